What follows belongs to an exercise in optimizing a design on an open flow for a short achievable clock period and few clock cycles; a production flow would make more cautious choices. In this exercise RTL edits were held to simulation tests only and were not proved equivalent to the original. The runs stand in the order in which they began. Some may have run side by side, so a run need not build on the results above it, and the first need not be the original design. The series may have gaps, and a smaller design here may also do less where the tests do not look. Power and IR drop assume default switching activity.

==> flow/design.v <==
module alu(
    input [5:0] op,        
    input [31:0] rv1,      
    input [31:0] rv2,      
    output reg [31:0] rvout,   
    input [31:0] drdata,   
    output reg [31:0] dwdata,  
    output reg [3:0] dwe,      
    input [31:0] daddr,     
    input [31:0] iaddr,
    input [31:0] instr
);
    always @* begin
	case(op)
        0  : begin rvout = rv1 + rv2;                   dwe=0;dwdata = 0;end					     
        1  : begin rvout = $signed(rv1) < $signed(rv2); dwe=0;dwdata = 0; end	     
        2  : begin rvout = rv1 < rv2;                   dwe=0;dwdata = 0;end				             
		3  : begin rvout = rv1 ^ rv2;                   dwe=0;dwdata = 0;end					         
		4  : begin rvout = rv1 | rv2;                   dwe=0;dwdata = 0;end					         
		5  : begin rvout = rv1 & rv2;                   dwe=0;dwdata = 0;end					         
        6  : begin rvout = rv1 << rv2[4:0];             dwe=0;dwdata = 0;end				     
        7  : begin rvout = $signed(rv1) >>> rv2[4:0];   dwe=0;dwdata = 0;end			 
        8  : begin rvout = rv1 >> rv2[4:0];             dwe=0;dwdata = 0;end				     
		9  : begin rvout = rv1 - rv2;                   dwe=0;dwdata = 0;end					         
		10 : begin rvout = rv1 + rv2;                   dwe=0;dwdata = 0;end					         
        11 : begin rvout = rv1 << rv2[4:0];             dwe=0;dwdata = 0;end				     
        12 : begin rvout = $signed(rv1) < $signed(rv2); dwe=0;dwdata = 0;end	     
		13 : begin rvout = rv1 < rv2;                   dwe=0;dwdata = 0;end				             
		14 : begin rvout = rv1 ^ rv2;                   dwe=0;dwdata = 0;end					         
        15 : begin rvout = $signed(rv1) >>> rv2[4:0];   dwe=0;dwdata = 0;end			 
        16 : begin rvout = rv1 >> rv2[4:0];             dwe=0;dwdata = 0;end				     
		17 : begin rvout = rv1 | rv2;                   dwe=0;dwdata = 0;end					         
        18 : begin rvout = rv1 & rv2;                   dwe=0;dwdata = 0;end					         
        19 : begin dwe = 0;dwdata = 0;                                              
            case (daddr[1:0])
                2'b00: rvout = {{24{drdata[7]}}, drdata[7:0]};
                2'b01: rvout = {{24{drdata[15]}}, drdata[15:8]};
                2'b10: rvout = {{24{drdata[23]}}, drdata[23:16]};
                2'b11: rvout = {{24{drdata[31]}}, drdata[31:24]};
                default: rvout = {{24{drdata[7]}}, drdata[7:0]};
            endcase
                end                                                    
        20 : begin  dwe = 0;dwdata = 0;                                               
            case (daddr[1:0])
                2'b00: rvout = {{16{drdata[15]}}, drdata[15:0]};
                2'b10: rvout = {{16{drdata[31]}}, drdata[31:16]};
                default:rvout = {{16{drdata[15]}}, drdata[15:0]};
            endcase
                end                                                     
        21 : begin rvout = drdata; dwe = 0;dwdata = 0; end                            
        22 : begin dwe = 0;dwdata = 0;                                                
            case (daddr[1:0])
                2'b00: rvout = {{24{1'b0}}, drdata[7:0]};
                2'b01: rvout = {{24{1'b0}}, drdata[15:8]};
                2'b10: rvout = {{24{1'b0}}, drdata[23:16]};
                2'b11: rvout = {{24{1'b0}}, drdata[31:24]};
                default: rvout = {{24{1'b0}}, drdata[7:0]};
            endcase
                end                                                     
        23 : begin dwe = 0;dwdata = 0;                                                 
            case (daddr[1:0])
                2'b00: rvout = {{16{1'b0}}, drdata[15:0]};
                2'b10: rvout = {{16{1'b0}}, drdata[31:16]};
                default:rvout = {{16{1'b0}}, drdata[15:0]};
            endcase
                end                                                   
        24 : begin dwdata = {4{rv2[7:0]}};rvout=0;                                            
            case(daddr[1:0])
                2'b00: dwe = 4'b0001;
                2'b01: dwe = 4'b0010;
                2'b10: dwe = 4'b0100;
                2'b11: dwe = 4'b1000;
                default:dwe = 4'b0001;
            endcase 
        end                                                            
        25 : begin dwdata = {2{rv2[15:0]}};rvout=0;                                             
            case(daddr[1:0])
                2'b00: dwe = 4'b0011;
                2'b10: dwe = 4'b1100;
                default:dwe = 4'b0011;
            endcase
        end                                                            
        26 : begin dwdata = rv2; dwe = 4'b1111;rvout=0; end                          
        27 : begin dwe = 0;dwdata = 0;rvout=0; end                                              
        28 : begin dwe = 0;dwdata = 0;rvout=0; end                                              
        29 : begin dwe = 0;dwdata = 0;rvout=0; end                                              
        30 : begin dwe = 0;dwdata = 0;rvout=0; end                                              
        31 : begin dwe = 0;dwdata = 0;rvout=0; end                                              
        32 : begin dwe = 0;dwdata = 0;rvout=0; end                                              
        33 : begin rvout = iaddr + 4; dwe = 0;dwdata = 0;end                            
        34 : begin rvout = iaddr + 4; dwe = 0;dwdata = 0;end                            
        35 : begin rvout = {instr[31:12],{12{1'b0}}}; dwe = 0;dwdata = 0;end            
        36 : begin rvout = iaddr + {instr[31:12],{12{1'b0}}}; dwe = 0;dwdata = 0;end    
        default : begin rvout = 0;dwdata=0;dwe=0;end
	endcase
    end
endmodule
module regfile(
    input [4:0] rs1,       
    input [4:0] rs2,       
    input [4:0] rd,        
    input we,              
    input [31:0] wdata,    
    output reg [31:0] rv1,     
    output reg [31:0] rv2,     
    input clk,             
    input [5:0] op,        
    input [31:0] instr,    
    output reg [31:0] daddr 
);
        integer i;
    reg [31:0] Reg [0:31];
    always @* begin
		rv1 = (rs1 == 0) ? 32'd0 : Reg[rs1];   
		rv2 = (rs2 == 0) ? 32'd0 : Reg[rs2]; 
        case (op)
            19,20,21,22,
            23: daddr = rv1 + {{20{instr[31]}},instr[31:20]};  
            24,25,
            26: daddr = rv1 + {{20{instr[31]}},instr[31:25], instr[11:7]};  
            default: daddr =0;
        endcase 
        end
    always @(posedge clk)begin
		if (we == 1)begin
            if (rd != 0)begin             
                Reg[rd] <= wdata;
            end
		end
    end   
endmodule
module dummydecoder(
    input [31:0] instr,       
    output reg [5:0] op,      
    output reg [4:0] rs1,     
    output reg [4:0] rs2,     
    output reg [4:0] rd,      
    input  [31:0] r_rv2,      
    output reg [31:0] rv2,    
    output reg we             
);
    always @* begin
        case({instr[14:12], instr[6:0]})
            10'b0000010011 : begin op = 0; rv2 = {{20{instr[31]}},instr[31:20]}; we = 1;end			 
            10'b0100010011 : begin op = 1; rv2 = {{20{instr[31]}},instr[31:20]}; we = 1;end			 
            10'b0110010011 : begin op = 2; rv2 = {{20{instr[31]}},instr[31:20]}; we = 1;end			 
            10'b1000010011 : begin op = 3; rv2 = {{20{instr[31]}},instr[31:20]}; we = 1;end			 
            10'b1100010011 : begin op = 4; rv2 = {{20{instr[31]}},instr[31:20]}; we = 1;end			 
            10'b1110010011 : begin op = 5; rv2 = {{20{instr[31]}},instr[31:20]}; we = 1;end			 
            10'b0010010011 : begin op = 6; rv2 = {{20{instr[31]}},instr[31:20]}; we = 1;end			 
            10'b1010010011 : begin op = instr[30] ? 7 : 8;  rv2 = instr[24:20]; we = 1;end	 
            10'b0000110011 : begin op = instr[30] ? 9 : 10; rv2 = r_rv2; we = 1;end	 
		    10'b0010110011 : begin op = 11; rv2 = r_rv2; we = 1;end			    
		    10'b0100110011 : begin op = 12; rv2 = r_rv2; we = 1;end			    
		    10'b0110110011 : begin op = 13; rv2 = r_rv2; we = 1;end			    
		    10'b1000110011 : begin op = 14; rv2 = r_rv2; we = 1;end			    
            10'b1010110011 : begin op = instr[30] ? 15 : 16; rv2 = r_rv2; we = 1;end	 
		    10'b1100110011 : begin op = 17; rv2 = r_rv2; we = 1;end			    
		    10'b1110110011 : begin op = 18; rv2 = r_rv2; we = 1;end			    
            10'b0000000011 : begin op = 19; rv2 = r_rv2; we = 1;end             
            10'b0010000011 : begin op = 20; rv2 = r_rv2; we = 1;end             
            10'b0100000011 : begin op = 21; rv2 = r_rv2; we = 1;end             
            10'b1000000011 : begin op = 22; rv2 = r_rv2; we = 1;end             
            10'b1010000011 : begin op = 23; rv2 = r_rv2; we = 1;end             
            10'b0000100011 : begin op = 24; rv2 = r_rv2; we = 0;end             
            10'b0010100011 : begin op = 25; rv2 = r_rv2; we = 0;end             
            10'b0100100011 : begin op = 26; rv2 = r_rv2; we = 0;end             
            10'b0001100011 : begin op = 27; rv2 = r_rv2; we = 0;end             
            10'b0011100011 : begin op = 28; rv2 = r_rv2; we = 0;end             
            10'b1001100011 : begin op = 29; rv2 = r_rv2; we = 0;end             
            10'b1011100011 : begin op = 30; rv2 = r_rv2; we = 0;end             
            10'b1101100011 : begin op = 31; rv2 = r_rv2; we = 0;end             
            10'b1111100011 : begin op = 32; rv2 = r_rv2; we = 0;end             
            10'b0001100111 : begin op = 34; rv2 = r_rv2; we = 1;end             
            default:begin
                 case (instr[6:0])
            7'b1101111 : begin op = 33; rv2 = r_rv2; we = 1;end             
            7'b0110111 : begin op = 35; rv2 = r_rv2; we = 1;end             
            7'b0010111 : begin op = 36; rv2 = r_rv2; we = 1;end             
                     default:begin op = 0; we = 0;rv2=r_rv2; end
        endcase
            end
	endcase
     rs1 = instr [19:15];
     rs2 = instr [24:20];
     rd  = instr [11:7];
    end
endmodule
module cpu (
    input clk, 
    input reset,
    output reg [31:0] iaddr,
    input [31:0] idata,
    output reg [31:0] daddr,
    input [31:0] drdata,
    output reg [31:0] dwdata,
    output reg [3:0] dwe
);
    wire [31:0] daddr1, dwdata1, rv1, rv2, rvout, r_rv2, wdata;
    wire [3:0] dwe1;
    wire [5:0] op;
    wire [4:0] rs1, rs2, rd;
    wire we;
    alu u1(
        .op(op),              
        .rv1(rv1),            
        .rv2(rv2),
        .rvout(rvout),        
        .drdata(drdata),      
        .dwdata(dwdata1),     
        .dwe(dwe1),
        .daddr(daddr1),
        .iaddr(iaddr),        
        .instr(idata)         
    );
    regfile u2(
        .rs1(rs1),            
        .rs2(rs2),
        .rd(rd),
        .we(we),              
        .wdata(rvout),
        .rv1(rv1),
        .rv2(r_rv2),
        .clk(clk),
        .op(op),              
        .instr(idata),
        .daddr(daddr1)        
    );
    dummydecoder u3(
        .instr(idata),
        .op(op),
        .rs1(rs1),
        .rs2(rs2),
        .rd(rd),
        .r_rv2(r_rv2),
        .rv2(rv2),
        .we(we)
    );
    always @* begin
        if (reset) begin
            daddr = 0;
            dwdata = 0;
            dwe = 0;
        end
            else begin
        daddr = daddr1;
        dwdata = dwdata1;
        dwe = dwe1;
            end
    end
    always @(posedge clk) begin
        if (reset) begin
            iaddr <= 0;
        end else begin 
            case (op)
                27 : begin if (rv1 == rv2) iaddr <= iaddr + {{20{idata[31]}},idata[7],idata[30:25],idata[11:8],1'b0};
                else iaddr <= iaddr + 4;end                                                                  
                28 : begin if (rv1 != rv2) iaddr <= iaddr + {{20{idata[31]}},idata[7],idata[30:25],idata[11:8],1'b0};
                else iaddr <= iaddr + 4;end                                                                  
                29 : begin if ($signed(rv1) < $signed(rv2)) iaddr <= iaddr + {{20{idata[31]}},idata[7],idata[30:25],idata[11:8],1'b0};
                else iaddr <= iaddr + 4;end                                                                  
                30 : begin if ($signed(rv1) >= $signed(rv2)) iaddr <= iaddr + {{20{idata[31]}},idata[7],idata[30:25],idata[11:8],1'b0};
                else iaddr <= iaddr + 4;end                                                                  
                31 : begin if (rv1 < rv2) iaddr <= iaddr + {{20{idata[31]}},idata[7],idata[30:25],idata[11:8],1'b0};
                else iaddr <= iaddr + 4;end                                                                  
                32 : begin if (rv1 >= rv2) iaddr <= iaddr + {{20{idata[31]}},idata[7],idata[30:25],idata[11:8],1'b0};
                else iaddr <= iaddr + 4;end                                                                  
                33 : begin iaddr <= iaddr + {{12{idata[31]}},idata[19:12],idata[20],idata[30:21],1'b0}; end   
                34 : begin iaddr <= (rv1 + {{20{idata[31]}},idata[31:20]}) & 32'hFFFFFFFE; end                    
           default: iaddr <= iaddr + 4; 
            endcase
        end
    end
endmodule
==> flow/run.sh <==
#!/bin/bash
# synth_recipe.tcl (not shown) runs the flow's synth.tcl, then flattens the netlist and writes it again
# the make line also repeats each setting of config.mk as NAME=value (left out here)
make -C /OpenROAD-flow-scripts/flow DESIGN_CONFIG=/design/flow/config.mk WORK_HOME=/design/flow/orfs CLKGATE_MAP_FILE= SYNTH_SCRIPT=/design/flow/synth_recipe.tcl finish
==> flow/config.mk <==
export PLATFORM = sky130hd
export DESIGN_NAME = cpu
export DESIGN_NICKNAME = cpu
export VERILOG_FILES = /design/flow/design.v
export SDC_FILE = /design/flow/constraint.sdc
export NUM_CORES = 4
export LEC_CHECK = 0
export CAP_MARGIN = 20
export CORE_MARGIN = 2
export CORE_UTILIZATION = 40
export SLEW_MARGIN = 20
==> flow/constraint.sdc <==
create_clock -name core_clock -period 10.0 [get_ports {clk}]
set_input_delay 2.0000 -clock core_clock [delete_from_list [all_inputs] [get_ports {clk}]]
set_output_delay 2.0000 -clock core_clock [all_outputs]
set_load 0.01 [all_outputs]
==> results.cfg, run 1 <==
[outcome]
status = complete, no violations

[worst_setup_path]
reg2reg_slack_ns = 3.26
critPathMaxFanout = 14
r2r_end = u2.Reg[29][25]
cp-start-kind = input port
crit_path_end_kind = primary output
cp.required_ns = 8.00
crit_type = in2out
r2r_cells = 21
r2r_start = u2.Reg[31][5]
cp.arrival_ns = 7.75

[yosys]
synth_common_cells = 1024 x edfxtp_1, 473 x mux4_2, 421 x nand2_1
ys_warn_count = 4
netlist_area_sq_mm = 0.06795
syn_inst = 5468
synth.avg_cell_area_sq_um = 12.43
synthFlopType = edfxtp_1
ys_seq_elements = 1055
yosys-top-cells-area = edfxtp_1 45%, mux4_2 16%, mux2i_1 3.7%
yosysSeqAreaShare_pct = 46.16
synthArstFlopShare_pct = 0
yosysMostFrequentCell = edfxtp_1
synth_edf_count = 1024
synth_top_area_share_pct = 45.25
ys_types = 134
yosysTopAreaCell = edfxtp_1

[grt]
grt_usage_pct = 36.53
grt_overflow = 0
grt_pass1_wl_um = 441100
grt_pass1_vias = 53940
grt_max_degree = 65
antenna_found_initial = 13

[place]
gp_congestion = 1.047
dp_hpwl_um = 237200
port_buffers = 164

[min_path]
holdPathEnd = iaddr[1]
hold_depth = 2
hp-class = reg2reg
min_from = iaddr[1]

[timing]
rsz0062_at_grt = false
slew_violations = 0
finalHoldViolations = 0
fin_crit_ns = 9.749
fmax_ghz = 0.1026
final-setup-viol-count = 0
slew_headroom_pct = 10.16
tightest_slew_ns = 1.335
fin_crit_sh_pct = 97.49
skew_ns = 0.05574

[floorplan]
dieArea_sq_mm = 0.1732
rows = 151
die_w_um = 416.2
fp.dieH_um = 416.2
core_sq_mm = 0.1691
ios = 166
start_util_pct = 40.19

[power]
p_sw_share_pct = 36.06
finalPower_w = 0.01519
seqPwrFrac_pct = 37.2
leakagePower_nw = 27.60
peakVddDrop_mv = 0.1787
p_int_w = 0.009712
power_switching_w = 0.005477
p_per_area_mw_per_mm2 = 193.1
comb_power_share_pct = 34.6
p_clk_share_pct = 28.2

[clocking]
h-tree-depth = 3
cts_tree = yes
ctsHoldBuffers = 0
clockBufferDepth = 3
path_clk_slew_ns = 0.05
postCtsSetupBuffers = 0
clock-root-buffer = clkbuf_16
clock_sinks = 1055
cts_buffers = 112
clkLatencyLatePin_ns = 0.80

[finish]
area_growth_syn_to_layout_pct = 15.79
nNetsFinal = 6131
utilization_pct = 46.53
nFillCells = 15090
final_layout_size_suffix_gt1_share_pct = 22.84

[detailed_routing]
via_per_inst = 6.864
drtIter0Drc = 8129
vias = 56150
wire_per_inst_um = 39.45
first_pass_iters = 9
wirelength_um = 322700
remaining_drc_errors = 0
drtAntennaViolNets = 0

[job]
drv_cap = 0
==> how the worst max path moves through the flow <==
stage          startpoint       endpoint  cells past startpoint
4_1_cts         idata[17]      daddr[28]                     20
2_1_floorplan   idata[20]  u2.Reg[0][30]                     23
5_1_grt         idata[17]      daddr[28]                     20
6_report        idata[17]      daddr[28]                     20
3_5_place_dp    idata[17]      daddr[28]                     20
3_3_place_gp    idata[17]      daddr[28]                     20
==> layout by cell type (no fill, tap or decap), types with 34 or more instances in the layout <==
| cell | n |
|---|---|
| a31oi_1 | 51 |
| xnor2_1 | 89 |
| nor2_1 | 309 |
| nor2_4 | 34 |
| nor4_1 | 37 |
| buf_4 | 447 |
| o21bai_1 | 39 |
| a221oi_1 | 57 |
| buf_12 | 39 |
| mux2_2 | 59 |
| ha_1 | 188 |
| xor2_1 | 43 |
| inv_1 | 132 |
| nand3_1 | 122 |
| o21ai_0 | 242 |
| nor3_1 | 104 |
| clkdlybuf4s50_1 | 153 |
| mux4_2 | 473 |
| o22ai_1 | 79 |
| clkbuf_16 | 112 |
| nand4_1 | 45 |
| a211oi_1 | 41 |
| o211ai_1 | 44 |
| a21oi_1 | 346 |
| a21o_1 | 68 |
| nand2b_1 | 42 |
| nand2_1 | 421 |
| edfxtp_1 | 1024 |
| a22oi_1 | 51 |
| mux2i_1 | 250 |
==> registers in the layout, indices dropped and copies added (netlist names) <==
register  flops
iaddr        31
u2.Reg     1024
==> area by class of cell <==
type | instances | area [sq um] | area share (%)
Sequential cell | 1055 | 31370 | 39.87
Inverter | 146 | 553.0 | 0.7029
Clock inverter | 72 | 857.1 | 1.089
Clock buffer | 130 | 2870 | 3.648
Antenna cell | 5 | 12.51 | 0.01590
Tap cell | 2218 | 2775 | 3.527
Timing Repair Buffer | 649 | 5764 | 7.326
Multi-Input combinational cell | 3906 | 34480 | 43.82
==> critical path, cell delays in order <==
cell and delay [ns]:
buf_4 0.24, buf_4 0.33, or3b_1 0.60, buf_4 0.27, o22ai_1 0.21, nor4_1 0.11
nor4_4 0.63, buf_4 0.23, nand2_1 0.17, inv_1 0.27, ha_1 0.26, buf_4 0.19
nand4_1 0.20, or3_1 0.48, nor4_1 0.36, buf_4 0.21, a21oi_1 0.08, o21bai_1 0.15
a2bb2oi_1 0.17, clkdlybuf4s50_1 0.55
==> logic make-up after synthesis <==
group                      after synthesis  synth area share [%]
muxes                                  800                 20.97
other                                    1              0.005519
AOI/OAI and AO/OA                     1410                 14.14
adders and majority gates              195                 3.668
and+or+nand+nor                       1336                 9.446
DFF                                   1055                 46.16
xor gates and xnor gates               132                 1.701
buffers and inverters                  539                 3.900
==> per-layer routing <==
metal	track usage [%]	wire, um	vias up
li1	-	-	22770
met1	47.25	122600	28880
met2	56.79	145800	3716
met3	7.578	31630	782
met4	21.68	22620	8
met5	0	53	-
==> stage by stage <==
| step | std cells | worst slack [ns] | hold slack [ns] | cell area, sq um | TNS [ns] |
|---|---|---|---|---|---|
| 6_report | 8181 | 0.2512 | 0.7321 | 78680 | 0 |
| 5_1_grt | 8176 | 0.09617 | 0.7921 | 78670 | 0 |
| 4_1_cts | 8175 | 0.1542 | 0.7453 | 78650 | 0 |
| 3_5_place_dp | 7973 | 0.1682 | 0.7315 | 74920 | 0 |
| 3_3_place_gp | 7973 | -0.2433 | 0.6958 | 74890 | -0.5242 |
| 2_1_floorplan | 5500 | 1.731 | 0.6156 | 68070 | 0 |
==> power by group through the flow <==
stage	clock, W	combinational (W)	sequential, W
after global placement	0	0.00509	0.00573
after CTS	0.00432	0.00512	0.00564
after floorplan	0	0.00285	0.00571
final	0.00428	0.00526	0.00565
after global routing	0.00448	0.00552	0.00566
after detailed placement	0	0.00509	0.00573
==> timing repair <==
action	CTS	global route
gates resized for setup	0	1
endpoints found under the hold margin	0	0
endpoints found under the setup margin	0	3
Testbench counts, summed over its fixed seeds: cycles 94,604.
==> run 2, diff against run 1 <==
==> flow/design.v (replaced) <==
module alu (
    input      [3:0]  op,
    input      [31:0] a,
    input      [31:0] b,
    output reg [31:0] y,
    output     [31:0] sum,       
    input      [2:0]  f3,        
    output reg        cond
);
    assign sum = a + b;
    wire lt  = $signed(a) < $signed(b);
    wire ltu = a < b;
    wire eq  = a == b;
    always @* begin
        case (op)
            4'd0: y = sum;
            4'd1: y = a - b;
            4'd2: y = {31'd0, lt};
            4'd3: y = {31'd0, ltu};
            4'd4: y = a ^ b;
            4'd5: y = a | b;
            4'd6: y = a & b;
            4'd7: y = a << b[4:0];
            4'd8: y = a >> b[4:0];
            default: y = $signed(a) >>> b[4:0];
        endcase
        case (f3)
            3'b000: cond = eq;
            3'b001: cond = !eq;
            3'b100: cond = lt;
            3'b101: cond = !lt;
            3'b110: cond = ltu;
            default: cond = !ltu;
        endcase
    end
endmodule
module regfile (
    input             clk,
    input      [4:0]  rs1,
    input      [4:0]  rs2,
    output     [31:0] rv1,
    output     [31:0] rv2,
    input             we,
    input      [4:0]  rd,
    input      [31:0] wdata
);
    reg [31:0] r [1:31];
    assign rv1 = (rs1 == 5'd0) ? 32'd0 : r[rs1];
    assign rv2 = (rs2 == 5'd0) ? 32'd0 : r[rs2];
    always @(posedge clk)
        if (we && rd != 5'd0)
            r[rd] <= wdata;
endmodule
module dummydecoder (
    input  [31:0] instr,
    output        is_lui,
    output        is_auipc,
    output        is_jal,
    output        is_jalr,
    output        is_branch,
    output        is_load,
    output        is_store,
    output        is_opimm,
    output        is_op,
    output        wen,         
    output        use_rs1,
    output        use_rs2,
    output        use_imm,     
    output [3:0]  aluop,       
    output [31:0] imm_i,
    output [31:0] imm_s,
    output [31:0] imm_b,
    output [31:0] imm_u,
    output [31:0] imm_j
);
    wire [6:0] opc = instr[6:0];
    wire [2:0] f3  = instr[14:12];
    wire [4:0] rd  = instr[11:7];
    assign is_lui    = opc == 7'b0110111;
    assign is_auipc  = opc == 7'b0010111;
    assign is_jal    = opc == 7'b1101111;
    assign is_jalr   = opc == 7'b1100111 && f3 == 3'b000;
    assign is_branch = opc == 7'b1100011 && f3[2:1] != 2'b01;
    assign is_load   = opc == 7'b0000011 && f3 != 3'b011 && f3 != 3'b110 && f3 != 3'b111;
    assign is_store  = opc == 7'b0100011 && f3[2] == 1'b0 && f3 != 3'b011;
    assign is_opimm  = opc == 7'b0010011;
    assign is_op     = opc == 7'b0110011;
    assign wen = (rd != 5'd0) && (is_lui | is_auipc | is_jal | is_jalr | is_load | is_opimm | is_op);
    assign use_rs1 = is_jalr | is_branch | is_load | is_store | is_opimm | is_op;
    assign use_rs2 = is_branch | is_store | is_op;
    assign use_imm = is_opimm | is_load | is_store | is_jalr;
    reg [3:0] op;
    always @* begin
        if (is_opimm | is_op) begin
            case (f3)
                3'b000: op = (is_op & instr[30]) ? 4'd1 : 4'd0;
                3'b001: op = 4'd7;
                3'b010: op = 4'd2;
                3'b011: op = 4'd3;
                3'b100: op = 4'd4;
                3'b101: op = instr[30] ? 4'd9 : 4'd8;
                3'b110: op = 4'd5;
                default: op = 4'd6;
            endcase
        end else
            op = 4'd0;                        
    end
    assign aluop = op;
    assign imm_i = {{20{instr[31]}}, instr[31:20]};
    assign imm_s = {{20{instr[31]}}, instr[31:25], instr[11:7]};
    assign imm_b = {{20{instr[31]}}, instr[7], instr[30:25], instr[11:8], 1'b0};
    assign imm_u = {instr[31:12], 12'd0};
    assign imm_j = {{12{instr[31]}}, instr[19:12], instr[20], instr[30:21], 1'b0};
endmodule
module cpu (
    input         clk,
    input         reset,
    output [31:0] iaddr,
    input  [31:0] idata,
    output [31:0] daddr,
    input  [31:0] drdata,
    output [31:0] dwdata,
    output [3:0]  dwe
);
    reg  [31:0] pc;
    reg         e_valid;
    reg  [31:0] e_pc, e_pc4, e_target, e_aux, e_rv1, e_rv2, e_imm;
    reg  [4:0]  e_rs1, e_rs2, e_rd;
    reg  [3:0]  e_aluop;
    reg  [2:0]  e_f3;
    reg         e_use_imm, e_use_aux, e_is_branch, e_is_jalr, e_is_load, e_is_store, e_wen;
    reg         e_pred, e_hit;
    reg  [1:0]  e_ctr;
    reg         m_wen, m_is_load;
    reg  [4:0]  m_rd;
    reg  [2:0]  m_f3;
    reg  [31:0] m_val, m_daddr, m_dwdata;
    reg  [3:0]  m_dwe;
    reg         w_wen;
    reg  [4:0]  w_rd;
    reg  [31:0] w_val;
    reg         pht_v   [0:15];
    reg  [25:0] pht_tag [0:15];
    reg  [1:0]  pht_ctr [0:15];
    wire f_lui, f_auipc, f_jal, f_jalr, f_branch, f_load, f_store, f_opimm, f_op;
    wire f_wen, f_use_rs1, f_use_rs2, f_use_imm;
    wire [3:0]  f_aluop;
    wire [31:0] imm_i, imm_s, imm_b, imm_u, imm_j;
    dummydecoder dec (
        .instr(idata), .is_lui(f_lui), .is_auipc(f_auipc), .is_jal(f_jal), .is_jalr(f_jalr),
        .is_branch(f_branch), .is_load(f_load), .is_store(f_store), .is_opimm(f_opimm),
        .is_op(f_op), .wen(f_wen), .use_rs1(f_use_rs1), .use_rs2(f_use_rs2),
        .use_imm(f_use_imm), .aluop(f_aluop),
        .imm_i(imm_i), .imm_s(imm_s), .imm_b(imm_b), .imm_u(imm_u), .imm_j(imm_j)
    );
    wire [4:0] f_rs1 = idata[19:15];
    wire [4:0] f_rs2 = idata[24:20];
    wire [4:0] f_rd  = idata[11:7];
    wire [31:0] f_pc4    = pc + 32'd4;
    wire [31:0] f_target = pc + (f_jal ? imm_j : f_auipc ? imm_u : imm_b);
    wire [31:0] f_aux    = f_lui ? imm_u : f_auipc ? f_target : f_pc4;
    wire [3:0]  p_idx = pc[5:2];
    wire        p_hit = pht_v[p_idx] && pht_tag[p_idx] == pc[31:6];
    wire [1:0]  p_ctr = pht_ctr[p_idx];
    wire        f_pred = f_jal | (f_branch & (p_hit ? p_ctr[1] : idata[31]));
    wire [31:0] f_rv1, f_rv2;
    wire        m_we;
    wire [31:0] m_wdata;
    regfile rf (
        .clk(clk), .rs1(f_rs1), .rs2(f_rs2), .rv1(f_rv1), .rv2(f_rv2),
        .we(m_we), .rd(m_rd), .wdata(m_wdata)
    );
    wire stall = e_valid & e_is_load & e_wen &
                 ((f_use_rs1 & (f_rs1 == e_rd)) | (f_use_rs2 & (f_rs2 == e_rd)));
    wire [31:0] fa = (m_wen && m_rd == e_rs1) ? m_val :
                     (w_wen && w_rd == e_rs1) ? w_val : e_rv1;
    wire [31:0] fb = (m_wen && m_rd == e_rs2) ? m_val :
                     (w_wen && w_rd == e_rs2) ? w_val : e_rv2;
    wire [31:0] opb = e_use_imm ? e_imm : fb;
    wire [31:0] alu_y, alu_sum;
    wire        cond;
    alu ex (.op(e_aluop), .a(fa), .b(opb), .y(alu_y), .sum(alu_sum), .f3(e_f3), .cond(cond));
    wire        redirect = e_valid & (e_is_jalr | (e_is_branch & (cond != e_pred)));
    wire [31:0] rpc = e_is_jalr ? {alu_sum[31:1], 1'b0} : cond ? e_target : e_pc4;
    wire [31:0] e_result = e_use_aux ? e_aux : alu_y;
    reg  [3:0]  st_mask;
    reg  [31:0] st_data;
    always @* begin
        case (e_f3[1:0])
            2'b00: begin
                st_data = {4{fb[7:0]}};
                st_mask = 4'b0001 << alu_sum[1:0];
            end
            2'b01: begin
                st_data = {2{fb[15:0]}};
                st_mask = (alu_sum[1:0] == 2'b10) ? 4'b1100 : 4'b0011;
            end
            default: begin
                st_data = fb;
                st_mask = 4'b1111;
            end
        endcase
    end
    reg [31:0] ld;
    always @* begin
        case (m_f3)
            3'b000: case (m_daddr[1:0])
                        2'b00: ld = {{24{drdata[7]}},  drdata[7:0]};
                        2'b01: ld = {{24{drdata[15]}}, drdata[15:8]};
                        2'b10: ld = {{24{drdata[23]}}, drdata[23:16]};
                        default: ld = {{24{drdata[31]}}, drdata[31:24]};
                    endcase
            3'b001: ld = (m_daddr[1:0] == 2'b10) ? {{16{drdata[31]}}, drdata[31:16]}
                                                 : {{16{drdata[15]}}, drdata[15:0]};
            3'b100: case (m_daddr[1:0])
                        2'b00: ld = {24'd0, drdata[7:0]};
                        2'b01: ld = {24'd0, drdata[15:8]};
                        2'b10: ld = {24'd0, drdata[23:16]};
                        default: ld = {24'd0, drdata[31:24]};
                    endcase
            3'b101: ld = (m_daddr[1:0] == 2'b10) ? {16'd0, drdata[31:16]} : {16'd0, drdata[15:0]};
            default: ld = drdata;
        endcase
    end
    assign m_we    = m_wen;
    assign m_wdata = m_is_load ? ld : m_val;
    assign iaddr  = pc;
    assign daddr  = m_daddr;
    assign dwdata = m_dwdata;
    assign dwe    = reset ? 4'b0000 : m_dwe;
    always @(posedge clk) begin
        if (reset)
            pc <= 32'd0;
        else if (redirect)
            pc <= rpc;
        else if (!stall)
            pc <= f_pred ? f_target : f_pc4;
    end
    always @(posedge clk) begin
        if (reset || redirect || stall)
            e_valid <= 1'b0;
        else
            e_valid <= 1'b1;
        e_pc      <= pc;
        e_pc4     <= f_pc4;
        e_target  <= f_target;
        e_aux     <= f_aux;
        e_rv1     <= f_rv1;
        e_rv2     <= f_rv2;
        e_imm     <= f_store ? imm_s : imm_i;
        e_rs1     <= f_rs1;
        e_rs2     <= f_rs2;
        e_rd      <= f_rd;
        e_aluop   <= f_aluop;
        e_f3      <= idata[14:12];
        e_use_imm <= f_use_imm;
        e_use_aux <= f_lui | f_auipc | f_jal | f_jalr;
        e_is_branch <= f_branch;
        e_is_jalr <= f_jalr;
        e_is_load <= f_load;
        e_is_store <= f_store;
        e_wen     <= f_wen;
        e_pred    <= f_pred;
        e_hit     <= p_hit;
        e_ctr     <= p_ctr;
    end
    always @(posedge clk) begin
        if (reset) begin
            m_wen     <= 1'b0;
            m_is_load <= 1'b0;
            m_dwe     <= 4'b0000;
            w_wen     <= 1'b0;
        end else begin
            m_wen     <= e_valid & e_wen;
            m_is_load <= e_valid & e_is_load;
            m_dwe     <= (e_valid & e_is_store) ? st_mask : 4'b0000;
            w_wen     <= m_wen;
        end
        m_rd     <= e_rd;
        m_f3     <= e_f3;
        m_val    <= e_result;
        m_daddr  <= alu_sum;
        m_dwdata <= st_data;
        w_rd     <= m_rd;
        w_val    <= m_wdata;
    end
    integer k;
    always @(posedge clk) begin
        if (reset) begin
            for (k = 0; k < 16; k = k + 1)
                pht_v[k] <= 1'b0;
        end else if (e_valid && e_is_branch) begin
            pht_v[e_pc[5:2]]   <= 1'b1;
            pht_tag[e_pc[5:2]] <= e_pc[31:6];
            if (!e_hit)
                pht_ctr[e_pc[5:2]] <= cond ? 2'b10 : 2'b01;
            else if (cond)
                pht_ctr[e_pc[5:2]] <= (e_ctr == 2'b11) ? 2'b11 : e_ctr + 2'b01;
            else
                pht_ctr[e_pc[5:2]] <= (e_ctr == 2'b00) ? 2'b00 : e_ctr - 2'b01;
        end
    end
endmodule
==> results.cfg, run 2 <==
[timing]
hold_ws_ns = 0.4465
finalHoldViolations = 0
skew_ns = 0.06982
fin_crit_sh_pct = 74.40
slew_headroom_pct = 19.80
final-setup-viol-count = 0
setup_tns_ns = 0
rsz0062_at_grt = false
tightest_slew_ns = 1.199
fin_crit_ns = 7.440
slew_violations = 0
fmax_ghz = 0.1344

[place]
port_buffers = 165
dp.cells = 9359
gp_congestion = 0.9976
dp_hpwl_um = 221400

[power]
p_sw_share_pct = 30.75
peakVddDrop_mv = 0.1574
leakagePower_nw = 35.41
comb_power_share_pct = 21.8
seqPwrFrac_pct = 43.9
p_clk_share_pct = 34.2
p_int_w = 0.01504
p_per_area_mw_per_mm2 = 209.8
power_switching_w = 0.006677

[clocking]
postCtsSetupBuffers = 0
clockBufferDepth = 3
path_clk_slew_ns = 0.06
clock_sinks = 1875
cts_buffers = 194
cts_tree = yes
cts_resized = 0
h-tree-depth = 4
clkLatencyLatePin_ns = 0.85
clock-root-buffer = clkbuf_16
ctsHoldBuffers = 0

[worst_setup_path]
r2r_cells = 19
cp.required_ns = 10.74
cp-start-kind = flip-flop
crit_type = reg2reg
cp_slowest_cell = or3b_2
critPathTopFamily = simple AND/OR/NAND/NOR gates
cp.arrival_ns = 8.18
path_buf_inv = 1
path_depth = 19
crit_path_end_kind = flip-flop
max_stage_delay_ns = 0.84
path_cells = xnor2_1, nand4_1, nor2_4, buf_4, nor2_1, a21oi_1, nor2_1, nor2_1, ha_1, nand4bb_1, nor4_1, nand4_1, or2_2, a32oi_1, nor4_1, or3b_2, o211ai_1, o41ai_1, nor4_1
critPathMaxFanout = 38

[grt]
grt_pass1_wl_um = 468000
grt_usage_pct = 28.68
antenna_found_initial = 27
grt_pass1_vias = 59460
grt_max_degree = 137
grt_overflow = 0

[finish]
nFillCells = 19630
nNetsFinal = 6760
final_cell_mix = 1440 x edfxtp_1, 658 x mux4_2, 483 x nor2_1
utilization_pct = 45.98
fin_cells = 9728
area_growth_syn_to_layout_pct = 14.04
regMostFlops = rf.r
largest_reg_flops = 992
final_layout_size_suffix_gt1_share_pct = 21.05
final_common_cell = edfxtp_1

[floorplan]
rows = 174
dieArea_sq_mm = 0.2307
ios = 166
fp.dieH_um = 480.4
core_sq_mm = 0.2251
die_w_um = 480.4
start_util_pct = 40.32

[yosys]
ys_types = 90
yosysSeqAreaShare_pct = 57.24
synth_edf_count = 1440
yosys-top-cells-area = edfxtp_1 48%, mux4_2 16%, dfxtp_1 9.6%
synth.avg_cell_area_sq_um = 14.11
synthArstFlopShare_pct = 0
syn_inst = 6431
ys_warn_count = 4
yosysTopAreaCell = edfxtp_1
yosysMostFrequentCell = edfxtp_1
synth_common_cells = 1440 x edfxtp_1, 658 x mux4_2, 533 x nor2_1
synthFlopType = edfxtp_1
synth_top_area_share_pct = 47.64
ys_seq_elements = 1875
netlist_area_sq_mm = 0.09076

[min_path]
hold_depth = 1
hp-class = reg2reg

[detailed_routing]
wirelength_um = 336100
wire_per_inst_um = 34.55
via_per_inst = 6.348
drtAntennaViolNets = 0
drtIter0Drc = 8123
first_pass_iters = 6
remaining_drc_errors = 0
vias = 61760

[outcome]
status = complete, no violations

[job]
drv_cap = 0
run 2: cell types whose count changed in the layout (fill, tap and decap cells not counted), moves of 115 or more:
cell      delta
buf_4      -202
mux2i_1    +115
edfxtp_1   +416
mux4_2     +185
nand2_1    -164
dfxtp_1    +399
nor2_1     +174
run 2: worst reg2reg max path: cells and delay by family (launching register included):
family	cells	cell delay [ns]
AO/OA/AOI/OAI	4	1.58
XOR/XNOR	1	0.18
adder cells (fa/ha/maj)	1	0.45
buffers and inverters	1	0.42
flip-flops	1	0.51
AND/OR/NAND/NOR	12	4.21
run 2: stage by stage:
stage	cell area (sq um)	total power, W	setup slack, ns
finish	103500	0.02171	2.561
global route	103500	0.02235	2.197
CTS	103400	0.02173	2.858
detailed placement	96810	0.01431	2.129
global placement	96780	0.01429	2.270
floorplan	90760	0.01209	3.757
run 2: cell type report:
class / instances / area, sq um / share of cell area [%]
clock inverter: 99 / 1195 / 1.154
sequential: 1875 / 51960 / 50.20
clock buffer: 261 / 5426 / 5.243
multi-input combinational: 3898 / 36910 / 35.66
antenna: 9 / 22.52 / 0.02176
tap: 2992 / 3744 / 3.617
timing repair buffer: 410 / 3560 / 3.439
inverter: 184 / 690.7 / 0.6673
run 2: cell families (layout without fill, tap and decap cells):
kind of cell,after synthesis,in the layout,share of synthesized area [%]
other cells,0,9,0
compound gates,1277,1277,9.211
buf+inv,658,954,2.885
fa+ha+maj,131,131,1.831
xor+xnor,175,175,1.689
flops,1875,1875,57.24
simple gates,1243,1243,6.190
mux,1072,1072,20.96
run 2: metal layers:
| metal | share of wire (%) | track usage [%] |
|---|---|---|
| met1 | 41 | 39.87 |
| met2 | 46 | 44.53 |
| met3 | 8.1 | 4.529 |
| met4 | 5.0 | 12.71 |
| met5 | 0.011 | 0 |
run 2: power by group through the flow:
| stage | logic [W] | registers (W) | clock network (W) |
|---|---|---|---|
| floorplan | 0.00247 | 0.00962 | 0 |
| global route | 0.00494 | 0.00956 | 0.00785 |
| finish | 0.00474 | 0.00954 | 0.00743 |
| global placement | 0.00459 | 0.00970 | 0 |
| CTS | 0.00464 | 0.00954 | 0.00755 |
| detailed placement | 0.00462 | 0.00970 | 0 |
run 2: worst paths after layout:
path | to | from | slack [ns]
worst min register to register | pht_v[12] | pht_v[12] | 0.45
worst min-delay path | pht_v[12] | pht_v[12] | 0.45
worst max-delay path | flip-flop | m_rd[3] | 2.56
worst max register to register | flip-flop | m_rd[3] | 2.56
Testbench counts for the RTL of run 2, summed over its fixed seeds: cycles 98,960.
==> run 3, diff against run 2 <==
--- a/flow/design.v
+++ b/flow/design.v
@@ -132,5 +132,5 @@
     reg         e_pred, e_hit;
     reg  [1:0]  e_ctr;
-    reg         m_wen, m_is_load;
+    reg         m_wen, m_is_load, m_aux;
     reg  [4:0]  m_rd;
     reg  [2:0]  m_f3;
@@ -163,5 +163,12 @@
     wire        p_hit = pht_v[p_idx] && pht_tag[p_idx] == pc[31:6];
     wire [1:0]  p_ctr = pht_ctr[p_idx];
-    wire        f_pred = f_jal | (f_branch & (p_hit ? p_ctr[1] : idata[31]));
+    wire        f_pred_br = f_jal | (f_branch & (p_hit ? p_ctr[1] : idata[31]));
+    wire        e_fuse = e_valid & e_use_aux & e_wen & (f_rs1 == e_rd);
+    wire        m_fuse = m_aux & (f_rs1 == m_rd);
+    wire        e_hits = e_valid & e_wen & (f_rs1 == e_rd);
+    wire        f_jfuse = f_jalr & (e_fuse | (~e_hits & m_fuse));
+    wire [31:0] f_jbase = e_hits ? e_aux : m_val;
+    wire [31:0] f_jsum  = f_jbase + imm_i;
+    wire        f_pred = f_pred_br | f_jfuse;
     wire [31:0] f_rv1, f_rv2;
     wire        m_we;
@@ -181,5 +188,5 @@
     wire        cond;
     alu ex (.op(e_aluop), .a(fa), .b(opb), .y(alu_y), .sum(alu_sum), .f3(e_f3), .cond(cond));
-    wire        redirect = e_valid & (e_is_jalr | (e_is_branch & (cond != e_pred)));
+    wire        redirect = e_valid & ((e_is_jalr & ~e_pred) | (e_is_branch & (cond != e_pred)));
     wire [31:0] rpc = e_is_jalr ? {alu_sum[31:1], 1'b0} : cond ? e_target : e_pc4;
     wire [31:0] e_result = e_use_aux ? e_aux : alu_y;
@@ -235,5 +242,5 @@
             pc <= rpc;
         else if (!stall)
-            pc <= f_pred ? f_target : f_pc4;
+            pc <= f_jfuse ? {f_jsum[31:1], 1'b0} : f_pred_br ? f_target : f_pc4;
     end
     always @(posedge clk) begin
@@ -269,4 +276,5 @@
             m_wen     <= 1'b0;
             m_is_load <= 1'b0;
+            m_aux     <= 1'b0;
             m_dwe     <= 4'b0000;
             w_wen     <= 1'b0;
@@ -274,4 +282,5 @@
             m_wen     <= e_valid & e_wen;
             m_is_load <= e_valid & e_is_load;
+            m_aux     <= e_valid & e_wen & e_use_aux;
             m_dwe     <= (e_valid & e_is_store) ? st_mask : 4'b0000;
             w_wen     <= m_wen;
--- a/flow/config.mk
+++ b/flow/config.mk
@@ -6,6 +6,9 @@
 export NUM_CORES = 4
 export LEC_CHECK = 0
+export ABC_CLOCK_PERIOD_IN_PS = 3500
 export CAP_MARGIN = 20
 export CORE_MARGIN = 2
 export CORE_UTILIZATION = 40
+export SETUP_SLACK_MARGIN = 5
 export SLEW_MARGIN = 20
+export TNS_END_PERCENT = 100
==> results.cfg, run 3 <==
[yosys]
ys_seq_elements = 1876
synth_top_area_share_pct = 46.55
yosysMostFrequentCell = edfxtp_1
synthArstFlopShare_pct = 0
synthFlopType = edfxtp_1
ys_warn_count = 4
syn_inst = 6734
netlist_area_sq_mm = 0.09290
synth.avg_cell_area_sq_um = 13.79
yosysTopAreaCell = edfxtp_1
yosysSeqAreaShare_pct = 55.94
yosys-top-cells-area = edfxtp_1 47%, mux4_2 16%, dfxtp_1 9.4%
synth_common_cells = 1440 x edfxtp_1, 660 x mux4_2, 517 x nor2_1
ys_types = 102
synth_edf_count = 1440

[power]
leakagePower_nw = 38.57
peakVddDrop_mv = 0.1834
p_per_area_mw_per_mm2 = 208.1
finalPower_w = 0.02343

[place]
gp_congestion = 1.041
port_buffers = 165
dp_hpwl_um = 239600

[clocking]
h-tree-depth = 4
clockBufferDepth = 3
clock-root-buffer = clkbuf_16
clock_sinks = 1876
path_clk_slew_ns = 0.06
cts_buffers = 199
clkLatencyLatePin_ns = 0.90
cts_tree = yes
ctsHoldBuffers = 0

[grt]
met3_usage_pct = 6.377
grt_usage_pct = 31.64
grt_pass1_vias = 65780
met1_usage_pct = 41.94
grt_busiest_layer = met2
grt_overflow = 0
grt_use_met2_pct = 47.65
antenna_found_initial = 30
grt_max_degree = 118
grt_pass1_wl_um = 524500

[detailed_routing]
first_pass_iters = 6
wirelength_um = 382200
remaining_drc_errors = 0
drtIter0Drc = 9095
via_per_inst = 6.562
wire_per_inst_um = 36.74
drtAntennaViolNets = 0
vias = 68270

[finish]
area_growth_syn_to_layout_pct = 21.23
final_layout_size_suffix_gt1_share_pct = 30.33
regMostFlops = rf.r
final_common_cell = edfxtp_1
final_cell_mix = 1440 x edfxtp_1, 660 x mux4_2, 439 x buf_4
nNetsFinal = 7425
largest_reg_flops = 992

[timing]
fin_crit_ns = 5.607
setup_tns_ns = 0
final-setup-viol-count = 0
finalHoldViolations = 0
fin_crit_sh_pct = 56.07
skew_ns = 0.08408
tightest_slew_ns = 1.274
slew_headroom_pct = 14.55
rsz0062_at_grt = true
fmax_ghz = 0.1784
slew_violations = 0
hold_ws_ns = 0.4000

[floorplan]
die_w_um = 485.9
ios = 166
start_util_pct = 40.33
rows = 176
fp.dieH_um = 485.9
core_sq_mm = 0.2303
dieArea_sq_mm = 0.2361

[worst_setup_path]
critPathMaxFanout = 7
crit_path_end_kind = flip-flop
crit_type = reg2reg
cp.arrival_ns = 6.34
r2r_cells = 26
cp-start-kind = flip-flop
r2r_start = w_rd[4]
reg2reg_slack_ns = 4.39
cp.required_ns = 10.73

[outcome]
status = complete, no violations

[job]
drv_cap = 0

[min_path]
holdPathEnd = e_target[0]
hold_depth = 0
hp-class = reg2reg
min_from = pc[0]
-- run 3: how the worst max path moves through the flow --
stage	cells past startpoint	to	startpoint	slack [ns]
CTS	22	pc[31]	idata[3]	4.62
detailed placement	21	pc[13]	e_rs2[1]	2.24
global placement	21	pc[30]	e_rs2[1]	2.29
finish	26	flip-flop	w_rd[4]	4.39
floorplan	19	pc[31]	idata[3]	4.13
global route	23	e_aux[31]	idata[3]	4.35
-- run 3: routing by layer --
metal	up-vias	part of all wire (%)
met5	-	0.018
met2	4215	44
met1	35470	39
met4	10	7.6
met3	1035	9.5
li1	27540	-
-- run 3: power breakdown --
group	switching, W	internal, W	leakage (nW)
sequential	0.000434	0.00923	16.4
combinational	0.00387	0.00219	18.8
clock	0.00333	0.00438	3.31
-- run 3: timing repair --
item,in CTS,in global routing
setup endpoints to repair,196,136
pin swaps,170,132
setup buffers,198,81
resized for setup,534,230
gates cloned,22,1
-- run 3: through the flow --
stage	setup WS, ns	util, %	instance area, sq um	instances
floorplan	4.130	-	93530	6734
global placement	2.289	43.17	99450	9720
detailed placement	2.241	43.19	99500	9720
CTS	4.616	48.09	110800	10310
global route	4.351	48.88	112600	10400
finish	4.393	48.89	112600	10400
-- run 3: critical path, stage by stage, from the launching register on --
cell,delay (ns)
dfxtp_2,0.34
xnor2_2,0.17
nand4_1,0.19
buf_4,0.20
nor2_4,0.19
buf_12,0.17
buf_6,0.10
mux2i_2,0.21
nor2_1,0.08
a21oi_2,0.25
inv_2,0.11
a21oi_4,0.20
ha_4,0.17
and3_4,0.19
and4_4,0.27
nand3_4,0.09
a2111oi_4,0.32
buf_4,0.21
o211ai_1,0.13
a211oi_2,0.37
nor3_4,0.08
buf_4,0.15
buf_6,0.12
o211ai_4,0.31
or3_4,0.27
a21oi_1,0.06
or4_4,0.51
-- run 3: kinds of logic (layout without fill, tap and decap cells) --
family | after synthesis | after routing | share of synthesized area (%)
DFF | 1876 | 1876 | 55.94
adders and majority gates | 163 | 163 | 2.225
buffers and inverters | 637 | 1259 | 2.838
AOI/OAI and AO/OA | 1376 | 1379 | 9.527
muxes | 1067 | 1067 | 20.58
xor gates and xnor gates | 184 | 184 | 1.735
other | 0 | 12 | 0
and+or+nand+nor | 1431 | 1438 | 7.148
-- run 3: area by class of cell --
| class | count | area [sq um] |
|---|---|---|
| Clock inverter | 113 | 1444 |
| Clock buffer | 257 | 5431 |
| Timing Repair Buffer | 724 | 6894 |
| Timing Repair inverter | 1 | 16.27 |
| Inverter | 164 | 663.1 |
| Multi-Input combinational cell | 4231 | 42330 |
| Tap cell | 3026 | 3786 |
| Antenna cell | 12 | 30.03 |
| Sequential cell | 1876 | 52020 |
| Fill cell | 19630 | 117700 |
Testbench counts for the RTL of run 3, summed over its fixed seeds: cycles 98,185.
==> run 4, diff against run 3 <==
==> flow/design.v (replaced) <==
module alu (
    input      [31:0] a,
    input      [31:0] b,         
    input             sub,
    input             b31,       
    input      [31:0] aux,       
    input             sel_sum,
    input             sel_slt,
    input             sel_sltu,
    input             sel_xor,
    input             sel_or,
    input             sel_and,
    input             sel_sll,
    input             sel_srl,
    input             sel_aux,
    input             sra,
    output     [31:0] y,
    output     [31:0] sum
);
    wire [32:0] s33 = {1'b0, a} + {1'b0, b} + {32'd0, sub};
    assign sum = s33[31:0];
    wire lt  = (a[31] ^ b31) ? a[31] : s33[31];
    wire ltu = ~s33[32];
    wire [31:0] shl = a << b[4:0];
    wire [32:0] sr  = $signed({sra & a[31], a}) >>> b[4:0];
    wire [31:0] shr = sr[31:0];
    assign y = ({32{sel_sum}}  & sum)
             | ({32{sel_slt}}  & {31'd0, lt})
             | ({32{sel_sltu}} & {31'd0, ltu})
             | ({32{sel_xor}}  & (a ^ b))
             | ({32{sel_or}}   & (a | b))
             | ({32{sel_and}}  & (a & b))
             | ({32{sel_sll}}  & shl)
             | ({32{sel_srl}}  & shr)
             | ({32{sel_aux}}  & aux);
endmodule
module zdet (
    input      [31:0] a,
    input      [31:0] b,
    input             cin,
    output            z
);
    assign z = &(~(a ^ b ^ {a[30:0] | b[30:0], cin}));
endmodule
module bcmp (
    input      [31:0] a,
    input      [31:0] b,
    input      [2:0]  f3,
    output reg        cond
);
    wire eq  = a == b;
    wire lt  = $signed(a) < $signed(b);
    wire ltu = a < b;
    always @* begin
        case (f3)
            3'b000: cond = eq;
            3'b001: cond = !eq;
            3'b100: cond = lt;
            3'b101: cond = !lt;
            3'b110: cond = ltu;
            default: cond = !ltu;
        endcase
    end
endmodule
module add_c #(parameter W = 13) (
    input      [W-1:0] a,
    input      [W-1:0] b,
    output     [W-1:0] s,
    output             co
);
    assign {co, s} = {1'b0, a} + {1'b0, b};
endmodule
module incdec #(parameter W = 19) (
    input      [W-1:0] x,
    output     [W-1:0] p,
    output     [W-1:0] m
);
    assign p = x + 1'b1;
    assign m = x - 1'b1;
endmodule
module csel #(parameter W = 19) (
    input              c,
    input              sgn,
    input      [W-1:0] h,
    input      [W-1:0] hp,
    input      [W-1:0] hm,
    output     [W-1:0] y
);
    wire same = c ~^ sgn;
    wire up   = c & ~sgn;
    wire down = ~c & sgn;
    assign y = ({W{same}} & h) | ({W{up}} & hp) | ({W{down}} & hm);
endmodule
module aor3 (
    input             s0, s1, s2,
    input      [31:0] d0, d1, d2,
    output     [31:0] q
);
    assign q = ({32{s0}} & d0) | ({32{s1}} & d1) | ({32{s2}} & d2);
endmodule
module aor4 (
    input             s0, s1, s2, s3,
    input      [31:0] d0, d1, d2, d3,
    output     [31:0] q
);
    assign q = ({32{s0}} & d0) | ({32{s1}} & d1) | ({32{s2}} & d2) | ({32{s3}} & d3);
endmodule
module aor6 (
    input             s0, s1, s2, s3, s4, s5,
    input      [31:0] d0, d1, d2, d3, d4, d5,
    output     [31:0] q
);
    assign q = ({32{s0}} & d0) | ({32{s1}} & d1) | ({32{s2}} & d2)
             | ({32{s3}} & d3) | ({32{s4}} & d4) | ({32{s5}} & d5);
endmodule
module ldalign (
    input      [31:0] drdata,
    input      [2:0]  f3,
    input      [1:0]  a,
    input             is_load,
    input      [31:0] val,
    output     [31:0] wdata
);
    reg [31:0] ld;
    always @* begin
        case (f3)
            3'b000: case (a)
                        2'b00: ld = {{24{drdata[7]}},  drdata[7:0]};
                        2'b01: ld = {{24{drdata[15]}}, drdata[15:8]};
                        2'b10: ld = {{24{drdata[23]}}, drdata[23:16]};
                        default: ld = {{24{drdata[31]}}, drdata[31:24]};
                    endcase
            3'b001: ld = (a == 2'b10) ? {{16{drdata[31]}}, drdata[31:16]}
                                      : {{16{drdata[15]}}, drdata[15:0]};
            3'b100: case (a)
                        2'b00: ld = {24'd0, drdata[7:0]};
                        2'b01: ld = {24'd0, drdata[15:8]};
                        2'b10: ld = {24'd0, drdata[23:16]};
                        default: ld = {24'd0, drdata[31:24]};
                    endcase
            3'b101: ld = (a == 2'b10) ? {16'd0, drdata[31:16]} : {16'd0, drdata[15:0]};
            default: ld = drdata;
        endcase
    end
    assign wdata = is_load ? ld : val;
endmodule
module rdec5 (
    input      [4:0]  a,
    output     [31:0] sel
);
    assign sel = 32'd1 << a;
endmodule
module rsel32 (
    input      [31:0]   sel,
    input      [1023:0] words,      
    output     [31:0]   q
);
    genvar b, w;
    generate
        for (b = 0; b < 32; b = b + 1) begin : col
            wire [31:0] bits;
            assign bits[0] = 1'b0;
            for (w = 1; w < 32; w = w + 1) begin : word
                assign bits[w] = words[32 * w + b];
            end
            assign q[b] = |(sel & bits);
        end
    endgenerate
endmodule
module dummydecoder (
    input  [31:0] instr,
    output        is_lui,
    output        is_auipc,
    output        is_jal,
    output        is_jalr,
    output        is_branch,
    output        is_load,
    output        is_store,
    output        is_opimm,
    output        is_op,
    output        wen,         
    output        use_rs1,
    output        use_rs2,
    output        use_imm,     
    output [3:0]  aluop,       
    output [31:0] imm_i,
    output [31:0] imm_s,
    output [31:0] imm_b,
    output [31:0] imm_u,
    output [31:0] imm_j
);
    wire [6:0] opc = instr[6:0];
    wire [2:0] f3  = instr[14:12];
    wire [4:0] rd  = instr[11:7];
    assign is_lui    = opc == 7'b0110111;
    assign is_auipc  = opc == 7'b0010111;
    assign is_jal    = opc == 7'b1101111;
    assign is_jalr   = opc == 7'b1100111 && f3 == 3'b000;
    assign is_branch = opc == 7'b1100011 && f3[2:1] != 2'b01;
    assign is_load   = opc == 7'b0000011 && f3 != 3'b011 && f3 != 3'b110 && f3 != 3'b111;
    assign is_store  = opc == 7'b0100011 && f3[2] == 1'b0 && f3 != 3'b011;
    assign is_opimm  = opc == 7'b0010011;
    assign is_op     = opc == 7'b0110011;
    assign wen = (rd != 5'd0) && (is_lui | is_auipc | is_jal | is_jalr | is_load | is_opimm | is_op);
    assign use_rs1 = is_jalr | is_branch | is_load | is_store | is_opimm | is_op;
    assign use_rs2 = is_branch | is_store | is_op;
    assign use_imm = is_opimm | is_load | is_store | is_jalr;
    reg [3:0] op;
    always @* begin
        if (is_opimm | is_op) begin
            case (f3)
                3'b000: op = (is_op & instr[30]) ? 4'd1 : 4'd0;
                3'b001: op = 4'd7;
                3'b010: op = 4'd2;
                3'b011: op = 4'd3;
                3'b100: op = 4'd4;
                3'b101: op = instr[30] ? 4'd9 : 4'd8;
                3'b110: op = 4'd5;
                default: op = 4'd6;
            endcase
        end else
            op = 4'd0;                        
    end
    assign aluop = op;
    assign imm_i = {{20{instr[31]}}, instr[31:20]};
    assign imm_s = {{20{instr[31]}}, instr[31:25], instr[11:7]};
    assign imm_b = {{20{instr[31]}}, instr[7], instr[30:25], instr[11:8], 1'b0};
    assign imm_u = {instr[31:12], 12'd0};
    assign imm_j = {{12{instr[31]}}, instr[19:12], instr[20], instr[30:21], 1'b0};
endmodule
module cpu (
    input         clk,
    input         reset,
    output [31:0] iaddr,
    input  [31:0] idata,
    output [31:0] daddr,
    input  [31:0] drdata,
    output [31:0] dwdata,
    output [3:0]  dwe
);
    reg  [31:0] pc;
    reg  [31:0] r [1:31];            
    reg         e_valid;
    reg  [31:0] e_pc, e_pc4, e_target, e_aux, e_rv1, e_rv2, e_opb;
    reg  [4:0]  e_rd;
    reg  [2:0]  e_f3;
    reg         e_sub, e_b31, e_sra;
    reg         e_sel_sum, e_sel_slt, e_sel_sltu, e_sel_xor, e_sel_or, e_sel_and;
    reg         e_sel_sll, e_sel_srl, e_use_aux, e_sumres;
    reg         e_is_branch, e_is_jalr, e_is_load, e_is_store, e_wen;
    reg         e_pred, e_hit;
    reg  [1:0]  e_ctr;
    reg         m_wen, m_is_load;
    reg  [4:0]  m_rd;
    reg  [2:0]  m_f3;
    reg  [31:0] m_val, m_daddr, m_dwdata;
    reg  [3:0]  m_dwe;
    reg         pht_v   [0:15];
    reg  [25:0] pht_tag [0:15];
    reg  [1:0]  pht_ctr [0:15];
    wire f_lui, f_auipc, f_jal, f_jalr, f_branch, f_load, f_store, f_opimm, f_op;
    wire f_wen, f_use_rs1, f_use_rs2, f_use_imm;
    wire [3:0]  f_aluop;
    wire [31:0] imm_i, imm_s, imm_b, imm_u, imm_j;
    dummydecoder dec (
        .instr(idata), .is_lui(f_lui), .is_auipc(f_auipc), .is_jal(f_jal), .is_jalr(f_jalr),
        .is_branch(f_branch), .is_load(f_load), .is_store(f_store), .is_opimm(f_opimm),
        .is_op(f_op), .wen(f_wen), .use_rs1(f_use_rs1), .use_rs2(f_use_rs2),
        .use_imm(f_use_imm), .aluop(f_aluop),
        .imm_i(imm_i), .imm_s(imm_s), .imm_b(imm_b), .imm_u(imm_u), .imm_j(imm_j)
    );
    wire [4:0] f_rs1 = idata[19:15];
    wire [4:0] f_rs2 = idata[24:20];
    wire [4:0] f_rd  = idata[11:7];
    wire [31:0] f_pc4 = pc + 32'd4;
    wire [12:0] tb_lo;
    wire        tb_c;
    wire [18:0] tb_hp, tb_hm, tb_hi;
    add_c  #(13) tb_add (.a(pc[12:0]), .b(imm_b[12:0]), .s(tb_lo), .co(tb_c));
    incdec #(19) tb_inc (.x(pc[31:13]), .p(tb_hp), .m(tb_hm));
    csel   #(19) tb_sel (.c(tb_c), .sgn(imm_b[31]), .h(pc[31:13]), .hp(tb_hp), .hm(tb_hm), .y(tb_hi));
    wire [31:0] f_tgt_b = {tb_hi, tb_lo};
    wire [20:0] tj_lo;
    wire        tj_c;
    wire [10:0] tj_hp, tj_hm, tj_hi;
    add_c  #(21) tj_add (.a(pc[20:0]), .b(imm_j[20:0]), .s(tj_lo), .co(tj_c));
    incdec #(11) tj_inc (.x(pc[31:21]), .p(tj_hp), .m(tj_hm));
    csel   #(11) tj_sel (.c(tj_c), .sgn(imm_j[31]), .h(pc[31:21]), .hp(tj_hp), .hm(tj_hm), .y(tj_hi));
    wire [31:0] f_tgt_j = {tj_hi, tj_lo};
    wire [11:0] tr_lo;
    wire        tr_c;
    wire [19:0] tr_hp, tr_hm, tr_hi;
    add_c  #(12) tr_add (.a(e_aux[11:0]), .b(imm_i[11:0]), .s(tr_lo), .co(tr_c));
    incdec #(20) tr_inc (.x(e_aux[31:12]), .p(tr_hp), .m(tr_hm));
    csel   #(20) tr_sel (.c(tr_c), .sgn(imm_i[31]), .h(e_aux[31:12]), .hp(tr_hp), .hm(tr_hm), .y(tr_hi));
    wire [31:0] f_tgt_r = {tr_hi, tr_lo[11:1], 1'b0};
    wire [31:0] f_tgt_u = {pc[31:12] + imm_u[31:12], pc[11:0]};
    wire [31:0] f_aux   = f_lui ? imm_u : f_auipc ? f_tgt_u : f_pc4;
    wire        e_hits1 = e_valid & e_wen & (f_rs1 == e_rd);
    wire        e_hits2 = e_valid & e_wen & (f_rs2 == e_rd);
    wire        m_hits1 = m_wen & (f_rs1 == m_rd);
    wire        m_hits2 = m_wen & (f_rs2 == m_rd);
    wire [3:0]  p_idx = pc[5:2];
    wire        p_hit = pht_v[p_idx] && pht_tag[p_idx] == pc[31:6];
    wire [1:0]  p_ctr = pht_ctr[p_idx];
    wire        z;
    zdet zd (.a(e_rv1), .b(e_opb), .cin(e_sub), .z(z));
    wire        f_zb = (idata[14:13] == 2'b00) & e_valid & e_wen & e_sumres &
                       (((f_rs2 == 5'd0) & (f_rs1 == e_rd)) | ((f_rs1 == 5'd0) & (f_rs2 == e_rd)));
    wire        f_pred_br = f_branch & (f_zb ? (z ^ idata[12]) : p_hit ? p_ctr[1] : idata[31]);
    wire        f_jfuse   = f_jalr & e_hits1 & e_use_aux;
    wire stall = e_valid & e_is_load & e_wen &
                 ((f_use_rs1 & (f_rs1 == e_rd)) | (f_use_rs2 & (f_rs2 == e_rd)));
    wire [1023:0] words;
    genvar gw;
    generate
        assign words[31:0] = 32'd0;
        for (gw = 1; gw < 32; gw = gw + 1) begin : rw
            assign words[32 * gw + 31 : 32 * gw] = r[gw];
        end
    endgenerate
    wire [31:0] sel1, sel2, f_rv1, f_rv2;
    rdec5  rd1 (.a(f_rs1), .sel(sel1));
    rdec5  rd2 (.a(f_rs2), .sel(sel2));
    rsel32 rp1 (.sel(sel1), .words(words), .q(f_rv1));
    rsel32 rp2 (.sel(sel2), .words(words), .q(f_rv2));
    wire [31:0] e_result, m_wdata;
    wire [31:0] f_op1, f_op2, f_b;
    aor3 byp1 (.s0(e_hits1), .s1(~e_hits1 & m_hits1), .s2(~e_hits1 & ~m_hits1),
               .d0(e_result), .d1(m_wdata), .d2(f_rv1), .q(f_op1));
    aor3 byp2 (.s0(e_hits2), .s1(~e_hits2 & m_hits2), .s2(~e_hits2 & ~m_hits2),
               .d0(e_result), .d1(m_wdata), .d2(f_rv2), .q(f_op2));
    aor4 bypb (.s0(f_use_imm), .s1(~f_use_imm & e_hits2), .s2(~f_use_imm & ~e_hits2 & m_hits2),
               .s3(~f_use_imm & ~e_hits2 & ~m_hits2),
               .d0(f_store ? imm_s : imm_i), .d1(e_result), .d2(m_wdata), .d3(f_rv2), .q(f_b));
    wire        f_sub = (f_op & idata[30] & (idata[14:12] == 3'b000)) |
                        ((f_op | f_opimm) & (idata[14:13] == 2'b01));
    wire        f_aux_op = f_lui | f_auipc | f_jal | f_jalr;
    wire [31:0] alu_y, alu_sum;
    alu ex (
        .a(e_rv1), .b(e_opb), .sub(e_sub), .b31(e_b31), .aux(e_aux),
        .sel_sum(e_sel_sum), .sel_slt(e_sel_slt), .sel_sltu(e_sel_sltu), .sel_xor(e_sel_xor),
        .sel_or(e_sel_or), .sel_and(e_sel_and), .sel_sll(e_sel_sll), .sel_srl(e_sel_srl),
        .sel_aux(e_use_aux), .sra(e_sra), .y(alu_y), .sum(alu_sum)
    );
    assign e_result = alu_y;
    wire cond;
    bcmp bc (.a(e_rv1), .b(e_rv2), .f3(e_f3), .cond(cond));
    wire        redirect = e_valid & ((e_is_jalr & ~e_pred) | (e_is_branch & (cond ^ e_pred)));
    wire [31:0] rpc = e_is_jalr ? {alu_sum[31:1], 1'b0} : cond ? e_target : e_pc4;
    reg  [3:0]  st_mask;
    reg  [31:0] st_data;
    always @* begin
        case (e_f3[1:0])
            2'b00: begin
                st_data = {4{e_rv2[7:0]}};
                st_mask = 4'b0001 << alu_sum[1:0];
            end
            2'b01: begin
                st_data = {2{e_rv2[15:0]}};
                st_mask = (alu_sum[1:0] == 2'b10) ? 4'b1100 : 4'b0011;
            end
            default: begin
                st_data = e_rv2;
                st_mask = 4'b1111;
            end
        endcase
    end
    ldalign la (.drdata(drdata), .f3(m_f3), .a(m_daddr[1:0]), .is_load(m_is_load),
                .val(m_val), .wdata(m_wdata));
    assign iaddr  = pc;
    assign daddr  = m_daddr;
    assign dwdata = m_dwdata;
    assign dwe    = reset ? 4'b0000 : m_dwe;
    wire        f_go   = ~reset & ~redirect & ~stall;
    wire [31:0] pc_next;
    aor6 pcsel (
        .s0(f_go & f_jfuse), .s1(f_go & f_jal), .s2(f_go & f_pred_br),
        .s3(f_go & ~f_jfuse & ~f_jal & ~f_pred_br),
        .s4(~reset & redirect), .s5(~reset & ~redirect & stall),
        .d0(f_tgt_r), .d1(f_tgt_j), .d2(f_tgt_b), .d3(f_pc4), .d4(rpc), .d5(pc),
        .q(pc_next)
    );
    always @(posedge clk)
        pc <= pc_next;
    always @(posedge clk)
        if (m_wen)
            r[m_rd] <= m_wdata;
    always @(posedge clk) begin
        if (reset || redirect || stall)
            e_valid <= 1'b0;
        else
            e_valid <= 1'b1;
        e_pc        <= pc;
        e_pc4       <= f_pc4;
        e_target    <= f_tgt_b;
        e_aux       <= f_aux;
        e_rv1       <= f_op1;
        e_rv2       <= f_op2;
        e_opb       <= f_b ^ {32{f_sub}};
        e_sub       <= f_sub;
        e_b31       <= f_b[31];
        e_sra       <= idata[30];
        e_sel_sum   <= (f_aluop == 4'd0 || f_aluop == 4'd1) && !f_aux_op;
        e_sel_slt   <= f_aluop == 4'd2;
        e_sel_sltu  <= f_aluop == 4'd3;
        e_sel_xor   <= f_aluop == 4'd4;
        e_sel_or    <= f_aluop == 4'd5;
        e_sel_and   <= f_aluop == 4'd6;
        e_sel_sll   <= f_aluop == 4'd7;
        e_sel_srl   <= f_aluop == 4'd8 || f_aluop == 4'd9;
        e_sumres    <= (f_op | f_opimm) & (f_aluop == 4'd0 || f_aluop == 4'd1);
        e_rd        <= f_rd;
        e_f3        <= idata[14:12];
        e_use_aux   <= f_aux_op;
        e_is_branch <= f_branch;
        e_is_jalr   <= f_jalr;
        e_is_load   <= f_load;
        e_is_store  <= f_store;
        e_wen       <= f_wen;
        e_pred      <= f_jalr ? f_jfuse : f_pred_br;
        e_hit       <= p_hit;
        e_ctr       <= p_ctr;
    end
    always @(posedge clk) begin
        if (reset) begin
            m_wen     <= 1'b0;
            m_is_load <= 1'b0;
            m_dwe     <= 4'b0000;
        end else begin
            m_wen     <= e_valid & e_wen;
            m_is_load <= e_valid & e_is_load;
            m_dwe     <= (e_valid & e_is_store) ? st_mask : 4'b0000;
        end
        m_rd     <= e_rd;
        m_f3     <= e_f3;
        m_val    <= e_result;
        m_daddr  <= alu_sum;
        m_dwdata <= st_data;
    end
    reg        u_valid, u_cond, u_hit;
    reg [1:0]  u_ctr;
    reg [31:0] u_pc;
    always @(posedge clk) begin
        if (reset)
            u_valid <= 1'b0;
        else
            u_valid <= e_valid & e_is_branch;
        u_cond <= cond;
        u_hit  <= e_hit;
        u_ctr  <= e_ctr;
        u_pc   <= e_pc;
    end
    integer k;
    always @(posedge clk) begin
        if (reset) begin
            for (k = 0; k < 16; k = k + 1)
                pht_v[k] <= 1'b0;
        end else if (u_valid) begin
            pht_v[u_pc[5:2]]   <= 1'b1;
            pht_tag[u_pc[5:2]] <= u_pc[31:6];
            if (!u_hit)
                pht_ctr[u_pc[5:2]] <= u_cond ? 2'b10 : 2'b01;
            else if (u_cond)
                pht_ctr[u_pc[5:2]] <= (u_ctr == 2'b11) ? 2'b11 : u_ctr + 2'b01;
            else
                pht_ctr[u_pc[5:2]] <= (u_ctr == 2'b00) ? 2'b00 : u_ctr - 2'b01;
        end
    end
endmodule
==> flow/flow/run.sh (new file) <==
#!/bin/bash
set -eo pipefail
bash standard.sh "BUFFER_PORTS_ARGS=-buffer_cell sky130_fd_sc_hd__buf_4" \
    SETUP_SLACK_MARGIN=5.8 finish > make.log 2>&1
==> flow/standard.sh (new file) <==
#!/bin/bash
# synth_recipe.tcl (not shown) runs the flow's synth.tcl, then flattens the netlist and writes it again
# the make line also repeats each setting of config.mk as NAME=value (left out here)
make -C /OpenROAD-flow-scripts/flow DESIGN_CONFIG=/design/flow/config.mk WORK_HOME=/design/flow/orfs CLKGATE_MAP_FILE= SYNTH_SCRIPT=/design/flow/synth_recipe.tcl "${@:-finish}"
--- a/flow/config.mk
+++ b/flow/config.mk
@@ -6,9 +6,9 @@
 export NUM_CORES = 4
 export LEC_CHECK = 0
-export ABC_CLOCK_PERIOD_IN_PS = 3500
 export CAP_MARGIN = 20
 export CORE_MARGIN = 2
 export CORE_UTILIZATION = 40
-export SETUP_SLACK_MARGIN = 5
 export SLEW_MARGIN = 20
+export SYNTH_HIERARCHICAL = 1
+export SYNTH_MINIMUM_KEEP_SIZE = 0
 export TNS_END_PERCENT = 100
removed: flow/run.sh
==> results.cfg, run 4 <==
[timing]
fmax_ghz = 0.2224
rsz0062_at_grt = true
fin_crit_ns = 4.497
fin_crit_sh_pct = 44.97
worst_slack_ns = 5.503
tightest_slew_ns = 1.314
slew_headroom_pct = 11.76
setup_tns_ns = 0
final-setup-viol-count = 0
slew_violations = 0
finalHoldViolations = 0
skew_ns = 0.1042

[worst_setup_path]
critPathMaxFanout = 7
r2r_end = e_rv1[6]
cp_slowest_cell = nor2b_4
cp-start-kind = input port
cp.arrival_ns = 2.50
reg2reg_slack_ns = 5.73
path_cells = buf_16, nor2b_4, buf_6
max_stage_delay_ns = 0.20
crit_path_start = reset
r2r_start = e_opb[0]
r2r_cells = 10
crit_type = in2out
cp.required_ns = 8.00
crit_path_end_kind = primary output

[place]
dp_hpwl_um = 232600
port_buffers = 165
gp_congestion = 1.000
dpl_worst_slack_ns = 4.322

[clocking]
h-tree-depth = 4
ctsHoldBuffers = 0
cts_buffers = 200
clockBufferDepth = 3
clock_sinks = 1886
path_clk_slew_ns = 0.06
clock-root-buffer = clkbuf_16
cts_tree = yes
clkLatencyLatePin_ns = 0.92

[floorplan]
ios = 166
die_w_um = 482.8
fp.dieH_um = 482.8
dieArea_sq_mm = 0.2331
rows = 175
start_util_pct = 40.26
core_sq_mm = 0.2277

[yosys]
ys_warn_count = 10
syn_inst = 7258
synth.avg_cell_area_sq_um = 12.63
netlist_area_sq_mm = 0.09168

[detailed_routing]
vias = 69770
drtAntennaViolNets = 0
wirelength_um = 366600
first_pass_iters = 11
via_per_inst = 6.605
drtIter0Drc = 11800
wire_per_inst_um = 34.71
remaining_drc_errors = 0

[min_path]
hold_depth = 0
holdPathEnd = u_pc[19]
hp-class = reg2reg
min_from = e_pc[19]

[finish]
regMostFlops = r
final_common_cell = edfxtp_1
area_growth_syn_to_layout_pct = 15.25
nNetsFinal = 7625
final_cell_mix = 1440 x edfxtp_1, 905 x a22oi_1, 418 x dfxtp_1
largest_reg_flops = 992
final_layout_size_suffix_gt1_share_pct = 20.43

[grt]
antenna_found_initial = 71
grt_overflow = 0
grt_pass1_vias = 64990
grt_usage_pct = 30.21
grt_pass1_wl_um = 501600
grt_max_degree = 65

[power]
peakVddDrop_mv = 0.1899
leakagePower_nw = 37.54
p_per_area_mw_per_mm2 = 216.6

[outcome]
status = complete, no violations

[job]
drv_cap = 0
-- run 4: cell count changes in the layout (fill, tap and decap cells not counted), sizes merged, moves of 90 or more --
cell,before,now
o21ai,302,191
a222oi,5,179
mux4,665,154
a22oi,21,950
mux2i,321,178
a21oi,418,158
nor2,521,325
inv,160,362
clkdlybuf4s50,142,0
nand4,34,163
buf,565,475
-- run 4: routing by layer --
layer,track usage (%),share of wire (%),vias to the layer above
li1,-,-,28790
met1,39.31,37,34910
met2,45.62,44,5053
met3,7.717,12,985
met4,17.67,6.9,38
met5,0,0.070,-
-- run 4: worst max-delay path by stage --
stage / endpoint / slack, ns
floorplan: pc[23] / 5.52
global placement: e_opb[15] / 4.38
detailed placement: e_opb[18] / 4.32
CTS: dwe[1] / 5.51
global route: dwe[1] / 5.49
finish: dwe[1] / 5.50
-- run 4: repair_timing --
item / CTS / global route
setup buffers: 43 / 28
pin swaps: 24 / 57
resized for setup: 139 / 160
cloned: 7 / 13
endpoints found under the setup margin: 148 / 100
-- run 4: stage by stage --
stage | power [W] | instance area (sq um) | std cells | hold slack, ns | util (%)
global route | 0.02343 | 105600 | 10540 | 0.2978 | 46.37
CTS | 0.02265 | 104300 | 10490 | 0.2837 | 45.80
global placement | 0.01461 | 96040 | 10060 | 0.3100 | 42.18
floorplan | 0.01231 | 91900 | 7271 | 0.3096 | -
detailed placement | 0.01470 | 96140 | 10060 | 0.3121 | 42.22
finish | 0.02288 | 105700 | 10560 | 0.2965 | 46.40
-- run 4: report_power, final --
group | internal (W) | switching [W]
clock | 0.00453 | 0.00334
sequential | 0.00931 | 0.000297
combinational | 0.00170 | 0.00370
-- run 4: area by class of cell --
| cell class | count | area [sq um] |
|---|---|---|
| fillers | 20200 | 122100 |
| diodes | 32 | 80.08 |
| well taps | 3009 | 3765 |
| clock inverters | 130 | 1719 |
| flip-flops and latches | 1886 | 52230 |
| clock buffers | 247 | 5321 |
| repair buffers | 487 | 4583 |
| multi-input cells | 4416 | 36620 |
| inverters | 356 | 1345 |
-- run 4: worst max-delay path, delay by kind of cell --
kind          cells  cell delay [ns]
buf+inv           2             0.27
simple gates      1             0.20
Testbench counts for the RTL of run 4, summed over its fixed seeds: cycles 96,911.
==> run 5, diff against run 4 <==
--- a/flow/design.v
+++ b/flow/design.v
@@ -308,5 +308,6 @@
     wire        f_zb = (idata[14:13] == 2'b00) & e_valid & e_wen & e_sumres &
                        (((f_rs2 == 5'd0) & (f_rs1 == e_rd)) | ((f_rs1 == 5'd0) & (f_rs2 == e_rd)));
-    wire        f_pred_br = f_branch & (f_zb ? (z ^ idata[12]) : p_hit ? p_ctr[1] : idata[31]);
+    wire        f_static  = idata[31] | (idata[14:12] == 3'b001);
+    wire        f_pred_br = f_branch & (f_zb ? (z ^ idata[12]) : p_hit ? p_ctr[1] : f_static);
     wire        f_jfuse   = f_jalr & e_hits1 & e_use_aux;
     wire stall = e_valid & e_is_load & e_wen &
--- a/flow/config.mk
+++ b/flow/config.mk
@@ -8,5 +8,5 @@
 export CAP_MARGIN = 20
 export CORE_MARGIN = 2
-export CORE_UTILIZATION = 40
+export CORE_UTILIZATION = 55
 export SLEW_MARGIN = 20
 export SYNTH_HIERARCHICAL = 1
==> results.cfg, run 5 <==
[yosys]
netlist_area_sq_mm = 0.09241
syn_inst = 7418
ys_warn_count = 10
synth.avg_cell_area_sq_um = 12.46

[finish]
final_cell_mix = 1440 x edfxtp_1, 949 x a22oi_1, 439 x buf_4
final_common_cell = edfxtp_1
regMostFlops = r
utilization_pct = 62.75
largest_reg_flops = 992
final_layout_size_suffix_gt1_share_pct = 20.27
area_growth_syn_to_layout_pct = 13.43
nNetsFinal = 7775

[clocking]
clockBufferDepth = 3
cts_buffers = 191
clock_sinks = 1886
clock-root-buffer = clkbuf_16
h-tree-depth = 4
clkLatencyLatePin_ns = 0.89
cts_tree = yes
path_clk_slew_ns = 0.06
ctsHoldBuffers = 0

[place]
dp_hpwl_um = 231800
port_buffers = 165
dpl_worst_slack_ns = 4.238
gp_congestion = 1.045

[detailed_routing]
wl_met1_um = 133100
wl_met3_um = 44210
wire_per_inst_um = 37.49
wirelength_um = 370700
met2_length_um = 159600
highest_layer = met5
remaining_drc_errors = 0
via_per_inst = 7.253
drtAntennaViolNets = 0
vias = 71710
drtIter0Drc = 12480
first_pass_iters = 14

[floorplan]
core_sq_mm = 0.1670
fp.dieH_um = 413.9
die_w_um = 413.9
start_util_pct = 55.32
rows = 150
ios = 166
dieArea_sq_mm = 0.1713

[timing]
tightest_slew_ns = 1.199
setup_tns_ns = 0
skew_ns = 0.05627
slew_violations = 0
final-setup-viol-count = 0
worst_slack_ns = 5.640
fmax_ghz = 0.2294
rsz0062_at_grt = true
slew_headroom_pct = 19.87
finalHoldViolations = 0
fin_crit_ns = 4.360
fin_crit_sh_pct = 43.60

[power]
p_per_area_mw_per_mm2 = 208.3
finalPower_w = 0.02184
leakagePower_nw = 38.02
peakVddDrop_mv = 0.2062

[worst_setup_path]
cp.arrival_ns = 2.36
crit_type = in2out
cp.required_ns = 8.00
reg2reg_slack_ns = 5.71
cp-start-kind = input port
crit_path_end_kind = primary output
critPathMaxFanout = 5

[grt]
grt_max_degree = 65
grt_pass1_wl_um = 507200
grt_overflow = 0
grt_usage_pct = 42.24
antenna_found_initial = 48
grt_pass1_vias = 66590

[job]
drv_cap = 0

[min_path]
hp-class = reg2reg

[outcome]
status = complete, no violations
## run 5: metal layers
| layer | GRT usage, % | up-vias |
|---|---|---|
| met4 | 31.83 | 30 |
| met2 | 61.80 | 5357 |
| met1 | 53.46 | 35730 |
| li1 | - | 29370 |
| met3 | 11.67 | 1223 |
| met5 | 0 | - |
## run 5: through the flow
step / std cells / hold slack [ns] / cell area, sq um
final: 9888 / 0.3216 / 104800
after global routing: 9873 / 0.3292 / 104800
after CTS: 9777 / 0.3264 / 103100
after detailed placement: 9379 / 0.3128 / 95660
after global placement: 9376 / 0.3102 / 95610
after floorplan: 7431 / 0.3096 / 92670
## run 5: layout make-up
class	count	area [sq um]
inverters	352	1334
well taps	2204	2758
diodes	23	57.56
clock inverters	102	1059
flip-flops and latches	1886	52290
multi-input cells	4556	37530
fillers	12990	62210
repair buffers	510	4487
clock buffers	255	5316
## run 5: path summary, 6_finish.rpt
path | startpoint | to | depth (start not counted)
worst max-delay path | reset | dwe[0] | 3
worst min-delay path | e_pc[14] | u_pc[14] | 0
worst max register to register | e_opb[1] | e_rv1[0] | 10
worst min register to register | e_pc[14] | u_pc[14] | 0
## run 5: critical path: stages
cell     delay [ns]
buf_16         0.12
nor2b_2        0.11
buf_4          0.13
## run 5: power by group
part	switching [W]	internal, W	total, W
sequential	0.000357	0.00929	0.00965
clock	0.00312	0.00420	0.00732
combinational	0.00336	0.00150	0.00486
total	0.00684	0.0150	0.0218
## run 5: repair_timing
| action | in CTS | in global routing |
|---|---|---|
| setup endpoints to repair | 165 | 164 |
| gates resized for setup | 165 | 189 |
| gates cloned | 5 | 4 |
| buffers inserted | 36 | 79 |
| pin swaps | 22 | 60 |
Testbench counts for the RTL of run 5, summed over its fixed seeds: cycles 96,386.
==> run 6, diff against run 5 <==
==> flow/flow/run.sh (replaced) <==
#!/bin/bash
set -eo pipefail
bash standard.sh "BUFFER_PORTS_ARGS=-buffer_cell sky130_fd_sc_hd__buf_4" \
    SETUP_SLACK_MARGIN=5.8 "IO_CONSTRAINTS=$PWD/flow/io.tcl" finish > make.log 2>&1
==> flow/flow/io.tcl (new file) <==
# Place reset and the four dwe outputs next to each other, mid-way up the
# right edge of the die: dwe depends combinationally on reset.
set die [ord::get_die_area]
set x1 [lindex $die 2]
set ymid [expr { ([lindex $die 1] + [lindex $die 3]) / 2.0 }]
set i 0
foreach p {dwe[0] dwe[1] reset dwe[2] dwe[3]} {
  place_pin -pin_name $p -layer met3 -pin_size {0.8 0.3} -force_to_die_boundary \
    -location [list $x1 [expr { $ymid + ($i - 2) * 2.72 }]]
  incr i
}
==> results.cfg, run 6 <==
[yosys]
ys_warn_count = 10
synth.avg_cell_area_sq_um = 12.46
syn_inst = 7418
netlist_area_sq_mm = 0.09241

[detailed_routing]
wire_per_inst_um = 37.03
wl_met1_um = 131300
via_per_inst = 7.192
wirelength_um = 365600
drtAntennaViolNets = 0
highest_layer = met5
drtIter0Drc = 12220
first_pass_iters = 13
wl_met3_um = 43580
remaining_drc_errors = 0
vias = 71010
met2_length_um = 160000

[power]
peakVddDrop_mv = 0.2156
seqPwrFrac_pct = 43.8
power_switching_w = 0.006828
comb_power_share_pct = 22.2
p_sw_share_pct = 31.18
p_per_area_mw_per_mm2 = 208.8
p_int_w = 0.01507
p_clk_share_pct = 34.0
leakagePower_nw = 37.94

[floorplan]
rows = 150
ios = 161
fp.dieH_um = 413.9
die_w_um = 413.9
core_sq_mm = 0.1670
start_util_pct = 55.32
dieArea_sq_mm = 0.1713

[timing]
final-setup-viol-count = 0
slew_headroom_pct = 19.35
setup_tns_ns = 0
rsz0062_at_grt = true
fin_crit_ns = 4.371
skew_ns = 0.06527
tightest_slew_ns = 1.210
worst_slack_ns = 5.629
slew_violations = 0
fmax_ghz = 0.2288
fin_crit_sh_pct = 43.71
finalHoldViolations = 0

[place]
dp_hpwl_um = 229200
gp_congestion = 1.043
dpl_worst_slack_ns = 4.210
port_buffers = 165

[min_path]
hp-class = reg2reg

[clocking]
clock_sinks = 1886
cts_buffers = 194
h-tree-depth = 4
cts_tree = yes
clkLatencyLatePin_ns = 0.88
path_clk_slew_ns = 0.06
clockBufferDepth = 3
ctsHoldBuffers = 0
clock-root-buffer = clkbuf_16

[grt]
grt_max_degree = 65
grt_overflow = 0
antenna_found_initial = 43
grt_usage_pct = 41.59
grt_pass1_vias = 65650
grt_pass1_wl_um = 500100

[outcome]
status = complete, no violations

[finish]
largest_reg_flops = 992
final_common_cell = edfxtp_1
final_layout_size_suffix_gt1_share_pct = 19.82
area_growth_syn_to_layout_pct = 13.52
nNetsFinal = 7759
final_cell_mix = 1440 x edfxtp_1, 946 x a22oi_1, 413 x dfxtp_1
regMostFlops = r
nFillCells = 13000

[worst_setup_path]
critPathMaxFanout = 32
cp-start-kind = input port
cp.arrival_ns = 5.08
cp.required_ns = 10.71
crit_type = in2reg
crit_path_end_kind = flip-flop

[job]
drv_cap = 0
==> run 6: final timing paths <==
| kind | cells past startpoint | endpoint | slack [ns] | start |
|---|---|---|---|---|
| worst max register to register | 14 | e_rv2[0] | 5.71 | e_opb[4] |
| worst min register to register | 0 | u_pc[26] | 0.32 | e_pc[26] |
| worst min-delay path | 0 | u_pc[26] | 0.32 | e_pc[26] |
| worst max-delay path | 9 | e_rv1[13] | 5.63 | idata[17] |
==> run 6: worst max-delay path, cell delays in order <==
cell,delay [ns]
buf_4,0.25
nand2b_4,0.24
nor2_2,0.06
buf_6,0.23
a22oi_1,0.26
nand4_1,0.59
or4_4,0.74
a222oi_1,0.56
inv_1,0.09
==> run 6: stage by stage <==
| stage | util (%) | instances | cell area, sq um | hold slack, ns | power, W |
|---|---|---|---|---|---|
| after detailed placement | 57.27 | 9378 | 95670 | 0.3121 | 0.01409 |
| after floorplan | - | 7431 | 92670 | 0.3096 | 0.01197 |
| after global placement | 57.25 | 9377 | 95630 | 0.3099 | 0.01405 |
| final | 62.80 | 9874 | 104900 | 0.3242 | 0.02190 |
| after global routing | 62.78 | 9864 | 104900 | 0.3231 | 0.02238 |
| after CTS | 61.90 | 9780 | 103400 | 0.3223 | 0.02154 |
==> run 6: power groups by stage <==
stage / logic [W] / registers (W) / clock network (W)
finish: 0.00486 / 0.00960 / 0.00744
global route: 0.00498 / 0.00960 / 0.00780
CTS: 0.00447 / 0.00959 / 0.00748
detailed placement: 0.00433 / 0.00977 / 0
global placement: 0.00428 / 0.00977 / 0
floorplan: 0.00234 / 0.00963 / 0
==> run 6: area by class of cell <==
class	count	area [sq um]	share of cell area (%)
flip-flops and latches	1886	52250	49.81
multi-input cells	4558	37510	35.76
clock buffers	249	5329	5.080
repair buffers	489	4429	4.222
well taps	2204	2758	2.629
inverters	352	1333	1.270
clock inverters	111	1226	1.169
diodes	25	62.56	0.05964
==> run 6: per-layer routing <==
metal,vias up,GRT usage [%]
met5,-,0
met4,26,29.49
met3,1111,11.26
met2,5292,61.55
met1,35260,52.94
li1,29330,-
==> run 6: what timing repair did <==
| item | in CTS | in global routing |
|---|---|---|
| pin swaps | 25 | 60 |
| cloned | 7 | 4 |
| setup endpoints to repair | 190 | 114 |
| gates resized for setup | 157 | 165 |
| setup buffers | 35 | 58 |
==> run 7, diff against run 6 <==
--- a/flow/design.v
+++ b/flow/design.v
@@ -156,16 +156,41 @@
     output     [31:0]   q
 );
-    genvar b, w;
+    genvar b, k;
     generate
         for (b = 0; b < 32; b = b + 1) begin : col
-            wire [31:0] bits;
-            assign bits[0] = 1'b0;
-            for (w = 1; w < 32; w = w + 1) begin : word
-                assign bits[w] = words[32 * w + b];
+            wire [15:0] t_n;             
+            wire [7:0]  p;               
+            wire [3:0]  u_n;             
+            wire [1:0]  v;               
+            g_nand2 t0 (.a(sel[1]), .b(words[32 + b]), .y(t_n[0]));
+            for (k = 1; k < 16; k = k + 1) begin : l1
+                g_aoi22 t (.a(sel[2 * k]), .b(words[64 * k + b]),
+                           .c(sel[2 * k + 1]), .d(words[64 * k + 32 + b]), .y(t_n[k]));
             end
-            assign q[b] = |(sel & bits);
+            for (k = 0; k < 8; k = k + 1) begin : l2
+                g_nand2 g (.a(t_n[2 * k]), .b(t_n[2 * k + 1]), .y(p[k]));
+            end
+            for (k = 0; k < 4; k = k + 1) begin : l3
+                g_nor2 g (.a(p[2 * k]), .b(p[2 * k + 1]), .y(u_n[k]));
+            end
+            for (k = 0; k < 2; k = k + 1) begin : l4
+                g_nand2 g (.a(u_n[2 * k]), .b(u_n[2 * k + 1]), .y(v[k]));
+            end
+            g_or2 o (.a(v[0]), .b(v[1]), .y(q[b]));
         end
     endgenerate
 endmodule
+module g_aoi22 (input a, input b, input c, input d, output y);
+    assign y = ~((a & b) | (c & d));
+endmodule
+module g_nand2 (input a, input b, output y);
+    assign y = ~(a & b);
+endmodule
+module g_nor2 (input a, input b, output y);
+    assign y = ~(a | b);
+endmodule
+module g_or2 (input a, input b, output y);
+    assign y = a | b;
+endmodule
 module dummydecoder (
     input  [31:0] instr,
==> flow/flow/run.sh (replaced) <==
#!/bin/bash
set -eo pipefail
bash standard.sh "BUFFER_PORTS_ARGS=-buffer_cell sky130_fd_sc_hd__buf_4" \
    SETUP_SLACK_MARGIN=5.8 finish > make.log 2>&1
removed: flow/flow/io.tcl
==> results.cfg, run 7 <==
[worst_setup_path]
crit_path_end_kind = primary output
reg2reg_slack_ns = 5.69
critPathMaxFanout = 5
cp.arrival_ns = 2.57
cp-start-kind = input port
crit_type = in2out
cp.required_ns = 8.00

[timing]
skew_ns = 0.04716
slew_headroom_pct = 18.74
fmax_ghz = 0.2190
fin_crit_sh_pct = 45.65
tightest_slew_ns = 1.214
setup_tns_ns = 0
slew_violations = 0
final-setup-viol-count = 0
fin_crit_ns = 4.565
rsz0062_at_grt = true
finalHoldViolations = 0

[finish]
fin_area_sq_mm = 0.1103
area_growth_syn_to_layout_pct = 13.58
final_cell_mix = 1440 x edfxtp_1, 1054 x nand2_1, 999 x a22oi_2
utilization_pct = 62.76
nNetsFinal = 8325
regMostFlops = r
largest_reg_flops = 992
final_layout_size_suffix_gt1_share_pct = 28.90
final_common_cell = edfxtp_1

[yosys]
syn_inst = 7799
synth.avg_cell_area_sq_um = 12.45
netlist_area_sq_mm = 0.09711
ys_warn_count = 10

[floorplan]
fp.dieH_um = 424.2
ios = 166
dieArea_sq_mm = 0.1799
rows = 154
core_sq_mm = 0.1757
start_util_pct = 55.26
die_w_um = 424.2

[detailed_routing]
drtIter0Drc = 10390
via_per_inst = 6.781
remaining_drc_errors = 0
vias = 71630
drtAntennaViolNets = 0
wire_per_inst_um = 34.02
first_pass_iters = 13
wirelength_um = 359400

[clocking]
clkLatencyLatePin_ns = 0.86
cts_tree = yes
clock-root-buffer = clkbuf_16
path_clk_slew_ns = 0.06
clock_sinks = 1886
cts_buffers = 193
ctsHoldBuffers = 0
h-tree-depth = 4
clockBufferDepth = 3

[place]
port_buffers = 165
placed_area_sq_mm = 0.1017
dp_hpwl_um = 228500
gp_congestion = 1.019

[job]
drv_cap = 0

[min_path]
hp-class = reg2reg

[power]
peakVddDrop_mv = 0.1970
leakagePower_nw = 40.46
p_per_area_mw_per_mm2 = 194.8
finalPower_w = 0.02149

[grt]
grt_usage_pct = 39.05
grt_pass1_wl_um = 502400
grt_pass1_vias = 68600
grt_overflow = 0
grt_max_degree = 64
antenna_found_initial = 24

[outcome]
status = complete, no violations
[run 7: final cells by class]
class	count	area, sq um
clock buffer	250	5196
multi-input combinational	5139	43210
timing repair buffer	476	4439
antenna	12	30.03
clock inverter	109	945.9
tap	2340	2928
sequential	1886	52220
fill	13590	65440
timing repair inverter	1	5.005
inverter	350	1324
[run 7: power breakdown]
| group | switching [W] | internal (W) |
|---|---|---|
| sequential | 0.000260 | 0.00928 |
| clock | 0.00315 | 0.00392 |
| combinational | 0.00335 | 0.00152 |
[run 7: critical path: stages]
cell     delay, ns
buf_16        0.13
nor2b_4       0.26
buf_6         0.15
[run 7: per-stage QoR]
step	hold WS [ns]	cells	setup slack, ns
final	0.3237	10560	5.435
after global routing	0.3172	10550	5.474
after CTS	0.3193	10500	5.451
after detailed placement	0.3121	10090	4.203
after global placement	0.3102	10090	4.228
after floorplan	0.3096	7812	5.516
[run 7: final timing paths]
check           start  endpoint  depth (start not counted)
max             reset    dwe[0]                          3
min          e_pc[16]  u_pc[16]                          0
max reg2reg     pc[2]    pc[21]                         14
min reg2reg  e_pc[16]  u_pc[16]                          0
[run 7: timing repair]
item	in CTS	in global routing
endpoints found under the setup margin	142	154
pin swaps	16	50
cloned	10	4
resized for setup	110	126
setup buffers	38	39
[run 7: per-layer routing]
layer | part of all wire [%] | global-route usage (%)
met2 | 43 | 57.51
met4 | 5.5 | 19.05
met3 | 12 | 11.21
met5 | 0.019 | 0
met1 | 39 | 53.11
Testbench counts for the RTL of run 7, summed over its fixed seeds: cycles 96,386.
==> run 8, diff against run 7 <==
==> flow/flow/run.sh (replaced) <==
#!/bin/bash
set -eo pipefail
bash standard.sh "BUFFER_PORTS_ARGS=-buffer_cell sky130_fd_sc_hd__buf_4" \
    SETUP_SLACK_MARGIN=5.8 "IO_CONSTRAINTS=$PWD/flow/io.tcl" finish > make.log 2>&1
==> flow/flow/io.tcl (new file) <==
# Place reset and the four dwe outputs next to each other, mid-way up the
# right edge of the die: dwe depends combinationally on reset.
set die [ord::get_die_area]
set x1 [lindex $die 2]
set ymid [expr { ([lindex $die 1] + [lindex $die 3]) / 2.0 }]
set i 0
foreach p {dwe[0] dwe[1] reset dwe[2] dwe[3]} {
  place_pin -pin_name $p -layer met3 -pin_size {0.8 0.3} -force_to_die_boundary \
    -location [list $x1 [expr { $ymid + ($i - 2) * 2.72 }]]
  incr i
}
==> results.cfg, run 8 <==
[floorplan]
rows = 154
die_w_um = 424.2
start_util_pct = 55.26
core_sq_mm = 0.1757
dieArea_sq_mm = 0.1799
ios = 161
fp.dieH_um = 424.2

[power]
leakagePower_nw = 40.52
finalPower_w = 0.02175
peakVddDrop_mv = 0.2046
p_per_area_mw_per_mm2 = 197.4

[timing]
setup_tns_ns = 0
rsz0062_at_grt = true
slew_headroom_pct = 17.10
hold_ws_ns = 0.3213
finalHoldViolations = 0
final-setup-viol-count = 0
skew_ns = 0.04778
fin_crit_ns = 4.396
fmax_ghz = 0.2275
tightest_slew_ns = 1.224
fin_crit_sh_pct = 43.96
slew_violations = 0

[detailed_routing]
via_per_inst = 6.761
vias = 71430
wirelength_um = 359500
drtAntennaViolNets = 0
remaining_drc_errors = 0
wire_per_inst_um = 34.02
first_pass_iters = 10
drtIter0Drc = 10480

[finish]
final_common_cell = edfxtp_1
multi_input_area_sq_mm = 0.04301
area_growth_syn_to_layout_pct = 13.49
nNetsFinal = 8322
fin_area_sq_mm = 0.1102
nFillCells = 13620
final_layout_size_suffix_gt1_share_pct = 28.83
regMostFlops = r
final_cell_mix = 1440 x edfxtp_1, 1058 x nand2_1, 991 x a22oi_2
largest_reg_flops = 992
seqCellArea_sq_mm = 0.05223
utilization_pct = 62.71

[grt]
met3_usage_pct = 11.15
grt_busiest_layer = met2
met1_usage_pct = 53.52
grt_usage_pct = 38.93
grt_pass1_wl_um = 498200
antenna_found_initial = 37
grt_pass1_vias = 67610
grt_max_degree = 65
grt_overflow = 0
grt_use_met2_pct = 56.41

[worst_setup_path]
path_cells = buf_4, ha_1, a21o_2, a21oi_1, nor3b_1, a221oi_4, ha_1, a222oi_1, inv_1, a22oi_1, nand3_1
critPathMaxFanout = 14
path_buf_inv = 2
cp.required_ns = 10.73
critPathTopFamily = compound AO/OA/AOI/OAI gates
cp_common_cell = ha_1
r2r_cells = 14
path_depth = 11
max_stage_delay_ns = 0.43
crit_type = in2reg
crit_path_end_kind = flip-flop
cp-start-kind = input port
cp.arrival_ns = 5.12
cp_slowest_cell = nor3b_1

[place]
port_buffers = 165
dp_hpwl_um = 232800
placed_area_sq_mm = 0.1018
gp_congestion = 0.9989

[yosys]
netlist_area_sq_mm = 0.09711
ys_warn_count = 10
synth.avg_cell_area_sq_um = 12.45
syn_inst = 7799

[clocking]
clockBufferDepth = 3
clock-root-buffer = clkbuf_16
h-tree-depth = 4
clock_sinks = 1886
ctsHoldBuffers = 0
path_clk_slew_ns = 0.06
clkLatencyLatePin_ns = 0.87
cts_tree = yes
cts_buffers = 193

[outcome]
status = complete, no violations

[min_path]
hp-class = reg2reg
hold_depth = 0

[job]
drv_cap = 0
==> run 8: final timing paths <==
kind | start | to | slack [ns]
worst max-delay path | idata[18] | pc[21] | 5.60
worst min-delay path | e_pc[27] | u_pc[27] | 0.32
worst max register to register | pc[2] | pc[4] | 5.65
worst min register to register | e_pc[27] | u_pc[27] | 0.32
==> run 8: cell type report <==
cell class,instances,area share (%)
diodes,14,0.03179
clock buffers,259,4.831
clock inverters,103,0.9900
inverters,350,1.201
multi-input cells,5139,39.03
flip-flops and latches,1886,47.39
well taps,2340,2.657
repair buffers,474,3.874
==> run 8: per-layer routing <==
metal | vias to the layer above | wire, um | part of all wire (%)
li1 | 30170 | - | -
met1 | 36070 | 142400 | 40
met2 | 4243 | 153200 | 43
met3 | 931 | 42610 | 12
met4 | 22 | 21060 | 5.9
met5 | - | 159 | 0.044
==> run 8: per-stage QoR <==
stage | worst slack [ns] | std cells
2_1_floorplan | 5.516 | 7812
3_3_place_gp | 4.253 | 10110
3_5_place_dp | 4.285 | 10110
4_1_cts | 5.648 | 10520
5_1_grt | 5.538 | 10560
6_report | 5.604 | 10570
==> run 8: power by group <==
group,switching (W),total [W],internal (W)
clock,0.00316,0.00735,0.00419
sequential,0.000292,0.00957,0.00928
combinational,0.00339,0.00483,0.00144
==> run 8: what timing repair did <==
| item | CTS | global route |
|---|---|---|
| setup buffers | 42 | 27 |
| pin swaps | 24 | 42 |
| endpoints found under the setup margin | 134 | 89 |
| cloned | 7 | 3 |
| gates resized for setup | 106 | 119 |
==> run 9, diff against run 8 <==
--- a/flow/config.mk
+++ b/flow/config.mk
@@ -8,5 +8,5 @@
 export CAP_MARGIN = 20
 export CORE_MARGIN = 2
-export CORE_UTILIZATION = 55
+export CORE_UTILIZATION = 65
 export SLEW_MARGIN = 20
 export SYNTH_HIERARCHICAL = 1
==> results.cfg, run 9 <==
[worst_setup_path]
r2r_end = pc[26]
cp.arrival_ns = 5.35
r2r_cells = 15
critPathMaxFanout = 13
r2r_start = pc[2]
crit_path_start = pc[2]
reg2reg_slack_ns = 5.42
cp.required_ns = 10.77
cp-start-kind = flip-flop
crit_path_end_kind = flip-flop
crit_type = reg2reg
crit_end = pc[26]

[grt]
grt_overflow = 0
antenna_found_initial = 36
grt_max_degree = 65
grt_pass1_vias = 68830
grt_usage_pct = 44.37
grt_pass1_wl_um = 486900

[detailed_routing]
wirelength_um = 345600
first_pass_iters = 14
remaining_drc_errors = 0
via_per_inst = 7.210
vias = 72930
drtIter0Drc = 12150
drtAntennaViolNets = 0
wire_per_inst_um = 34.17

[job]
drv_cap = 0

[power]
finalPower_w = 0.02160
p_per_area_mw_per_mm2 = 197.5
peakVddDrop_mv = 0.2383
leakagePower_nw = 40.29

[timing]
setup_tns_ns = 0
slew_headroom_pct = 13.14
fmax_ghz = 0.2182
fin_crit_ns = 4.582
skew_ns = 0.08154
rsz0062_at_grt = true
finalHoldViolations = 0
fin_crit_sh_pct = 45.82
slew_violations = 0
tightest_slew_ns = 1.303
final-setup-viol-count = 0

[min_path]
hold_depth = 0
hp-class = reg2reg

[yosys]
netlist_area_sq_mm = 0.09711
syn_inst = 7799
ys_warn_count = 10
synth.avg_cell_area_sq_um = 12.45

[clocking]
clkLatencyLatePin_ns = 0.88
cts_buffers = 186
cts_tree = yes
path_clk_slew_ns = 0.07
clock-root-buffer = clkbuf_16
clock_sinks = 1886
h-tree-depth = 4
ctsHoldBuffers = 0
clockBufferDepth = 3

[finish]
fin_cells = 10120
final_cell_mix = 1440 x edfxtp_1, 1061 x nand2_1, 999 x a22oi_2
area_growth_syn_to_layout_pct = 12.62
final_common_cell = edfxtp_1
largest_reg_flops = 992
regMostFlops = r
nNetsFinal = 8292
final_layout_size_suffix_gt1_share_pct = 28.22

[floorplan]
fp.dieH_um = 390.5
core_sq_mm = 0.1480
ios = 161
rows = 141
start_util_pct = 65.61
dieArea_sq_mm = 0.1525
die_w_um = 390.5

[place]
port_buffers = 165
dp_hpwl_um = 214900
gp_congestion = 1.019
dp.cells = 9668

[outcome]
status = complete, no violations
-- run 9: how the worst min path moves through the flow --
stage	from	slack [ns]	end
global placement	e_pc[5]	0.31	u_pc[5]
finish	e_pc[29]	0.30	u_pc[29]
floorplan	e_ctr[0]	0.31	u_ctr[0]
detailed placement	e_ctr[0]	0.31	u_ctr[0]
global route	e_pc[29]	0.31	u_pc[29]
CTS	e_pc[29]	0.30	u_pc[29]
-- run 9: stage by stage --
step	instance area [sq um]	setup WS, ns	hold WS (ns)	util, %
6_report	109400	5.418	0.3020	73.88
5_1_grt	109300	5.261	0.3126	73.87
4_1_cts	108600	5.649	0.3000	73.35
3_5_place_dp	101100	4.477	0.3121	68.30
3_3_place_gp	101000	4.594	0.3101	68.26
2_1_floorplan	97810	5.516	0.3096	-
-- run 9: where the power goes --
part           internal [W]  switching (W)  leakage (nW)  total (W)
sequential          0.00928       0.000314          17.0    0.00959
combinational       0.00151        0.00332          20.2    0.00483
clock               0.00400        0.00318          3.05    0.00718
-- run 9: cell type report --
cell class,instances,area [sq um]
clock inverters,93,1126
diodes,14,35.03
flip-flops and latches,1886,52220
repair buffers,449,4265
fillers,9460,38650
inverters,350,1326
multi-input cells,5139,42810
repair inverters,2,10.01
clock buffers,252,5159
well taps,1930,2415
-- run 9: timing repair --
action / CTS / global route
setup endpoints to repair: 140 / 105
buffers inserted: 37 / 23
gates cloned: 13 / 2
pin swaps: 33 / 21
resized for setup: 115 / 50
endpoints found under the hold margin: 0 / 0
-- run 9: worst max-delay path, stage by stage, from the launching register on --
cell	delay (ns)
dfxtp_4	0.36
buf_12	0.16
bufbuf_16	0.33
mux4_2	0.57
mux4_2	0.55
xnor2_1	0.20
nand2_1	0.21
a211oi_1	0.29
nand4b_1	0.15
buf_4	0.21
or4b_1	0.51
nand4_1	0.12
and4_4	0.30
bufbuf_16	0.30
a22oi_1	0.08
nand3_1	0.13
-- run 9: routing by layer --
metal	wire, um	part of all wire (%)	global-route usage, %	vias to the layer above
met1	123100	36	59.06	35890
met3	49050	14	13.62	1124
met4	22700	6.6	23.80	20
met5	152	0.044	0	-
met2	150700	44	65.38	5822
li1	-	-	-	30070
==> run 10, diff against run 9 <==
==> flow/flow/run.sh (replaced) <==
#!/bin/bash
set -eo pipefail
bash standard.sh "BUFFER_PORTS_ARGS=-buffer_cell sky130_fd_sc_hd__buf_4" \
    SETUP_SLACK_MARGIN=6.2 "IO_CONSTRAINTS=$PWD/flow/io.tcl" finish > make.log 2>&1
--- a/flow/config.mk
+++ b/flow/config.mk
@@ -8,5 +8,5 @@
 export CAP_MARGIN = 20
 export CORE_MARGIN = 2
-export CORE_UTILIZATION = 65
+export CORE_UTILIZATION = 55
 export SLEW_MARGIN = 20
 export SYNTH_HIERARCHICAL = 1
==> results.cfg, run 10 <==
[outcome]
status = complete, no violations

[clocking]
clockBufferDepth = 3
path_clk_slew_ns = 0.07
clock-root-buffer = clkbuf_16
ctsHoldBuffers = 0
clock_sinks = 1886
cts_buffers = 194
cts_tree = yes
h-tree-depth = 4
clkLatencyLatePin_ns = 0.87

[floorplan]
fp.dieH_um = 424.2
die_w_um = 424.2
dieArea_sq_mm = 0.1799
ios = 161
core_sq_mm = 0.1757
rows = 154
start_util_pct = 55.26

[place]
placed_area_sq_mm = 0.1022
dp_hpwl_um = 226200
port_buffers = 165
dp.cells = 10100
gp_congestion = 1.009

[min_path]
holdPathEnd = u_pc[17]
hp-class = reg2reg
hold_depth = 0
min_from = e_pc[17]

[grt]
grt_max_degree = 64
grt_overflow = 0
antenna_found_initial = 34
grt_pass1_vias = 68250
grt_pass1_wl_um = 498800
grt_usage_pct = 38.75

[worst_setup_path]
cp.required_ns = 10.76
cp.arrival_ns = 5.10
critPathTopFamily = simple AND/OR/NAND/NOR gates
crit_path_end_kind = flip-flop
max_stage_delay_ns = 0.55
r2r_end = pc[10]
crit_path_start = pc[2]
r2r_start = pc[2]
path_cells = buf_16, mux4_2, mux4_2, xnor2_4, or4b_4, a2111o_1, or4b_1, nand4_1, buf_6, and4_4, buf_6, buf_12, a22oi_2, nand3_1
critPathMaxFanout = 7
reg2reg_slack_ns = 5.66
cp_slowest_cell = mux4_2
crit_type = reg2reg
path_buf_inv = 4
cp-start-kind = flip-flop
r2r_cells = 14

[power]
p_per_area_mw_per_mm2 = 196.5
leakagePower_nw = 41.66
peakVddDrop_mv = 0.1950

[detailed_routing]
first_pass_iters = 14
drtAntennaViolNets = 0
drtIter0Drc = 10420
wirelength_um = 358900
via_per_inst = 6.759
vias = 72120
remaining_drc_errors = 0
wire_per_inst_um = 33.64

[timing]
fin_crit_ns = 4.338
fin_crit_sh_pct = 43.38
rsz0062_at_grt = true
tightest_slew_ns = 1.350
final-setup-viol-count = 0
slew_violations = 0
fmax_ghz = 0.2305
slew_headroom_pct = 8.847
skew_ns = 0.05965
setup_tns_ns = 0
hold_ws_ns = 0.3219
finalHoldViolations = 0

[finish]
nFillCells = 13210
final_cell_mix = 1440 x edfxtp_1, 1051 x a22oi_2, 1012 x nand2_1
regMostFlops = r
final_layout_size_suffix_gt1_share_pct = 32.46
area_growth_syn_to_layout_pct = 16.85
nNetsFinal = 8423
largest_reg_flops = 992
final_common_cell = edfxtp_1
fin_area_sq_mm = 0.1135
fin_cells = 10670

[yosys]
synth.avg_cell_area_sq_um = 12.45
syn_inst = 7799
netlist_area_sq_mm = 0.09711
ys_warn_count = 10

[job]
drv_cap = 0
run 10: cell types whose count changed in the layout (fill, tap and decap cells not counted), sizes merged:
cell and change:
and4 +1, clkinv +2, inv +3, nor2 -2, buf +116, bufinv +10, bufbuf +1, clkinvlp +2
clkbuf +13, diode -1
run 10: worst max path at each step:
stage | to | slack, ns | cells past startpoint
6_report | pc[10] | 5.66 | 14
5_1_grt | pc[7] | 5.60 | 17
4_1_cts | dwe[0] | 5.67 | 3
3_5_place_dp | e_opb[21] | 4.20 | 12
3_3_place_gp | e_opb[30] | 4.30 | 10
2_1_floorplan | pc[23] | 5.52 | 15
run 10: layout make-up:
| class | count | area (sq um) | share of cell area, % |
|---|---|---|---|
| Timing Repair Buffer | 573 | 5979 | 5.270 |
| Multi-Input combinational cell | 5138 | 44290 | 39.03 |
| Timing Repair inverter | 2 | 12.51 | 0.01103 |
| Inverter | 350 | 1330 | 1.172 |
| Tap cell | 2340 | 2928 | 2.580 |
| Antenna cell | 13 | 32.53 | 0.02867 |
| Sequential cell | 1886 | 52260 | 46.06 |
| Clock buffer | 258 | 5279 | 4.652 |
| Clock inverter | 110 | 1356 | 1.195 |
run 10: per-stage QoR:
step | power (W) | worst slack (ns) | utilization, %
after detailed placement | 0.01424 | 4.199 | 58.15
after global routing | 0.02282 | 5.599 | 64.56
after CTS | 0.02194 | 5.666 | 63.54
after floorplan | 0.01203 | 5.516 | -
final | 0.02230 | 5.662 | 64.57
after global placement | 0.01416 | 4.295 | 58.07
run 10: metal layers:
metal,vias to the layer above,wire (um),global-route usage (%)
met5,-,59,0
met4,10,21660,20.51
met3,911,39890,9.235
met2,4578,155400,56.93
met1,36220,141900,53.44
li1,30400,-,-
run 10: timing repair:
| item | in CTS | in global routing |
|---|---|---|
| gates cloned | 15 | 9 |
| pin swaps | 74 | 97 |
| resized for setup | 388 | 231 |
| setup buffers | 107 | 52 |
| endpoints found under the hold margin | 0 | 0 |
| endpoints found under the setup margin | 208 | 145 |
run 10: power breakdown:
group	total (W)	internal, W	switching (W)
logic	0.00523	0.00171	0.00352
clock network	0.00750	0.00434	0.00317
registers	0.00956	0.00929	0.000279
total	0.0223	0.0153	0.00696
==> run 11, diff against run 10 <==
==> flow/flow/run.sh (replaced) <==
#!/bin/bash
set -eo pipefail
bash standard.sh "BUFFER_PORTS_ARGS=-buffer_cell sky130_fd_sc_hd__buf_4" \
    SETUP_SLACK_MARGIN=6.6 "IO_CONSTRAINTS=$PWD/flow/io.tcl" finish > make.log 2>&1
==> results.cfg, run 11 <==
[timing]
slew_headroom_pct = 20.17
skew_ns = 0.05234
tightest_slew_ns = 1.197
finalHoldViolations = 0
slew_violations = 0
fin_crit_ns = 4.330
setup_tns_ns = 0
rsz0062_at_grt = true
hold_ws_ns = 0.3175
final-setup-viol-count = 0
fin_crit_sh_pct = 43.30
fmax_ghz = 0.2309

[job]
drv_cap = 0

[worst_setup_path]
cp.arrival_ns = 2.33
cp-start-kind = input port
critPathTopFamily = buffers and inverters
path_buf_inv = 2
cp.required_ns = 8.00
critPathMaxFanout = 5
cp_slowest_cell = buf_16
path_cells = buf_16, nor2b_4, buf_6
crit_path_end_kind = primary output
crit_type = in2out
max_stage_delay_ns = 0.12

[detailed_routing]
via_per_inst = 6.852
wire_per_inst_um = 34.99
drtAntennaViolNets = 0
drtIter0Drc = 11200
remaining_drc_errors = 0
first_pass_iters = 14
vias = 74550
wirelength_um = 380600

[finish]
largest_reg_flops = 992
final_cell_mix = 1440 x edfxtp_1, 1059 x a22oi_2, 973 x nand2_1
nNetsFinal = 8639
final_layout_size_suffix_gt1_share_pct = 37.85
seqCellArea_sq_mm = 0.05237
area_growth_syn_to_layout_pct = 22.63
regMostFlops = r
fin_area_sq_mm = 0.1191
utilization_pct = 67.77
nFillCells = 12580
final_common_cell = edfxtp_1
multi_input_area_sq_mm = 0.04604

[floorplan]
dieArea_sq_mm = 0.1799
start_util_pct = 55.26
fp.dieH_um = 424.2
rows = 154
die_w_um = 424.2
ios = 161
core_sq_mm = 0.1757

[yosys]
ys_warn_count = 10
syn_inst = 7799
synth.avg_cell_area_sq_um = 12.45
netlist_area_sq_mm = 0.09711

[grt]
grt_usage_pct = 40.46
grt_pass1_vias = 69450
grt_pass1_wl_um = 517900
grt_overflow = 0
antenna_found_initial = 32
grt_max_degree = 56

[power]
finalPower_w = 0.02266
peakVddDrop_mv = 0.2691
p_per_area_mw_per_mm2 = 190.2
leakagePower_nw = 43.83

[clocking]
ctsHoldBuffers = 0
cts_tree = yes
h-tree-depth = 4
cts_buffers = 192
path_clk_slew_ns = 0.07
clock_sinks = 1886
clkLatencyLatePin_ns = 0.88
clock-root-buffer = clkbuf_16
clockBufferDepth = 3

[outcome]
status = complete, no violations

[place]
dp_hpwl_um = 224900
placed_area_sq_mm = 0.1023
gp_congestion = 1.011
port_buffers = 165

[min_path]
hp-class = reg2reg
run 11: layer usage:
layer / up-vias / GRT usage, % / part of all wire, %
li1: 30880 / - / -
met1: 37610 / 54.60 / 38
met2: 5029 / 59.54 / 43
met3: 1008 / 11.23 / 12
met4: 14 / 21.54 / 6.1
met5: - / 0 / 0.033
run 11: worst reg2reg max path: stages, from the launching register on:
cell and delay (ns):
dfxtp_4 0.39, buf_12 0.16, mux4_2 0.53, mux4_2 0.55, xnor2_4 0.27, or4b_1 0.48
a2111o_1 0.37, or4b_1 0.49, nand4_1 0.14, buf_4 0.15, and4_4 0.30, buf_6 0.12
buf_6 0.12, a22oi_2 0.07, nand3_1 0.12
run 11: what timing repair did:
| action | 4_1_cts | 5_1_grt |
|---|---|---|
| pin swaps | 285 | 268 |
| setup buffers | 249 | 66 |
| setup endpoints to repair | 503 | 210 |
| gates resized for setup | 1049 | 345 |
| gates cloned | 61 | 26 |
run 11: worst paths after layout:
kind | depth (start not counted) | slack, ns | end | startpoint
setup / recovery | 3 | 5.67 | dwe[1] | reset
hold / removal | 0 | 0.32 | u_pc[19] | e_pc[19]
hold reg to reg | 0 | 0.32 | u_pc[19] | e_pc[19]
setup reg to reg | 14 | 5.68 | pc[4] | pc[2]
run 11: where the power goes:
part           internal, W  switching [W]
Combinational      0.00193        0.00375
Clock              0.00421        0.00322
Sequential         0.00928       0.000262
Total               0.0154        0.00723
run 11: layout make-up:
cell class	instances	area share (%)
Clock inverter	121	1.116
Tap cell	2340	2.459
Timing Repair Buffer	788	8.266
Inverter	350	1.122
Multi-Input combinational cell	5142	38.66
Sequential cell	1886	43.98
Clock buffer	245	4.373
Antenna cell	7	0.01471
Timing Repair inverter	1	0.006304
run 11: metrics by stage:
stage / setup WS (ns) / cells
detailed placement: 4.274 / 10100
global route: 5.562 / 10880
floorplan: 5.516 / 7812
CTS: 5.660 / 10780
finish: 5.670 / 10880
global placement: 4.283 / 10100

[port drivers added, routing unchanged]
Ports are ideal in the flow. The routed layouts listed here were re-timed in OpenROAD.
Step 1 assumes that a clkbuf_16 drives the clock port and a buf_2 every other input.
Step 2 times the ports against the registers' clock, not the clock port: input delays grow and output delays shrink by t, the midpoint of the rising clock arrivals with the driver on.
a / b / c = no drivers / after step 1 / after step 2; a / b = the first two.
run | shift t [ns] | setup WS [ns] | hold slack, ns
run 1 | 0.858 | 0.251 / 0.223 / 0.223 | 0.732 / 0.732 / 0.732
run 2 | 0.915 | 2.560 / 2.560 / 1.860 | 0.446 / 0.446 / 0.446
run 3 | 0.953 | 4.393 / 4.393 / 3.598 | 0.400 / 0.400 / 0.400
run 4 | 0.959 | 5.503 / 5.443 / 4.693 | 0.297 / 0.297 / 0.297
run 5 | 0.952 | 5.640 / 5.546 / 4.723 | 0.322 / 0.322 / 0.322
run 6 | 0.939 | 5.629 / 5.580 / 4.743 | 0.324 / 0.324 / 0.324
run 7 | 0.914 | 5.435 / 5.374 / 4.797 | 0.324 / 0.324 / 0.324
run 8 | 0.924 | 5.604 / 5.591 / 4.728 | 0.321 / 0.321 / 0.321
run 9 | 0.933 | 5.418 / 5.418 / 4.738 | 0.302 / 0.302 / 0.302
run 10 | 0.935 | 5.662 / 5.598 / 4.865 | 0.322 / 0.322 / 0.322
run 11 | 0.942 | 5.670 / 5.603 / 4.745 | 0.318 / 0.318 / 0.318
After both steps setup and hold are still met in every run listed. For run 11, which loses most, drivers alone change the setup slack by -0.067 ns; drivers and shift together by -0.925 ns.
